Context: an optimization exercise on an open-source flow, tuned for small area. The choices shown serve that exercise and are no tape-out recipe. RTL that was checked went through simulation tests only; none was proved equivalent to the original. Runs are listed by start time; runs that overlapped did not see each other's results, and the first one shown may already differ from the original design. Some runs may be left out. An edit can pass the tests and still lose a function that they never use. For run 9, only the layout was checked, not whether the RTL still works. Power figures rest on the tool's default switching activity, not on a simulated workload.

--- design/flow/design.v ---
module clock_divider(in_clk, rst, out_clk, rise);
input in_clk, rst;
output reg out_clk;
output rise;
reg [5:0] count;
wire wrap = count[5] & count[4] & count[0];    
always @(posedge in_clk or posedge rst)
  if (rst) begin
    count <= 6'd0;
    out_clk <= 1'b0;
  end else if (wrap) begin
    count <= 6'd0;
    out_clk <= ~out_clk;
  end else
    count <= count + 6'd1;
assign rise = wrap & ~out_clk;
endmodule
module trans_fsm(clk, rst, tick, serial_inp, dot, dash, eoc);
input clk, rst, tick, serial_inp;
output reg dot, dash, eoc;
reg [3:0] z;
reg [3:0] zn;
always @(*) begin
  zn = 4'bxxxx; dot = 1'bx; dash = 1'bx; eoc = 1'bx;
  case (z)
    4'd0: begin zn = serial_inp ? 4'd0 : 4'd1; dot = 1'b0; dash = 1'b0; eoc = 1'b0; end
    4'd1: begin zn = serial_inp ? 4'd2 : 4'd10; dot = 1'b0; dash = 1'b0; eoc = 1'b0; end
    4'd2: begin zn = serial_inp ? 4'd7 : 4'd6; dot = 1'b0; dash = 1'b0; eoc = 1'b0; end
    4'd3: begin zn = serial_inp ? 4'd7 : 4'd6; dot = 1'b1; dash = 1'b0; eoc = 1'b0; end
    4'd4: begin zn = serial_inp ? 4'd7 : 4'd6; dot = 1'b0; dash = 1'b1; eoc = 1'b0; end
    4'd5: begin zn = serial_inp ? 4'd7 : 4'd6; dot = 1'b0; dash = 1'b0; eoc = 1'b1; end
    4'd6: begin zn = serial_inp ? 4'd3 : 4'd11; dot = 1'b0; dash = 1'b0; eoc = 1'b0; end
    4'd7: begin zn = serial_inp ? 4'd8 : 4'd0; dot = 1'b0; dash = 1'b0; eoc = 1'b0; end
    4'd8: begin zn = serial_inp ? 4'd0 : 4'd9; dot = 1'b0; dash = 1'b0; eoc = 1'b0; end
    4'd9: begin zn = serial_inp ? 4'd4 : 4'd12; dot = 1'b0; dash = 1'b0; eoc = 1'b0; end
    4'd10: begin zn = serial_inp ? 4'd2 : 4'd13; dot = 1'b0; dash = 1'b0; eoc = 1'b0; end
    4'd11: begin zn = serial_inp ? 4'd2 : 4'd13; dot = 1'b1; dash = 1'b0; eoc = 1'b0; end
    4'd12: begin zn = serial_inp ? 4'd2 : 4'd13; dot = 1'b0; dash = 1'b1; eoc = 1'b0; end
    4'd13: begin zn = serial_inp ? 4'd5 : 4'd14; dot = 1'b0; dash = 1'b0; eoc = 1'b0; end
    4'd14: begin zn = serial_inp ? 4'd5 : 4'd14; dot = 1'b0; dash = 1'b0; eoc = 1'b1; end
    default: ;
  endcase
end
always @(posedge clk or posedge rst)
  if (rst) z <= 4'd0;
  else if (tick) z <= zn;
endmodule
module rec_fsm(mid_clk, clk, rst, serial_inp, VSS_LCD, VCCC, VEE, RS, RW, ENE, s_out, LEDP, LEDN);
input serial_inp, rst, clk;
output [7:0] s_out;
output mid_clk;
output VSS_LCD, VCCC, VEE, RS, RW, ENE, LEDP, LEDN;
assign VSS_LCD = 1'b0;
assign VCCC = 1'b1;
assign VEE = 1'b1;
assign RS = 1'b1;
assign RW = 1'b0;
assign ENE = 1'b1;
assign LEDP = 1'b1;
assign LEDN = 1'b0;
wire tick, dot, dash, eoc;
clock_divider clk_rec(.in_clk(clk), .rst(rst), .out_clk(mid_clk), .rise(tick));
trans_fsm trans_rec(.clk(clk), .rst(rst), .tick(tick), .serial_inp(serial_inp), .dot(dot), .dash(dash), .eoc(eoc));
reg [5:0] r;
reg f;
reg valid;
reg [7:0] asc;
always @(*) begin
  valid = 1'bx;
  case ({r, dash})
    7'd2: valid = 1'b1;
    7'd3: valid = 1'b1;
    7'd6: valid = 1'b1;
    7'd7: valid = 1'b1;
    7'd4: valid = 1'b1;
    7'd5: valid = 1'b1;
    7'd14: valid = 1'b1;
    7'd15: valid = 1'b1;
    7'd12: valid = 1'b1;
    7'd13: valid = 1'b1;
    7'd10: valid = 1'b1;
    7'd11: valid = 1'b1;
    7'd8: valid = 1'b1;
    7'd9: valid = 1'b1;
    7'd30: valid = 1'b1;
    7'd31: valid = 1'b1;
    7'd28: valid = 1'b1;
    7'd29: valid = 1'b1;
    7'd26: valid = 1'b1;
    7'd27: valid = 1'b1;
    7'd24: valid = 1'b1;
    7'd25: valid = 1'b1;
    7'd22: valid = 1'b1;
    7'd23: valid = 1'b1;
    7'd20: valid = 1'b1;
    7'd21: valid = 1'b0;
    7'd18: valid = 1'b1;
    7'd19: valid = 1'b1;
    7'd16: valid = 1'b1;
    7'd17: valid = 1'b1;
    7'd62: valid = 1'b1;
    7'd63: valid = 1'b1;
    7'd60: valid = 1'b1;
    7'd61: valid = 1'b0;
    7'd58: valid = 1'b0;
    7'd59: valid = 1'b0;
    7'd56: valid = 1'b1;
    7'd57: valid = 1'b0;
    7'd54: valid = 1'b0;
    7'd55: valid = 1'b0;
    7'd52: valid = 1'b0;
    7'd53: valid = 1'b0;
    7'd50: valid = 1'b0;
    7'd51: valid = 1'b0;
    7'd48: valid = 1'b1;
    7'd49: valid = 1'b0;
    7'd46: valid = 1'b0;
    7'd47: valid = 1'b1;
    7'd44: valid = 1'b0;
    7'd45: valid = 1'b0;
    7'd40: valid = 1'b0;
    7'd41: valid = 1'b0;
    7'd38: valid = 1'b0;
    7'd39: valid = 1'b1;
    7'd36: valid = 1'b0;
    7'd37: valid = 1'b0;
    7'd34: valid = 1'b0;
    7'd35: valid = 1'b1;
    7'd32: valid = 1'b1;
    7'd33: valid = 1'b1;
    7'd126: valid = 1'b0;
    7'd127: valid = 1'b0;
    7'd124: valid = 1'b0;
    7'd125: valid = 1'b0;
    7'd120: valid = 1'b0;
    7'd121: valid = 1'b0;
    7'd112: valid = 1'b0;
    7'd113: valid = 1'b0;
    7'd96: valid = 1'b0;
    7'd97: valid = 1'b0;
    7'd94: valid = 1'b0;
    7'd95: valid = 1'b0;
    7'd78: valid = 1'b0;
    7'd79: valid = 1'b0;
    7'd70: valid = 1'b0;
    7'd71: valid = 1'b0;
    7'd66: valid = 1'b0;
    7'd67: valid = 1'b0;
    7'd64: valid = 1'b0;
    7'd65: valid = 1'b0;
    default: ;
  endcase
end
always @(*) begin
  asc = 8'hxx;
  case (r)
    6'd1: asc = 8'h20;
    6'd3: asc = 8'h54;
    6'd2: asc = 8'h45;
    6'd7: asc = 8'h4d;
    6'd6: asc = 8'h4e;
    6'd5: asc = 8'h41;
    6'd4: asc = 8'h49;
    6'd15: asc = 8'h4f;
    6'd14: asc = 8'h47;
    6'd13: asc = 8'h4b;
    6'd12: asc = 8'h44;
    6'd11: asc = 8'h57;
    6'd10: asc = 8'h52;
    6'd9: asc = 8'h55;
    6'd8: asc = 8'h53;
    6'd31: asc = 8'h20;
    6'd30: asc = 8'h20;
    6'd29: asc = 8'h51;
    6'd28: asc = 8'h5a;
    6'd27: asc = 8'h59;
    6'd26: asc = 8'h43;
    6'd25: asc = 8'h58;
    6'd24: asc = 8'h42;
    6'd23: asc = 8'h4a;
    6'd22: asc = 8'h50;
    6'd20: asc = 8'h4c;
    6'd19: asc = 8'h20;
    6'd18: asc = 8'h46;
    6'd17: asc = 8'h56;
    6'd16: asc = 8'h48;
    6'd63: asc = 8'h30;
    6'd62: asc = 8'h39;
    6'd60: asc = 8'h38;
    6'd56: asc = 8'h37;
    6'd48: asc = 8'h36;
    6'd47: asc = 8'h31;
    6'd39: asc = 8'h32;
    6'd35: asc = 8'h33;
    6'd33: asc = 8'h34;
    6'd32: asc = 8'h35;
    default: ;
  endcase
end
always @(posedge clk or posedge rst)
  if (rst) begin
    r <= 6'd1;
    f <= 1'b0;
  end else if (tick) begin
    f <= eoc & ~f;
    if (f | ((dot | dash) & ~valid)) r <= 6'd1;
    else if (dot | dash) r <= {r[4:0], dash};
  end
assign s_out = f ? asc : 8'h20;
endmodule
--- design/flow/run.sh ---
#!/bin/bash
# synth_recipe.tcl (not shown) runs the flow's synth.tcl, then flattens the netlist and writes it again
# the make line also repeats each setting of config.mk as NAME=value (left out here)
make -C /OpenROAD-flow-scripts/flow DESIGN_CONFIG=/design/flow/config.mk WORK_HOME=/design/flow/orfs CLKGATE_MAP_FILE= SYNTH_SCRIPT=/design/flow/synth_recipe.tcl finish
--- design/flow/config.mk ---
export PLATFORM = sky130hd
export DESIGN_NAME = rec_fsm
export DESIGN_NICKNAME = rec_fsm
export VERILOG_FILES = /design/flow/design.v
export SDC_FILE = /design/flow/constraint.sdc
export NUM_CORES = 4
export LEC_CHECK = 0
export CAP_MARGIN = 20
export CORE_MARGIN = 2
export CORE_UTILIZATION = 40
export SLEW_MARGIN = 20
--- design/flow/constraint.sdc ---
create_clock -name core_clock -period 10.0 [get_ports {clk}]
set_input_delay 2.0000 -clock core_clock [delete_from_list [all_inputs] [get_ports {clk}]]
set_output_delay 2.0000 -clock core_clock [all_outputs]
set_load 0.01 [all_outputs]
==> reports/qor.yml, run 1 <==
status: "timing/DRC/antenna clean"
yosys.area.top_type: "dfrtp_1"
internal_power_mw: 0.109
p_comb_share_pct: 3.5
drtPass1Iterations: 4
gp_congestion: 0.885
syn_area_sq_um: 1640
post_cts_buffers: 0
synth_top_family_by_area: "compound AO/OA/AOI/OAI gates"
cp_num_buf_inv: 2
port_buffers: 10
netSwitchingFraction_pct: 20.5
cts_resized: 0
vias_per_cell: 5.52
setup_viol: 0
async_flop_share_pct: 100
synth_top_flop_cell: "dfrtp_1"
cts_hold_buf: 0
drc: 0
grt.overflow.total: 0
reg2reg_slack_ps: 8080
clockBufferDepth: 2
synth_compound_area_share_pct: 26.2
die_w_um: 68.1
n_antenna_cell: 0
die_area_sq_um: 4640
crit_fanout: 9
grt_max_degree: 21
ir_drop_uv: 80.6
p_leak_nw: 0.765
cpMaxStageDelayCell: "dfstp_2"
synth_area_leaders: "dfrtp_1, nand2_1, o21ai_0, ha_1, a21oi_1"
switchingPower_mw: 0.0281
grt_pass1_vias: 1168
die_y_um: 68.1
wl_mm: 3.42
worst_slew_margin_rel_pct: 46.3
p_per_area_nw_per_um2: 78.6
maxCapViolCount: 0
htree_levels: 1
cts_tree: "done"
area_growth_pct: 6.01
slowest_delay_ps: 620
routedWlPerCell_um: 13.0
grt_usage_pct: 16.3
fin_crit_ps: 4620
ant_nets: 0
yosysWarnings: 3
coreArea_sq_um: 3970
synth_simple_gate_area_share_pct: 25.9
top_level_ports: 20
num_rows: 23
initial_core_util_pct: 41.4
fin_setup_tns_ps: 0
yosysUniqueCellTypes: 53
initialDrtViolationCount: 86
required_ps: 8000
finClkSkew_ps: 1.75
clk_latency_ps: 250
p_clk_share_pct: 43.4
antenna_found_initial: 0
crit_family: "buffers and inverters"
worstPathCellList: "inv_1 -> ha_1 -> mux4_2 -> a211oi_1 -> nor2_1 -> clkdlybuf4s50_1"
syn_avg_cell_area_sq_um: 7.61
nets: 223
cp-start-kind: "flip-flop"
postSynthCellCount: 216
slew_viol_final: 0
min_period_over_period_pct: 46.2
crit_type: "flip-flop to output port"
yosys.area.top_type_share_pct: 25.9
hold_class: "flip-flop to flip-flop"
cts-root-buf: "clkbuf_8"
hold_viol_final: 0
synth_mux_area_share_pct: 1.98
drive_above_1_share_pct: 7.55
ys_ff_latch: 18
fmax_ghz: 0.216
worstMarginPinSlew_ps: 797
final_util_pct: 43.9
clk_pin_slew_ps: 70
end_kind: "output port"
synthAdderAreaFrac_pct: 5.33
synth_xor_area_share_pct: 1.60
synth_edf_count: 0
arrival_ps: 2620
clock-sinks: 18
rsz0062_at_grt: "false"
seqPwrFrac_pct: 53.2
grt_pass1_wl_mm: 5.78
vias: 1445
synth-seq-area-share_pct: 27.5
cts-buffers-inserted: 3
dp.final_hpwl_mm: 2.46
power_mw: 0.137
[through the flow]
step | area (sq um) | setup WS (ps) | cells | hold slack, ps
after global placement | 1690 | 5660 | 258 | 543
after detailed placement | 1690 | 5650 | 258 | 546
final | 1740 | 5380 | 262 | 563
after global routing | 1740 | 5210 | 262 | 589
after CTS | 1740 | 5370 | 262 | 563
after floorplan | 1670 | 6240 | 223 | 520
[synth_stat cells, types with 4 or more instances]
cell type and n:
nand2_1 26, o21ai_0 19, dfrtp_1 17, a21oi_1 16, nand3_1 14, nor2_1 13, buf_4 10, inv_1 10
clkbuf_1 8, ha_1 7, nor3_1 6, buf_2 5, nand2b_1 5, a211oi_1 4, nor2b_1 4, o21ai_1 4
[sequential cells by signal (all words and copies together), names as in the netlist]
signal,count
clk_rec.count,6
clk_rec.out_clk,1
f,1
r,6
trans_rec.z,4
[cells in the final DEF (no fill, tap or decap), types with 2 or more instances in the layout]
master / n
nand3_1: 14
nand4b_1: 3
a31oi_1: 3
inv_1: 10
o21ai_1: 4
and2_1: 3
clkdlybuf4s50_1: 10
nor2_1: 13
xnor2_1: 2
and3_1: 2
nor3_1: 6
dfrtp_1: 17
ha_1: 7
o21ai_0: 19
a211oi_1: 4
a22o_1: 2
a21oi_1: 16
clkbuf_8: 4
nand2b_1: 5
nor2b_1: 4
nand2_1: 26
conb_1: 9
a2111oi_0: 2
[worst register-to-register path: stages (launching register included)]
cell and delay [ps]:
dfrtp_1 560, or3b_4 350, o21ai_0 70, o21ai_0 640, nand2_1 140, o31ai_2 80
[area by class of cell]
type	count	area, sq um
Timing Repair Buffer	10	100
Sequential cell	18	452
Inverter	10	37.5
Multi-Input combinational cell	170	1040
Fill cell	410	2230
Tap cell	50	62.6
Clock buffer	4	55.1
[logic make-up after synthesis]
group,after synthesis
simple gates,84
flops,18
other cells,2
buf+inv,35
fa+ha+maj,7
xor+xnor,3
mux,2
compound gates,65
[worst paths after layout]
path | startpoint | to | cells after the start
max | r[0] | s_out[1] | 6
max in group asynchronous | rst | clk_rec.count[2] | 2
min reg2reg | clk_rec.out_clk | clk_rec.out_clk | 2
max reg2reg | trans_rec.z[2] | r[5] | 5
min in group asynchronous | rst | clk_rec.count[3] | 2
min | clk_rec.out_clk | clk_rec.out_clk | 2
[layer usage]
metal  part of all wire, %  GRT usage (%)  wire length [um]  up-vias
met5                     0              0                 0        -
met3                   4.1           1.97               140        5
li1                      -              -                 -      734
met4                   1.3           5.25                43        0
met2                    46           25.6              1590       37
met1                    48           23.1              1650      669
[power groups by stage]
stage	clock network [mW]	registers, mW	logic [mW]
finish	0.0594	0.0728	0.00474
global route	0.0646	0.0728	0.00560
CTS	0.0603	0.0728	0.00481
detailed placement	0	0.0742	0.00481
global placement	0	0.0742	0.00482
floorplan	0	0.0742	0.00613
==> run 2: changes to the inputs <==
==> design/flow/design.v (replaced) <==
module clock_divider(in_clk, rst, out_clk, rise);
input in_clk, rst;
output reg out_clk;
output rise;
reg t;
reg [4:0] n;
wire fb = n[4] ? (n[2] & (n[0] | n[3])) : ~n[2];
wire wrap = t & n[4] & ~n[3] & ~n[1] & ~n[0];    
always @(posedge in_clk or posedge rst)
  if (rst) begin
    t <= 1'b0;
    n <= 5'd0;
    out_clk <= 1'b0;
  end else begin
    t <= ~t;
    n <= {n[3:0], fb};
    out_clk <= out_clk ^ wrap;
  end
assign rise = wrap & ~out_clk;
endmodule
module trans_fsm(clk, rst, tick, serial_inp, sym, dsh, eoc);
input clk, rst, tick, serial_inp;
output sym, dsh, eoc;
reg [3:0] z;
wire [3:0] zn;
assign zn[0] = (z[2]) | (~z[0] & z[1] & ~z[3] & serial_inp);
assign zn[1] = (~z[2] & ~z[3] & ~serial_inp) | (z[0]) | (z[1] & ~z[3]);
assign zn[2] = (z[0] & ~serial_inp) | (z[1] & ~z[3] & ~serial_inp) | (z[2] & ~serial_inp) | (~z[1] & z[3] & ~serial_inp);
assign zn[3] = (z[0] & ~z[2]) | (~z[0] & z[2] & ~z[3]) | (z[1] & ~z[2] & serial_inp) | (z[0] & ~z[1]);
assign sym = (z[0] & ~z[1]);
assign dsh = (z[3]);
assign eoc = (z[0] & z[1] & ~z[3]);
always @(posedge clk or posedge rst)
  if (rst) z <= 4'd0;
  else if (tick) z <= zn;
endmodule
module rec_fsm(mid_clk, clk, rst, serial_inp, VSS_LCD, VCCC, VEE, RS, RW, ENE, s_out, LEDP, LEDN);
input serial_inp, rst, clk;
output [7:0] s_out;
output mid_clk;
output VSS_LCD, VCCC, VEE, RS, RW, ENE, LEDP, LEDN;
assign VSS_LCD = 1'b0;
assign VCCC = 1'b1;
assign VEE = 1'b1;
assign RS = 1'b1;
assign RW = 1'b0;
assign ENE = 1'b1;
assign LEDP = 1'b1;
assign LEDN = 1'b0;
wire tick, sym, dsh, eoc;
clock_divider clk_rec(.in_clk(clk), .rst(rst), .out_clk(mid_clk), .rise(tick));
trans_fsm trans_rec(.clk(clk), .rst(rst), .tick(tick), .serial_inp(serial_inp), .sym(sym), .dsh(dsh), .eoc(eoc));
reg [5:0] r;
reg f;
wire valid, ischar, hb;
wire [6:0] a;
assign valid = (r[0] & ~r[1] & r[2] & ~r[3]) | (r[0] & r[1] & r[3] & ~r[5] & ~dsh) | (r[0] & ~r[4] & ~r[5]) | (r[1] & ~r[4] & ~r[5]) | (r[2] & ~r[4] & ~r[5]) | (~r[0] & ~r[3] & ~r[5] & dsh) | (~r[1] & ~r[2] & r[3] & ~r[5] & ~dsh) | (~r[0] & ~r[1] & ~r[2] & r[3] & r[4]);
assign ischar = (r[3] & ~r[4]) | (r[0] & r[1]) | (~r[1] & r[2]) | (~r[2] & ~r[3] & r[4]) | (~r[0] & ~r[4]) | (r[1] & r[3]);
assign hb = (r[1]) | (r[3]);
assign a[0] = (r[0] & ~r[1] & r[5]) | (r[2] & ~r[3] & r[5]) | (~r[0] & r[1] & ~r[4]) | (~r[1] & r[2] & ~r[4] & ~r[5]) | (~r[1] & r[3] & r[4]) | (r[0] & ~r[2] & r[3] & ~r[4] & ~r[5]) | (~r[0] & ~r[2] & r[3] & r[4]);
assign a[1] = (r[0] & r[1] & r[2] & ~r[3]) | (~r[0] & r[3] & ~r[4] & ~r[5]) | (r[0] & r[3] & r[4]) | (~r[1] & r[3] & ~r[4]) | (~r[0] & ~r[3] & r[4] & ~r[5]);
assign a[2] = (~r[1] & r[2] & r[3] & ~r[4] & ~r[5]) | (r[1] & r[2] & ~r[3]) | (r[0] & r[1] & ~r[4]) | (r[1] & r[3] & r[5]) | (r[0] & ~r[1] & ~r[2] & ~r[5]) | (r[1] & ~r[3] & ~r[4]) | (~r[0] & r[2] & ~r[3] & r[4]);
assign a[3] = (~r[0] & r[2] & r[3] & ~r[5]) | (r[0] & ~r[1] & ~r[3]) | (r[0] & ~r[2] & r[3] & r[4]) | (r[1] & r[2] & ~r[3] & ~r[4]) | (r[1] & ~r[2] & r[4] & r[5]) | (~r[0] & r[1] & ~r[3] & r[4]);
assign a[4] = (~r[2] & r[3]) | (r[0] & r[1] & ~r[2]) | (r[5]) | (~r[0] & r[2] & r[4]);
assign a[6] = (~r[5]);
always @(posedge clk or posedge rst)
  if (rst) begin
    r <= 6'd1;
    f <= 1'b0;
  end else if (tick) begin
    f <= eoc & ~f & ischar;
    if (f | (sym & ~valid) | (eoc & ~ischar)) r <= 6'd1;
    else if (sym) r <= {r[4:0], dsh ^ hb};
  end
assign s_out = {1'b0, f & a[6], ~(f & a[6]), f & a[4], f & a[3], f & a[2], f & a[1], f & a[0]};
endmodule
--- a/design/flow/config.mk
+++ b/design/flow/config.mk
@@ -10,2 +10,3 @@
 export CORE_UTILIZATION = 40
+export CTS_BUF_LIST = sky130_fd_sc_hd__clkbuf_4
 export SLEW_MARGIN = 20
==> run 2 against run 1 <==
Critical path depth stayed put. Utilization increased by 0.79 points. Power fell by 18%. Sequential share of layout area increased by 6.9 points. First-iteration DRC count is 21% higher. Setup slack better by 350 ps. Routed wire length down 22%. Die area down 19%. Worst hold slack lost 180 ps. Highest routed layer unchanged.
==> reports/qor.yml, run 2 <==
setup_viol: 0  # unchanged
hold_class: "flip-flop to flip-flop"  # unchanged
reg2reg_depth: 6  # was 5
num_rows: 20  # was 23
antenna_found_initial: 0  # unchanged
routedWlPerCell_um: 13.0  # about the same
status: "timing/DRC/antenna clean"  # unchanged
htree_levels: 1  # unchanged
switchingPower_mw: 0.0244  # was 0.0281 mW
crit_fanout: 21  # was 9
grt_pass1_vias: 1001  # was 1168
layout_setup_ws_ps: 5730  # was 5380 ps
maxCapViolCount: 0  # unchanged
clk_pin_slew_ps: 100  # was 70 ps
area_growth_pct: 5.37  # was 6.01%
pre_cts_ws_ps: 6060  # was 5650 ps
synth_area_leaders: "dfrtp_1, o211ai_1, buf_4, nand2b_1, a21oi_1"  # was dfrtp_1, nand2_1, o21ai_0, ha_1, a21oi_1
seqPwrFrac_pct: 64.7  # was 53.2%
vias: 1110  # was 1445
largest_registers: "r x6, clk_rec.n x5, trans_rec.z x4"  # was clk_rec.count x6, r x6, trans_rec.z x4
drtPass1Iterations: 5  # was 4
largest_reg_flops: 6
p_per_area_nw_per_um2: 81.8  # was 78.6 nW/um^2
gp_congestion: 0.794  # was 0.885
end_kind: "output port"  # unchanged
fin_area_sq_um: 1380  # was 1740 sq um
clk_latency_ps: 280  # was 250 ps
p_comb_share_pct: 3.6  # was 3.5%
top_level_ports: 20  # unchanged
whs_ps: 386  # was 563 ps
arrival_ps: 2270  # was 2620 ps
synth-seq-area-share_pct: 34.6  # was 27.5%
port_buffers: 10  # unchanged
grt_max_degree: 22  # was 21
postSynthCellCount: 163  # was 216
cts-root-buf: "clkbuf_4"  # was clkbuf_8
syn_avg_cell_area_sq_um: 8.01  # was 7.61 sq um
fin_cells: 205  # was 262
vias_per_cell: 5.41  # was 5.52
die_area_sq_um: 3740  # was 4640 sq um
yosysWarnings: 3  # unchanged
ys_ff_latch: 18  # unchanged
worstHoldEndpoint: "clk_rec.n[2]"  # was clk_rec.out_clk
cts_hold_buf: 0  # unchanged
worstReg2RegStart: "clk_rec.n[3]"  # was trans_rec.z[2]
crit_type: "flip-flop to output port"  # unchanged
worst_slew_margin_rel_pct: 55.7  # was 46.3%
cts_tree: "done"  # unchanged
finClkSkew_ps: 6.31  # was 1.75 ps
reg2reg_slack_ps: 7880  # was 8080 ps
drc: 0  # unchanged
worstMarginPinSlew_ps: 663  # was 797 ps
synth_most_common_cell: "dfrtp_1"  # was nand2_1
required_ps: 8000  # about the same
layout_common_cells: "dfrtp_1, nor2_1, a21oi_1, o211ai_1"  # was nand2_1, o21ai_0, dfrtp_1, a21oi_1, nand3_1
cts_resized: 0  # unchanged
place_inst: 201  # was 258
synth_edf_count: 0  # unchanged
internal_power_mw: 0.0881  # was 0.109 mW
initialDrtViolationCount: 104  # was 86
yosys.area.top_type_share_pct: 32.6  # was 25.9%
grt.overflow.total: 0  # unchanged
n_antenna_cell: 0  # unchanged
die_y_um: 61.1  # was 68.1 um
post_dp_cell_area_sq_um: 1350  # was 1690 sq um
fin_setup_tns_ps: 0  # unchanged
post_cts_buffers: 0  # unchanged
nets: 166  # was 223
syn_area_sq_um: 1310  # was 1640 sq um
min-delay-start: "clk_rec.n[1]"  # was clk_rec.out_clk
synth_common_cells: "dfrtp_1, nor2_1, a21oi_1"  # was nand2_1, o21ai_0, dfrtp_1
clock-sinks: 18  # unchanged
synth_top_flop_cell: "dfrtp_1"  # unchanged
yosys.area.top_type: "dfrtp_1"  # unchanged
cts-buffers-inserted: 3  # unchanged
grt_usage_pct: 16.8  # was 16.3%
final_common_cell: "dfrtp_1"  # was nand2_1
ant_nets: 0  # unchanged
fin_crit_ps: 4270  # was 4620 ps
netSwitchingFraction_pct: 21.7  # was 20.5%
slew_viol_final: 0  # unchanged
p_clk_share_pct: 31.7  # was 43.4%
fmax_ghz: 0.234  # was 0.216 GHz
wl_mm: 2.67  # was 3.42 mm
p_leak_nw: 0.570  # was 0.765 nW
rsz0062_at_grt: "false"  # unchanged
yosysUniqueCellTypes: 43  # was 53
max_flop_register: "r"
power_mw: 0.113  # was 0.137 mW
hold_depth: 0  # was 2
dp.final_hpwl_mm: 1.89  # was 2.46 mm
cp-start-kind: "flip-flop"  # unchanged
grt_pass1_wl_mm: 4.80  # was 5.78 mm
clockBufferDepth: 2  # unchanged
coreArea_sq_um: 3080  # was 3970 sq um
final_util_pct: 44.7  # was 43.9%
drive_above_1_share_pct: 5.59  # was 7.55%
async_flop_share_pct: 100  # unchanged
r2r_end: "r[5]"  # unchanged
min_period_over_period_pct: 42.7  # was 46.2%
die_w_um: 61.1  # was 68.1 um
ir_drop_uv: 71.7  # was 80.6 uV
initial_core_util_pct: 42.4  # was 41.4%
hold_viol_final: 0  # unchanged
run 2: cell count changes in the layout (fill, tap and decap cells not counted), sizes merged, moves of 4 or more:
cell	before	now
o211ai	1	11
ha	7	1
nor3	7	2
nand3	14	10
nand2	26	8
nand2b	5	10
o21ai	24	10
a21oi	16	12
run 2: layout make-up:
cell class	count	area, sq um
Clock buffer	3	22.5
Clock inverter	1	3.75
Fill cell	310	1700
Inverter	10	37.5
Multi-Input combinational cell	119	704
Sequential cell	18	452
Tap cell	44	55.1
Timing Repair Buffer	10	100
run 2: power by group through the flow:
stage | clock, mW | sequential [mW] | combinational [mW]
3_3_place_gp | 0 | 0.0742 | 0.00401
5_1_grt | 0.0402 | 0.0728 | 0.00475
4_1_cts | 0.0365 | 0.0728 | 0.00410
6_report | 0.0357 | 0.0728 | 0.00402
2_1_floorplan | 0 | 0.0742 | 0.00537
3_5_place_dp | 0 | 0.0742 | 0.00410
run 2: logic make-up (layout without fill, tap and decap cells):
| group | after synthesis | in the layout | share of synthesized area, % |
|---|---|---|---|
| AO/OA/AOI/OAI | 50 | 50 | 25.8 |
| XOR/XNOR | 3 | 3 | 2.01 |
| adder cells (fa/ha/maj) | 1 | 1 | 0.959 |
| buffers and inverters | 33 | 24 | 13.4 |
| flip-flops | 18 | 18 | 34.6 |
| multiplexers | 1 | 1 | 0.767 |
| other | 2 | 9 | 0.575 |
| AND/OR/NAND/NOR | 55 | 55 | 21.9 |
run 2: worst max path at each step:
stage / cells after the start / slack, ps / from / endpoint
floorplan: 5 / 6680 / r[0] / s_out[3]
global route: 5 / 5500 / r[3] / s_out[2]
detailed placement: 6 / 6060 / r[3] / s_out[0]
CTS: 6 / 5730 / r[3] / s_out[0]
finish: 6 / 5730 / r[3] / s_out[0]
global placement: 6 / 6090 / r[3] / s_out[0]
run 2: worst max-delay path, cell delays in order, from the launching register on:
cell and delay, ps:
dfrtp_1 710, nand2b_1 140, nand2_1 100, a21oi_1 60, or2_2 290, a21oi_1 140, clkdlybuf4s50_1 550
run 2: metal layers:
metal / track usage [%] / share of wire (%)
met1: 24.5 / 49
met2: 27.1 / 47
met3: 1.26 / 3.5
met4: 4.66 / 0.67
met5: 0 / 0
==> run 3: changes to the inputs <==
--- a/design/flow/design.v
+++ b/design/flow/design.v
@@ -20,14 +20,15 @@
 endmodule
-module trans_fsm(clk, rst, tick, serial_inp, sym, dsh, eoc);
-input clk, rst, tick, serial_inp;
-output sym, dsh, eoc;
+module trans_fsm(clk, rst, tick, serial_inp, ischar, ap, dsh, broot, fst);
+input clk, rst, tick, serial_inp, ischar;
+output ap, dsh, broot, fst;
 reg [3:0] z;
 wire [3:0] zn;
-assign zn[0] = (z[2]) | (~z[0] & z[1] & ~z[3] & serial_inp);
-assign zn[1] = (~z[2] & ~z[3] & ~serial_inp) | (z[0]) | (z[1] & ~z[3]);
-assign zn[2] = (z[0] & ~serial_inp) | (z[1] & ~z[3] & ~serial_inp) | (z[2] & ~serial_inp) | (~z[1] & z[3] & ~serial_inp);
-assign zn[3] = (z[0] & ~z[2]) | (~z[0] & z[2] & ~z[3]) | (z[1] & ~z[2] & serial_inp) | (z[0] & ~z[1]);
-assign sym = (z[0] & ~z[1]);
-assign dsh = (z[3]);
-assign eoc = (z[0] & z[1] & ~z[3]);
+assign zn[0] = (~z[0] & ~z[2] & ~serial_inp) | (z[0] & z[2]) | (z[2] & z[3]);
+assign zn[1] = (z[0] & serial_inp) | (z[2] & serial_inp);
+assign zn[2] = (z[0] & ~z[1]) | (~z[1] & z[2]);
+assign zn[3] = (~z[0] & z[2] & ~z[3]) | (z[0] & ~z[2] & serial_inp) | (z[2] & ~z[3] & ischar);
+assign ap = (z[1] & z[2] & ~serial_inp & ~ischar) | (~z[1] & ~z[2] & z[3]) | (z[1] & z[2] & z[3] & ~serial_inp) | (~z[0] & z[1] & ~serial_inp);
+assign dsh = (~z[0] & ~z[2]);
+assign broot = (z[0] & z[2] & ~ischar) | (z[0] & z[3]);
+assign fst = (z[0] & z[3]);
 always @(posedge clk or posedge rst)
@@ -49,7 +50,6 @@
 assign LEDN = 1'b0;
-wire tick, sym, dsh, eoc;
+wire tick, ap, dsh, broot, fst;
 clock_divider clk_rec(.in_clk(clk), .rst(rst), .out_clk(mid_clk), .rise(tick));
-trans_fsm trans_rec(.clk(clk), .rst(rst), .tick(tick), .serial_inp(serial_inp), .sym(sym), .dsh(dsh), .eoc(eoc));
+trans_fsm trans_rec(.clk(clk), .rst(rst), .tick(tick), .serial_inp(serial_inp), .ischar(ischar), .ap(ap), .dsh(dsh), .broot(broot), .fst(fst));
 reg [5:0] r;
-reg f;
 wire valid, ischar, hb;
@@ -66,11 +66,12 @@
 always @(posedge clk or posedge rst)
-  if (rst) begin
+  if (rst)
     r <= 6'd1;
-    f <= 1'b0;
-  end else if (tick) begin
-    f <= eoc & ~f & ischar;
-    if (f | (sym & ~valid) | (eoc & ~ischar)) r <= 6'd1;
-    else if (sym) r <= {r[4:0], dsh ^ hb};
+  else if (tick) begin
+    if (ap) begin
+      if (broot) r <= 6'd2;
+      else if (valid) r <= {r[4:0], dsh ^ hb};
+      else r <= 6'd1;
+    end else if (broot) r <= 6'd1;
   end
-assign s_out = {1'b0, f & a[6], ~(f & a[6]), f & a[4], f & a[3], f & a[2], f & a[1], f & a[0]};
+assign s_out = {1'b0, fst & a[6], ~(fst & a[6]), fst & a[4], fst & a[3], fst & a[2], fst & a[1], fst & a[0]};
 endmodule
==> design/flow/flow/run.sh (new file) <==
#!/bin/bash
# Layout flow: the standard ORFS flow (standard.sh) with three changes.
#  1. Synthesis is the standard synthesis except that the ABC call mapping the
#     logic to cells runs flow/area.abc (area-oriented) instead of ORFS's
#     delay-oriented script; registers are untouched.
#  2. Port buffers (one per input and output port, as in the standard flow) are
#     sky130_fd_sc_hd__buf_1.
#  3. Constant outputs share one tie-high and one tie-low cell (no tie cloning).
# Each tool's full output is in the ORFS logs under orfs/logs; make's output is in
# standard.log.
set -euo pipefail
export AREA_ABC_SCRIPT="$PWD/flow/area.abc"
bash standard.sh SYNTH_SCRIPT="$PWD/flow/synth_area.tcl" \
  "BUFFER_PORTS_ARGS=-buffer_cell sky130_fd_sc_hd__buf_1" \
  SKIP_REPAIR_TIE_FANOUT=1 finish > standard.log 2>&1
==> design/flow/flow/area.abc (new file) <==
strash; &get -n; &deepsyn -I 10 -J 50; &put; dch; map -a
==> design/flow/flow/synth_area.tcl (new file) <==
# The standard flow's synthesis script (synth_recipe.tcl) with one change: the ABC call that
# maps the logic to cells runs flow/area.abc instead of ORFS's delay-oriented
# script. Everything else, registers included, is the standard synthesis.
proc synth {args} { yosys synth -nofsm -noshare {*}$args }
proc abc {args} {
  set i [lsearch -exact $args -script]
  if { $i >= 0 } {
    lset args [expr {$i + 1}] $::env(AREA_ABC_SCRIPT)
  }
  yosys abc {*}$args
}
source $::env(SCRIPTS_DIR)/synth.tcl
# left out here: clear keep_hierarchy, flatten, clean up, hide names made inside functions, write 1_2_yosys.v
==> design/flow/standard.sh (new file) <==
#!/bin/bash
# synth_recipe.tcl (not shown) runs the flow's synth.tcl, then flattens the netlist and writes it again
# the make line also repeats each setting of config.mk as NAME=value (left out here)
make -C /OpenROAD-flow-scripts/flow DESIGN_CONFIG=/design/flow/config.mk WORK_HOME=/design/flow/orfs CLKGATE_MAP_FILE= SYNTH_SCRIPT=/design/flow/synth_recipe.tcl "${@:-finish}"
--- a/design/flow/config.mk
+++ b/design/flow/config.mk
@@ -8,5 +8,5 @@
 export CAP_MARGIN = 20
-export CORE_MARGIN = 2
-export CORE_UTILIZATION = 40
+export CORE_AREA = 2.3 2.72 63.48 62.56
 export CTS_BUF_LIST = sky130_fd_sc_hd__clkbuf_4
+export DIE_AREA = 0 0 66 66
 export SLEW_MARGIN = 20
removed: design/flow/run.sh
==> run 3 against run 2 <==
Synthesized cell count is 20% lower. Area after synthesis is 22% lower. Sequential power down 5.5%. Maximum frequency is 7.1% higher. Global-route usage is 6.4 points lower. Worst hold slack got worse by 11 ps. Routed wire length decreased by 21%. Design area down 22%. Largest power group unchanged.
==> reports/qor.yml, run 3 <==
cp-startpoint: "r[3]"  # unchanged
wl_mm: 2.12  # was 2.67 mm
rsz0062_at_grt: "false"  # unchanged
maxCapViolCount: 0  # unchanged
reg2reg_slack_ps: 7760  # was 7880 ps
crit_family: "buffers and inverters"  # was flip-flops
pre_cts_ws_ps: 6360  # was 6060 ps
die_w_um: 66  # was 61.1 um
worstPathCellList: "clkinv_1 -> nor2_1 -> clkinv_1 -> nor2_1 -> o21ai_0 -> a31oi_1 -> buf_1"  # was nand2b_1 -> nand2_1 -> a21oi_1 -> or2_2 -> a21oi_1 -> clkdlybuf4s50_1
layout_common_cells: "clkinv_1, dfrtp_1, nor2_1"  # was dfrtp_1, nor2_1, a21oi_1, o211ai_1
initial_core_util_pct: 27.9  # was 42.4%
status: "timing/DRC/antenna clean"  # unchanged
worstReg2RegStart: "clk_rec.n[3]"  # unchanged
cts_tree: "done"  # unchanged
p_per_area_nw_per_um2: 101  # was 81.8 nW/um^2
fin_crit_ps: 3990  # was 4270 ps
cp_num_cells: 7  # was 6
power_mw: 0.109  # was 0.113 mW
num_rows: 22  # was 20
p_leak_nw: 0.426  # was 0.570 nW
required_ps: 8000  # about the same
synth-seq-area-share_pct: 41.8  # was 34.6%
finClkSkew_ps: 8.53  # was 6.31 ps
cp-endpoint: "s_out[0]"  # unchanged
area_growth_pct: 5.64  # was 5.37%
drive_above_1_share_pct: 5.93  # was 5.59%
cts_hold_buf: 0  # unchanged
port_buffers: 10  # unchanged
coreArea_sq_um: 3660  # was 3080 sq um
clockBufferDepth: 2  # unchanged
worstMarginPinSlew_ps: 611  # was 663 ps
drc: 0  # unchanged
arrival_ps: 1990  # was 2270 ps
postSynthCellCount: 130  # was 163
gp_congestion: 0.847  # was 0.794
reg2reg_depth: 7  # was 6
antenna_found_initial: 0  # unchanged
synth_area_leaders: "dfrtp_1, clkinv_1, buf_4, nor2_1, a21oi_1"  # was dfrtp_1, o211ai_1, buf_4, nand2b_1, a21oi_1
n_antenna_cell: 0  # unchanged
post_cts_buffers: 0  # unchanged
die_y_um: 66  # was 61.1 um
synth_common_cells: "clkinv_1, dfrtp_1, nor2_1"  # was dfrtp_1, nor2_1, a21oi_1
grt_pass1_vias: 818  # was 1001
cts_resized: 0  # unchanged
max_flop_register: "r"  # unchanged
hold_viol_final: 0  # unchanged
htree_levels: 1  # unchanged
worst_slew_margin_rel_pct: 58.9  # was 55.7%
slowest_delay_ps: 540  # was 710 ps
dp.final_hpwl_mm: 1.57  # was 1.89 mm
syn_avg_cell_area_sq_um: 7.85  # was 8.01 sq um
die_area_sq_um: 4360  # was 3740 sq um
end_kind: "output port"  # unchanged
ys_ff_latch: 17  # was 18
syn_area_sq_um: 1020  # was 1310 sq um
ant_nets: 0  # unchanged
largest_registers: "r x6, clk_rec.n x5, trans_rec.z x4"  # unchanged
synth_top_flop_cell: "dfrtp_1"  # unchanged
slew_viol_final: 0  # unchanged
yosysUniqueCellTypes: 23  # was 43
nets: 140  # was 166
fin_cells: 183  # was 205
min_period_over_period_pct: 39.9  # was 42.7%
synth_most_common_cell: "clkinv_1"  # was dfrtp_1
clk_pin_slew_ps: 100  # about the same
yosys.area.top_type_share_pct: 39.2  # was 32.6%
grt_pass1_wl_mm: 3.57  # was 4.80 mm
fin_setup_tns_ps: 0  # unchanged
fin_area_sq_um: 1080  # was 1380 sq um
use_met2_pct: 14.8  # was 27.1%
yosysWarnings: 3  # unchanged
setup_viol: 0  # unchanged
clock-sinks: 17  # was 18
final_common_cell: "clkinv_1"  # was dfrtp_1
largest_reg_flops: 6  # unchanged
place_inst: 179  # was 201
grt_max_degree: 18  # was 22
grt_usage_pct: 10.4  # was 16.8%
cts-buffers-inserted: 3  # unchanged
cp-start-kind: "flip-flop"  # unchanged
grt.overflow.total: 0  # unchanged
crit_type: "flip-flop to output port"  # unchanged
use_met1_pct: 14.7  # was 24.5%
drtPass1Iterations: 4  # was 5
hold_class: "flip-flop to flip-flop"  # unchanged
vias: 912  # was 1110
cpMaxStageDelayCell: "dfrtp_1"  # unchanged
cts-root-buf: "clkbuf_4"  # unchanged
cp_num_buf_inv: 3  # was 1
ir_drop_uv: 70.7  # was 71.7 uV
clk_latency_ps: 290  # was 280 ps
top_usage_layer: "met2"  # unchanged
synth_edf_count: 0  # unchanged
r2r_end: "r[0]"  # was r[5]
fmax_ghz: 0.251  # was 0.234 GHz
yosys.area.top_type: "dfrtp_1"  # unchanged
layout_setup_ws_ps: 6010  # was 5730 ps
routedWlPerCell_um: 11.6  # was 13.0 um
post_dp_cell_area_sq_um: 1050  # was 1350 sq um
vias_per_cell: 4.98  # was 5.41
initialDrtViolationCount: 112  # was 104
crit_fanout: 10  # was 21
top_level_ports: 20  # unchanged
grtUsageMet3_pct: 3.07  # was 1.26%
async_flop_share_pct: 100  # unchanged
## run 3: metal layers
layer / part of all wire, % / vias up
li1: - / 464
met2: 45 / 25
met1: 49 / 423
met5: 0 / -
met4: 0 / 0
met3: 5.2 / 0
## run 3: through the flow
stage,util (%),hold WS [ps]
after CTS,29.5,379
after detailed placement,28.7,355
final,29.5,376
after global routing,29.5,394
after floorplan,-,346
after global placement,28.7,352
## run 3: worst min-delay path by stage
stage / slack, ps / depth (start not counted) / end / from
2_1_floorplan: 350 / 0 / clk_rec.n[1] / clk_rec.n[0]
3_3_place_gp: 350 / 0 / clk_rec.n[1] / clk_rec.n[0]
3_5_place_dp: 360 / 0 / clk_rec.n[1] / clk_rec.n[0]
4_1_cts: 380 / 0 / clk_rec.n[1] / clk_rec.n[0]
5_1_grt: 390 / 0 / clk_rec.n[2] / clk_rec.n[1]
6_report: 380 / 0 / clk_rec.n[1] / clk_rec.n[0]
## run 3: final cells by class
class                      count  area (sq um)
multi-input combinational     83           448
tap                           48          60.1
clock inverter                 1          5.00
sequential                    17           427
clock buffer                   3          22.5
timing repair buffer          10          37.5
inverter                      21          78.8
fill                         393          2580
## run 3: logic make-up after synthesis
| group | share of synthesized area (%) |
|---|---|
| simple gates | 17.8 |
| compound gates | 23.3 |
| buf+inv | 14.3 |
| flops | 41.8 |
| other cells | 0.736 |
| xor+xnor | 0.858 |
| fa+ha+maj | 1.23 |
## run 3: worst register-to-register path, cell delays in order, from the launching register on
cell and delay [ps]:
dfrtp_1 400, or2_2 310, nor3_1 150, ha_1 310, clkinv_1 120, nor3_1 250
o21ai_0 280, o221a_2 360
## run 3: report_power, final
group,switching (mW),internal (mW),leakage [nW],total (mW)
Sequential,0,0.0688,0.188,0.0688
Combinational,0.00334,0.000585,0.220,0.00392
Clock,0.0214,0.0148,0.0177,0.0362
==> run 4: changes to the inputs <==
--- a/design/flow/design.v
+++ b/design/flow/design.v
@@ -56,10 +56,10 @@
 wire [6:0] a;
-assign valid = (r[0] & ~r[1] & r[2] & ~r[3]) | (r[0] & r[1] & r[3] & ~r[5] & ~dsh) | (r[0] & ~r[4] & ~r[5]) | (r[1] & ~r[4] & ~r[5]) | (r[2] & ~r[4] & ~r[5]) | (~r[0] & ~r[3] & ~r[5] & dsh) | (~r[1] & ~r[2] & r[3] & ~r[5] & ~dsh) | (~r[0] & ~r[1] & ~r[2] & r[3] & r[4]);
-assign ischar = (r[3] & ~r[4]) | (r[0] & r[1]) | (~r[1] & r[2]) | (~r[2] & ~r[3] & r[4]) | (~r[0] & ~r[4]) | (r[1] & r[3]);
-assign hb = (r[1]) | (r[3]);
-assign a[0] = (r[0] & ~r[1] & r[5]) | (r[2] & ~r[3] & r[5]) | (~r[0] & r[1] & ~r[4]) | (~r[1] & r[2] & ~r[4] & ~r[5]) | (~r[1] & r[3] & r[4]) | (r[0] & ~r[2] & r[3] & ~r[4] & ~r[5]) | (~r[0] & ~r[2] & r[3] & r[4]);
-assign a[1] = (r[0] & r[1] & r[2] & ~r[3]) | (~r[0] & r[3] & ~r[4] & ~r[5]) | (r[0] & r[3] & r[4]) | (~r[1] & r[3] & ~r[4]) | (~r[0] & ~r[3] & r[4] & ~r[5]);
-assign a[2] = (~r[1] & r[2] & r[3] & ~r[4] & ~r[5]) | (r[1] & r[2] & ~r[3]) | (r[0] & r[1] & ~r[4]) | (r[1] & r[3] & r[5]) | (r[0] & ~r[1] & ~r[2] & ~r[5]) | (r[1] & ~r[3] & ~r[4]) | (~r[0] & r[2] & ~r[3] & r[4]);
-assign a[3] = (~r[0] & r[2] & r[3] & ~r[5]) | (r[0] & ~r[1] & ~r[3]) | (r[0] & ~r[2] & r[3] & r[4]) | (r[1] & r[2] & ~r[3] & ~r[4]) | (r[1] & ~r[2] & r[4] & r[5]) | (~r[0] & r[1] & ~r[3] & r[4]);
-assign a[4] = (~r[2] & r[3]) | (r[0] & r[1] & ~r[2]) | (r[5]) | (~r[0] & r[2] & r[4]);
+assign valid = (r[0] & r[1] & r[2] & r[3] & ~dsh) | (r[1] & ~r[4] & ~r[5]) | (~r[0] & r[1] & ~r[3] & ~r[5] & dsh) | (r[2] & ~r[4] & ~r[5]) | (r[0] & ~r[1] & ~r[3] & ~r[5]) | (r[0] & ~r[1] & ~r[2] & ~r[5]) | (~r[0] & ~r[2] & r[3] & ~r[5] & ~dsh) | (~r[1] & r[2] & ~r[3] & ~r[5] & dsh);
+assign ischar = (r[3] & ~r[4]) | (~r[1] & r[2]) | (r[1] & r[3]) | (r[1] & ~r[4]) | (~r[2] & ~r[3] & r[4]) | (r[0] & r[2]);
+assign hb = (r[1] & ~r[4]) | (r[0] & ~r[2] & r[3] & ~r[4]) | (r[1] & ~r[2] & ~r[3]) | (r[0] & ~r[3] & r[4]) | (~r[0] & ~r[1] & r[3] & r[4]);
+assign a[0] = (r[0] & ~r[2] & r[3]) | (~r[1] & r[2] & r[3] & ~r[5]) | (~r[0] & ~r[3] & r[5]) | (~r[0] & r[1] & ~r[4] & ~r[5]) | (~r[1] & ~r[3] & ~r[4]);
+assign a[1] = (r[0] & r[1] & r[2] & ~r[3]) | (~r[0] & r[2] & ~r[3] & r[4]) | (~r[1] & r[3] & ~r[4]) | (r[0] & r[2] & r[3] & r[4]) | (~r[0] & r[3] & ~r[4] & ~r[5]) | (~r[0] & r[1] & ~r[2] & r[4] & ~r[5]) | (r[3] & r[4] & r[5]);
+assign a[2] = (r[1] & r[2] & ~r[3]) | (~r[0] & ~r[1] & ~r[3] & r[4]) | (r[1] & r[3] & r[5]) | (r[0] & r[3] & ~r[4] & ~r[5]) | (r[1] & ~r[3] & ~r[4]) | (~r[1] & r[2] & r[3] & ~r[4] & ~r[5]);
+assign a[3] = (r[0] & ~r[1] & ~r[3]) | (~r[0] & ~r[2] & r[4]) | (~r[0] & r[2] & r[3] & ~r[5]) | (r[1] & r[2] & ~r[3] & ~r[4]);
+assign a[4] = (r[0] & ~r[2]) | (~r[2] & r[3]) | (~r[0] & r[2] & r[4]) | (r[5]);
 assign a[6] = (~r[5]);
==> run 4 against run 3 <==
Sequential cell count did not move. Non-clock buffer count did not move. Still clean on timing, DRC and antenna. Critical endpoint is now s_out[1]. Synthesized cell count rose by 0.77%. Area after synthesis fell by 1.5%. Critical path type unchanged. Utilization fell by 0.34 points. Largest cell class unchanged. Sequential power barely moved. Combinational power rose by 31%.
==> reports/qor.yml, run 4 <==
status: "timing/DRC/antenna clean"  # unchanged
grt_pass1_vias: 884  # was 818
worstPathCellList: "nor2_1 -> clkinv_1 -> a22oi_1 -> o221ai_1 -> a21oi_1 -> buf_1"  # was clkinv_1 -> nor2_1 -> clkinv_1 -> nor2_1 -> o21ai_0 -> a31oi_1 -> buf_1
cts-buffers-inserted: 3  # unchanged
ir_drop_uv: 63.7  # was 70.7 uV
top_usage_layer: "met2"  # unchanged
clk_latency_ps: 290  # about the same
cp-start-kind: "flip-flop"  # unchanged
maxCapViolCount: 0  # unchanged
yosysWarnings: 3  # unchanged
initialDrtViolationCount: 155  # was 112
nets: 141  # was 140
largest_registers: "r x6, clk_rec.n x5, trans_rec.z x4"  # unchanged
synth_edf_count: 0  # unchanged
cts_resized: 0  # unchanged
vias: 907  # was 912
power_mw: 0.112  # was 0.109 mW
syn_avg_cell_area_sq_um: 7.68  # was 7.85 sq um
die_w_um: 66  # unchanged
hold_class: "flip-flop to flip-flop"  # unchanged
synth_most_common_cell: "clkinv_1"  # unchanged
setup_viol: 0  # unchanged
use_met1_pct: 14.1  # was 14.7%
gp_congestion: 0.970  # was 0.847
finClkSkew_ps: 1.76  # was 8.53 ps
max_flop_register: "r"  # unchanged
nFillCells: 407  # was 393
postSynthCellCount: 131  # was 130
cts_hold_buf: 0  # unchanged
grt_usage_pct: 10.9  # was 10.4%
yosysUniqueCellTypes: 23  # unchanged
hold_viol_final: 0  # unchanged
syn_area_sq_um: 1010  # was 1020 sq um
ff_latch_area_sq_um: 427  # unchanged
initial_core_util_pct: 27.5  # was 27.9%
crit_fanout: 7  # was 10
clockBufferDepth: 2  # unchanged
p_leak_nw: 0.424  # was 0.426 nW
rsz0062_at_grt: "false"  # unchanged
yosys.area.top_type_share_pct: 39.8  # was 39.2%
cpMaxStageDelayCell: "dfrtp_1"  # unchanged
dp.final_hpwl_mm: 1.57  # about the same
min_period_over_period_pct: 39.3  # was 39.9%
vias_per_cell: 4.93  # was 4.98
post_cts_buffers: 0  # unchanged
synth_top_flop_cell: "dfrtp_1"  # unchanged
coreArea_sq_um: 3660  # unchanged
grt_max_degree: 18  # unchanged
async_flop_share_pct: 100  # unchanged
drc: 0  # unchanged
yosys.area.top_type: "dfrtp_1"  # unchanged
fin_crit_ps: 3930  # was 3990 ps
end_kind: "output port"  # unchanged
p_per_area_nw_per_um2: 105  # was 101 nW/um^2
slew_viol_final: 0  # unchanged
drive_above_1_share_pct: 5.88  # was 5.93%
ys_ff_latch: 17  # unchanged
required_ps: 8000  # about the same
num_rows: 22  # unchanged
synth_common_cells: "clkinv_1, dfrtp_1, nor2_1"  # unchanged
ant_nets: 0  # unchanged
synth_area_leaders: "dfrtp_1, clkinv_1, buf_4, nor2_1, o21ai_0"  # was dfrtp_1, clkinv_1, buf_4, nor2_1, a21oi_1
grt_pass1_wl_mm: 3.73  # was 3.57 mm
slowest_delay_ps: 470  # was 540 ps
grtUsageMet3_pct: 1.36  # was 3.07%
drtPass1Iterations: 4  # unchanged
worst_slew_margin_rel_pct: 58.5  # was 58.9%
die_y_um: 66  # unchanged
cts-root-buf: "clkbuf_4"  # unchanged
die_area_sq_um: 4360  # unchanged
worstMarginPinSlew_ps: 618  # was 611 ps
wl_mm: 2.12  # about the same
use_met2_pct: 17.2  # was 14.8%
antenna_found_initial: 0  # unchanged
routedWlPerCell_um: 11.5  # was 11.6 um
fmax_ghz: 0.254  # was 0.251 GHz
top_level_ports: 20  # unchanged
multi_input_area_sq_um: 433  # was 448 sq um
clk_pin_slew_ps: 100  # about the same
htree_levels: 1  # unchanged
synth-seq-area-share_pct: 42.4  # was 41.8%
grt.overflow.total: 0  # unchanged
fin_setup_tns_ps: 0  # unchanged
largest_reg_flops: 6  # unchanged
cts_tree: "done"  # unchanged
crit_type: "flip-flop to output port"  # unchanged
area_growth_pct: 5.97  # was 5.64%
final_common_cell: "clkinv_1"  # unchanged
n_antenna_cell: 0  # unchanged
clock-sinks: 17  # unchanged
port_buffers: 10  # unchanged
arrival_ps: 1930  # was 1990 ps
layout_common_cells: "clkinv_1, nor2_1, dfrtp_1, nand2_1"  # was clkinv_1, dfrtp_1, nor2_1
==> run 4: cell types whose count changed after synthesis, sizes merged, moves of 2 or more <==
cell   previous run  this run
a31oi             5         3
a41oi             3         0
nand2            10        13
o21ai             5        10
o22ai             7         4
==> run 4: through the flow <==
step                cells  instance area [sq um]  setup WS, ps  utilization, %  hold WS, ps
finish                184                   1070          6070            29.1          378
global route          184                   1070          5910            29.1          396
detailed placement    180                   1040          6440            28.3          355
floorplan             131                   1010          6720               -          346
global placement      180                   1040          6400            28.3          354
CTS                   184                   1070          6090            29.1          380
==> run 4: worst max-delay path: cells and delay by family, from the launching register on <==
kind / cells / cell delay, ps
buf+inv: 2 / 330
simple gates: 1 / 330
flops: 1 / 470
compound gates: 3 / 500
==> run 4: worst paths after layout <==
kind                               from           end  slack [ps]  cells past startpoint
setup / recovery                   r[3]      s_out[1]        6070                      6
hold / removal             clk_rec.n[0]  clk_rec.n[1]         380                      0
setup reg to reg           clk_rec.n[3]          r[0]        7850                      8
hold reg to reg            clk_rec.n[0]  clk_rec.n[1]         380                      0
max in group asynchronous           rst          r[0]        8000                      2
min in group asynchronous           rst  clk_rec.n[0]        1660                      2
==> run 4: layer usage <==
| metal | share of wire, % | vias to the layer above |
|---|---|---|
| met5 | 0 | - |
| met3 | 10 | 8 |
| met4 | 2.1 | 0 |
| li1 | - | 447 |
| met1 | 46 | 397 |
| met2 | 41 | 55 |
==> run 4: cell type report <==
class / instances / area share [%]
Sequential cell: 17 / 40.0
Clock inverter: 1 / 0.704
Inverter: 21 / 7.39
Tap cell: 48 / 5.63
Timing Repair Buffer: 10 / 3.52
Clock buffer: 3 / 2.11
Multi-Input combinational cell: 84 / 40.6
==> run 4: kinds of logic after synthesis <==
logic type | synth area share [%]
AND/OR/NAND/NOR | 19.5
flip-flops | 42.4
adder cells (fa/ha/maj) | 1.24
other | 0.747
buffers and inverters | 14.6
AO/OA/AOI/OAI | 21.5
==> run 4: report_power, final <==
part / internal, mW / switching, mW / leakage, nW
clock: 0.0152 / 0.0225 / 0.0139
sequential: 0.0688 / 0 / 0.217
combinational: 0.000873 / 0.00427 / 0.193
==> run 5: changes to the inputs <==
--- a/design/flow/flow/run.sh
+++ b/design/flow/flow/run.sh
@@ -14,2 +14,3 @@
   "BUFFER_PORTS_ARGS=-buffer_cell sky130_fd_sc_hd__buf_1" \
+  "CTS_ARGS=-sink_clustering_enable -repair_clock_nets -buf_list sky130_fd_sc_hd__clkbuf_4 -dont_use_dummy_load" \
   SKIP_REPAIR_TIE_FANOUT=1 finish > standard.log 2>&1
==> run 5 against run 4 <==
Die area unchanged. Utilization down 0.21 points. Synthesized cell count did not move. Critical path type unchanged. Highest routed layer unchanged. Maximum frequency is 0.62% higher. Final cell count decreased by 0.54%. Setup slack better by 24 ps. Still clean. Critical path depth is the same. Combinational power is essentially flat. Global-route usage barely moved. Largest cell class unchanged. Design area down 0.70%. Sequential power about the same.
==> reports/qor.yml, run 5 <==
power_mw: 0.107  # was 0.112 mW
layout_common_cells: "clkinv_1, nor2_1, dfrtp_1, nand2_1"  # unchanged
dp.final_hpwl_mm: 1.57  # unchanged
drc: 0  # unchanged
drtPass1Iterations: 4  # unchanged
fin_setup_tns_ps: 0  # unchanged
routedWlPerCell_um: 11.6  # was 11.5 um
port_buffers: 10  # unchanged
synth_compound_area_share_pct: 21.5  # unchanged
p_per_area_nw_per_um2: 101  # was 105 nW/um^2
num_rows: 22  # unchanged
cp-endpoint: "s_out[1]"  # unchanged
r2r_end: "r[0]"  # unchanged
status: "timing/DRC/antenna clean"  # unchanged
final_common_cell: "clkinv_1"  # unchanged
syn_area_sq_um: 1010  # unchanged
cpMaxStageDelayCell: "dfrtp_1"  # unchanged
ant_nets: 0  # unchanged
vias: 910  # was 907
synth_common_cells: "clkinv_1, dfrtp_1, nor2_1"  # unchanged
largest_reg_flops: 6  # unchanged
nFillCells: 407  # unchanged
setup_viol: 0  # unchanged
vias_per_cell: 4.97  # was 4.93
largest_registers: "r x6, clk_rec.n x5, trans_rec.z x4"  # unchanged
synth-seq-area-share_pct: 42.4  # unchanged
ys_ff_latch: 17  # unchanged
grt.overflow.total: 0  # unchanged
finClkSkew_ps: 22.0  # was 1.76 ps
cts_resized: 0  # unchanged
grt_usage_pct: 10.8  # was 10.9%
worstPathCellList: "nor2_1 -> clkinv_1 -> a22oi_1 -> o221ai_1 -> a21oi_1 -> buf_1"  # unchanged
n_antenna_cell: 0  # unchanged
maxCapViolCount: 0  # unchanged
cts_tree: "done"  # unchanged
grt_pass1_vias: 880  # was 884
cts_hold_buf: 0  # unchanged
grt_pass1_wl_mm: 3.72  # was 3.73 mm
reg2reg_depth: 8  # unchanged
pre_cts_ws_ps: 6440  # unchanged
arrival_ps: 1910  # was 1930 ps
slew_viol_final: 0  # unchanged
syn_avg_cell_area_sq_um: 7.68  # unchanged
cp-start-kind: "flip-flop"  # unchanged
yosysUniqueCellTypes: 23  # unchanged
synth_mux_area_share_pct: 0  # unchanged
clock-sinks: 17  # unchanged
die_y_um: 66  # unchanged
initialDrtViolationCount: 131  # was 155
antenna_found_initial: 0  # unchanged
layout_setup_ws_ps: 6090  # was 6070 ps
worstReg2RegStart: "clk_rec.n[3]"  # unchanged
worst_slew_margin_rel_pct: 58.5  # about the same
async_flop_share_pct: 100  # unchanged
whs_ps: 378  # unchanged
synth_xor_area_share_pct: 0  # unchanged
die_w_um: 66  # unchanged
cts-root-buf: "clkbuf_4"  # unchanged
hold_viol_final: 0  # unchanged
coreArea_sq_um: 3660  # unchanged
cp-startpoint: "r[3]"  # unchanged
synth_simple_gate_area_share_pct: 19.5  # unchanged
top_level_ports: 20  # unchanged
gp_congestion: 0.970  # unchanged
post_cts_buffers: 0  # unchanged
min_period_over_period_pct: 39.1  # was 39.3%
crit_type: "flip-flop to output port"  # unchanged
hold_class: "flip-flop to flip-flop"  # unchanged
synth_area_leaders: "dfrtp_1, clkinv_1, buf_4, nor2_1, o21ai_0"  # unchanged
drive_above_1_share_pct: 5.19  # was 5.88%
worstMarginPinSlew_ps: 618  # about the same
max_flop_register: "r"  # unchanged
fmax_ghz: 0.256  # was 0.254 GHz
end_kind: "output port"  # unchanged
synth_most_common_cell: "clkinv_1"  # unchanged
clk_latency_ps: 290  # about the same
ir_drop_uv: 63.7  # about the same
synthAdderAreaFrac_pct: 1.24  # unchanged
area_growth_pct: 5.22  # was 5.97%
htree_levels: 1  # unchanged
postSynthCellCount: 131  # unchanged
reg2reg_slack_ps: 7850  # about the same
synth_edf_count: 0  # unchanged
yosys.area.top_type: "dfrtp_1"  # unchanged
post_dp_cell_area_sq_um: 1040  # unchanged
grt_max_degree: 18  # unchanged
slowest_delay_ps: 460  # was 470 ps
p_leak_nw: 0.424  # about the same
fin_area_sq_um: 1060  # was 1070 sq um
initial_core_util_pct: 27.5  # unchanged
yosysWarnings: 3  # unchanged
cts-buffers-inserted: 3  # unchanged
yosys.area.top_type_share_pct: 39.8  # unchanged
die_area_sq_um: 4360  # unchanged
nets: 141  # unchanged
wl_mm: 2.12  # unchanged
synth_top_flop_cell: "dfrtp_1"  # unchanged
required_ps: 8000  # about the same
crit_fanout: 7  # unchanged
clk_pin_slew_ps: 100  # about the same
clockBufferDepth: 2  # unchanged
rsz0062_at_grt: "false"  # unchanged
synth_top_family_by_area: "compound AO/OA/AOI/OAI gates"  # unchanged
fin_crit_ps: 3910  # was 3930 ps
[run 5: metal layers]
layer  routed length (um)  track usage (%)  up-vias
li1                     -                -      447
met1                  983             14.1      401
met2                  880             17.0       54
met3                  209             1.36        8
met4                   43             6.63        0
met5                    0                0        -
[run 5: how the worst min path moves through the flow]
| stage | from | endpoint | slack [ps] | cells past startpoint |
|---|---|---|---|---|
| finish | clk_rec.n[0] | clk_rec.n[1] | 380 | 0 |
| global route | clk_rec.n[0] | clk_rec.n[1] | 400 | 0 |
| CTS | clk_rec.n[0] | clk_rec.n[1] | 380 | 0 |
| detailed placement | clk_rec.n[0] | clk_rec.n[1] | 360 | 0 |
| global placement | clk_rec.n[0] | clk_rec.n[1] | 350 | 0 |
| floorplan | clk_rec.n[0] | clk_rec.n[1] | 350 | 0 |
[run 5: cell families after synthesis]
| kind of cell | count (synthesis) |
|---|---|
| buf+inv | 30 |
| fa+ha+maj | 1 |
| compound gates | 35 |
| flops | 17 |
| simple gates | 46 |
| other cells | 2 |
[run 5: metrics by stage]
step           utilization, %  std cells
2_1_floorplan               -        131
3_3_place_gp             28.3        180
3_5_place_dp             28.3        180
4_1_cts                  28.9        183
5_1_grt                  28.9        183
6_report                 28.9        183
[run 5: where the power goes]
group          switching (mW)  internal (mW)
clock                  0.0194         0.0140
sequential                  0         0.0688
combinational         0.00427       0.000873
total                  0.0237         0.0836
[run 5: final cells by class]
| class | instances | area (sq um) | area share [%] |
|---|---|---|---|
| tap | 48 | 60.1 | 5.67 |
| timing repair buffer | 10 | 37.5 | 3.55 |
| clock buffer | 3 | 22.5 | 2.13 |
| inverter | 21 | 78.8 | 7.45 |
| multi-input combinational | 84 | 433 | 40.9 |
| sequential | 17 | 427 | 40.3 |
[run 5: critical path: cells and delay by family (launching register included)]
kind	cells	cell delay, ps
buffers and inverters	2	330
AND/OR/NAND/NOR	1	340
AO/OA/AOI/OAI	3	500
flip-flops	1	460
==> run 6: changes to the inputs <==
--- a/design/flow/flow/run.sh
+++ b/design/flow/flow/run.sh
@@ -14,3 +14,3 @@
   "BUFFER_PORTS_ARGS=-buffer_cell sky130_fd_sc_hd__buf_1" \
-  "CTS_ARGS=-sink_clustering_enable -repair_clock_nets -buf_list sky130_fd_sc_hd__clkbuf_4 -dont_use_dummy_load" \
+  "CTS_ARGS=-sink_clustering_enable -repair_clock_nets -buf_list sky130_fd_sc_hd__clkbuf_4 -dont_use_dummy_load -sink_clustering_size 30 -sink_clustering_max_diameter 300" \
   SKIP_REPAIR_TIE_FANOUT=1 finish > standard.log 2>&1
==> run 6 against run 5 <==
Area after synthesis stayed put. Critical endpoint unchanged. Via count did not move. Setup slack unchanged. Largest power group unchanged. Worst hold slack unchanged. Die area is the same. Clock power about the same. First-iteration DRC count unchanged. Sequential share of layout area unchanged.
==> reports/qor.yml, run 6 <==
status: "timing/DRC/antenna clean"  # unchanged
hold_depth: 0  # unchanged
top_usage_layer: "met2"  # unchanged
clockBufferDepth: 2  # unchanged
fin_crit_ps: 3910  # unchanged
power_mw: 0.107  # unchanged
clock-sinks: 17  # unchanged
largest_registers: "r x6, clk_rec.n x5, trans_rec.z x4"  # unchanged
synth-seq-area-share_pct: 42.4  # unchanged
yosysUniqueCellTypes: 23  # unchanged
routedWlPerCell_um: 11.6  # unchanged
arrival_ps: 1910  # about the same
yosysWarnings: 3  # unchanged
fin_area_sq_um: 1060  # unchanged
clk_pin_slew_ps: 100  # about the same
use_met2_pct: 17.0  # unchanged
required_ps: 8000  # about the same
cp-start-kind: "flip-flop"  # unchanged
num_rows: 22  # unchanged
cts_resized: 0  # unchanged
cts_hold_buf: 0  # unchanged
pre_cts_ws_ps: 6440  # unchanged
initialDrtViolationCount: 131  # unchanged
p_leak_nw: 0.424  # unchanged
reg2reg_depth: 8  # unchanged
htree_levels: 1  # unchanged
slew_viol_final: 0  # unchanged
coreArea_sq_um: 3660  # unchanged
grt_usage_pct: 10.8  # unchanged
vias: 910  # unchanged
crit_type: "flip-flop to output port"  # unchanged
synth_top_flop_cell: "dfrtp_1"  # unchanged
postSynthCellCount: 131  # unchanged
grt_max_degree: 18  # unchanged
die_y_um: 66  # unchanged
die_w_um: 66  # unchanged
syn_area_sq_um: 1010  # unchanged
rsz0062_at_grt: "false"  # unchanged
largest_reg_flops: 6  # unchanged
antenna_found_initial: 0  # unchanged
synth_common_cells: "clkinv_1, dfrtp_1, nor2_1"  # unchanged
area_growth_pct: 5.22  # unchanged
max_flop_register: "r"  # unchanged
maxCapViolCount: 0  # unchanged
top_level_ports: 20  # unchanged
grt_pass1_wl_mm: 3.72  # unchanged
nets: 141  # unchanged
drc: 0  # unchanged
layout_setup_ws_ps: 6090  # unchanged
finClkSkew_ps: 22.0  # unchanged
ys_ff_latch: 17  # unchanged
use_met1_pct: 14.1  # unchanged
hold_viol_final: 0  # unchanged
cts-root-buf: "clkbuf_4"  # unchanged
min_period_over_period_pct: 39.1  # unchanged
layout_common_cells: "clkinv_1, nor2_1, dfrtp_1, nand2_1"  # unchanged
yosys.area.top_type: "dfrtp_1"  # unchanged
final_common_cell: "clkinv_1"  # unchanged
vias_per_cell: 4.97  # unchanged
wl_mm: 2.12  # unchanged
crit_fanout: 7  # unchanged
gp_congestion: 0.970  # unchanged
initial_core_util_pct: 27.5  # unchanged
async_flop_share_pct: 100  # unchanged
p_per_area_nw_per_um2: 101  # unchanged
grt_pass1_vias: 880  # unchanged
drtPass1Iterations: 4  # unchanged
clk_latency_ps: 290  # about the same
whs_ps: 378  # unchanged
port_buffers: 10  # unchanged
cts_tree: "done"  # unchanged
synth_most_common_cell: "clkinv_1"  # unchanged
fin_setup_tns_ps: 0  # unchanged
fmax_ghz: 0.256  # unchanged
cts-buffers-inserted: 3  # unchanged
grtUsageMet3_pct: 1.36  # unchanged
ir_drop_uv: 63.7  # unchanged
yosys.area.top_type_share_pct: 39.8  # unchanged
synth_edf_count: 0  # unchanged
worstMarginPinSlew_ps: 618  # unchanged
n_antenna_cell: 0  # unchanged
ant_nets: 0  # unchanged
die_area_sq_um: 4360  # unchanged
synth_area_leaders: "dfrtp_1, clkinv_1, buf_4, nor2_1, o21ai_0"  # unchanged
post_dp_cell_area_sq_um: 1040  # unchanged
post_cts_buffers: 0  # unchanged
end_kind: "output port"  # unchanged
worst_slew_margin_rel_pct: 58.5  # unchanged
drive_above_1_share_pct: 5.19  # unchanged
setup_viol: 0  # unchanged
syn_avg_cell_area_sq_um: 7.68  # unchanged
hold_class: "flip-flop to flip-flop"  # unchanged
dp.final_hpwl_mm: 1.57  # unchanged
grt.overflow.total: 0  # unchanged
## run 6: cell counts after synthesis
Identical to the previous run, type by type.
## run 6: area by class of cell
cell class | instances | area (sq um)
fill | 407 | 2600
clock buffer | 3 | 22.5
inverter | 21 | 78.8
sequential | 17 | 427
tap | 48 | 60.1
timing repair buffer | 10 | 37.5
multi-input combinational | 84 | 433
## run 6: report_power, final
group	switching, mW	leakage (nW)	internal [mW]
combinational	0.00427	0.193	0.000873
sequential	0	0.217	0.0688
clock	0.0194	0.0138	0.0140
total	0.0237	0.424	0.0836
## run 6: final timing paths
path                                   start      endpoint  slack, ps
max in group asynchronous                rst          r[0]       8000
worst min-delay path            clk_rec.n[0]  clk_rec.n[1]        380
worst max register to register  clk_rec.n[3]          r[0]       7850
min in group asynchronous                rst  clk_rec.n[0]       1660
worst max-delay path                    r[3]      s_out[1]       6090
worst min register to register  clk_rec.n[0]  clk_rec.n[1]        380
## run 6: critical path, cell delays in order, from the launching register on
cell	delay, ps
dfrtp_1	460
nor2_1	340
clkinv_1	170
a22oi_1	220
o221ai_1	140
a21oi_1	140
buf_1	160
## run 6: per-stage QoR
step / util [%] / std cells
6_report: 28.9 / 183
5_1_grt: 28.9 / 183
4_1_cts: 28.9 / 183
3_5_place_dp: 28.3 / 180
3_3_place_gp: 28.3 / 180
2_1_floorplan: - / 131
## run 6: logic make-up (layout without fill, tap and decap cells)
| group | Yosys count | count (layout) | synth area share (%) |
|---|---|---|---|
| other | 2 | 2 | 0.747 |
| buffers and inverters | 30 | 34 | 14.6 |
| and+or+nand+nor | 46 | 46 | 19.5 |
| AOI/OAI and AO/OA | 35 | 35 | 21.5 |
| DFF | 17 | 17 | 42.4 |
| adders and majority gates | 1 | 1 | 1.24 |
## run 6: routing by layer
| metal | part of all wire [%] | up-vias |
|---|---|---|
| met3 | 9.9 | 8 |
| met1 | 46 | 401 |
| met5 | 0 | - |
| met4 | 2.0 | 0 |
| li1 | - | 447 |
| met2 | 42 | 54 |
==> run 7: changes to the inputs <==
--- a/design/flow/flow/run.sh
+++ b/design/flow/flow/run.sh
@@ -14,3 +14,3 @@
   "BUFFER_PORTS_ARGS=-buffer_cell sky130_fd_sc_hd__buf_1" \
-  "CTS_ARGS=-sink_clustering_enable -repair_clock_nets -buf_list sky130_fd_sc_hd__clkbuf_4 -dont_use_dummy_load -sink_clustering_size 30 -sink_clustering_max_diameter 300" \
+  "CTS_ARGS=-sink_clustering_enable -repair_clock_nets -buf_list sky130_fd_sc_hd__clkbuf_8 -sink_clustering_size 30 -sink_clustering_max_diameter 300 -dont_use_dummy_load" \
   SKIP_REPAIR_TIE_FANOUT=1 finish > standard.log 2>&1
==> run 7 against run 6 <==
Non-clock buffer count is the same. First-iteration DRC count decreased by 1.5%. Die area stayed put. Clock power rose by 44%. Critical path depth did not move. Largest power group unchanged. Setup slack improved by 38 ps. Via count down 0.11%. Worst hold slack got worse by 7.9 ps. Count of clock-buffer cells in the layout unchanged. Maximum frequency rose by 0.99%.
==> reports/qor.yml, run 7 <==
min_period_over_period_pct: 38.7  # was 39.1%
worstMarginPinSlew_ps: 620  # was 618 ps
post_dp_cell_area_sq_um: 1040  # unchanged
routedWlPerCell_um: 11.7  # was 11.6 um
yosys.area.top_type: "dfrtp_1"  # unchanged
postSynthCellCount: 131  # unchanged
synth_top_flop_cell: "dfrtp_1"  # unchanged
finClkSkew_ps: 15.3  # was 22.0 ps
cts_resized: 0  # unchanged
cts-buffers-inserted: 3  # unchanged
setup_viol: 0  # unchanged
cpMaxStageDelayCell: "dfrtp_1"  # unchanged
whs_ps: 370  # was 378 ps
p_leak_nw: 0.432  # was 0.424 nW
p_per_area_nw_per_um2: 113  # was 101 nW/um^2
fin_area_sq_um: 1080  # was 1060 sq um
yosysWarnings: 3  # unchanged
cts-root-buf: "clkbuf_8"  # was clkbuf_4
cts_hold_buf: 0  # unchanged
die_w_um: 66  # unchanged
antenna_found_initial: 0  # unchanged
fmax_ghz: 0.258  # was 0.256 GHz
yosysUniqueCellTypes: 23  # unchanged
fin_setup_tns_ps: 0  # unchanged
clk_latency_ps: 260  # was 290 ps
synth_edf_count: 0  # unchanged
syn_area_sq_um: 1010  # unchanged
clockBufferDepth: 2  # unchanged
grt_pass1_vias: 885  # was 880
largest_reg_flops: 6  # unchanged
clk_pin_slew_ps: 70  # was 100 ps
worstPathCellList: "nor2_1 -> clkinv_1 -> a22oi_1 -> o221ai_1 -> a21oi_1 -> buf_1"  # unchanged
slowest_delay_ps: 450  # was 460 ps
synth_common_cells: "clkinv_1, dfrtp_1, nor2_1"  # unchanged
top_level_ports: 20  # unchanged
grt_pass1_wl_mm: 3.75  # was 3.72 mm
gp_congestion: 0.970  # unchanged
pre_cts_ws_ps: 6440  # unchanged
synth_most_common_cell: "clkinv_1"  # unchanged
fin_cells: 183  # unchanged
drive_above_1_share_pct: 5.19  # unchanged
layout_common_cells: "clkinv_1, nor2_1, dfrtp_1, nand2_1"  # unchanged
num_rows: 22  # unchanged
vias: 909  # was 910
max_flop_register: "r"  # unchanged
drc: 0  # unchanged
crit_type: "flip-flop to output port"  # unchanged
slew_viol_final: 0  # unchanged
port_buffers: 10  # unchanged
yosys.area.top_type_share_pct: 39.8  # unchanged
dp.final_hpwl_mm: 1.57  # unchanged
required_ps: 8000  # about the same
area_growth_pct: 7.09  # was 5.22%
ys_ff_latch: 17  # unchanged
htree_levels: 1  # unchanged
fin_crit_ps: 3870  # was 3910 ps
status: "timing/DRC/antenna clean"  # unchanged
final_util_pct: 29.4  # was 28.9%
clock-sinks: 17  # unchanged
vias_per_cell: 4.97  # about the same
n_antenna_cell: 0  # unchanged
syn_avg_cell_area_sq_um: 7.68  # unchanged
drtPass1Iterations: 4  # unchanged
grt_usage_pct: 11.0  # was 10.8%
layout_setup_ws_ps: 6130  # was 6090 ps
wl_mm: 2.14  # was 2.12 mm
worst_slew_margin_rel_pct: 58.4  # was 58.5%
arrival_ps: 1870  # was 1910 ps
coreArea_sq_um: 3660  # unchanged
die_y_um: 66  # unchanged
die_area_sq_um: 4360  # unchanged
maxCapViolCount: 0  # unchanged
hold_viol_final: 0  # unchanged
grt.overflow.total: 0  # unchanged
cp_num_buf_inv: 2  # unchanged
grt_max_degree: 18  # unchanged
post_cts_buffers: 0  # unchanged
cts_tree: "done"  # unchanged
cp-start-kind: "flip-flop"  # unchanged
initial_core_util_pct: 27.5  # unchanged
largest_registers: "r x6, clk_rec.n x5, trans_rec.z x4"  # unchanged
nets: 141  # unchanged
ir_drop_uv: 89.5  # was 63.7 uV
crit_fanout: 7  # unchanged
place_inst: 180  # unchanged
hold_class: "flip-flop to flip-flop"  # unchanged
rsz0062_at_grt: "false"  # unchanged
synth_area_leaders: "dfrtp_1, clkinv_1, buf_4, nor2_1, o21ai_0"  # unchanged
initialDrtViolationCount: 129  # was 131
final_common_cell: "clkinv_1"  # unchanged
nFillCells: 406  # was 407
async_flop_share_pct: 100  # unchanged
crit_family: "compound AO/OA/AOI/OAI gates"  # unchanged
power_mw: 0.122  # was 0.107 mW
end_kind: "output port"  # unchanged
ant_nets: 0  # unchanged
synth-seq-area-share_pct: 42.4  # unchanged
-- run 7: cell counts after synthesis --
No cell type changed its count.
-- run 7: worst paths after layout --
| check | slack (ps) | startpoint | cells after the start | end |
|---|---|---|---|---|
| worst min register to register | 370 | clk_rec.n[0] | 0 | clk_rec.n[1] |
| worst max-delay path | 6130 | r[3] | 6 | s_out[1] |
| min in group asynchronous | 1710 | rst | 2 | clk_rec.n[0] |
| worst min-delay path | 370 | clk_rec.n[0] | 0 | clk_rec.n[1] |
| max in group asynchronous | 7950 | rst | 2 | r[0] |
| worst max register to register | 7860 | clk_rec.n[3] | 8 | r[0] |
-- run 7: final cells by class --
cell class | count | area (sq um) | share of cell area (%)
inverter | 21 | 78.8 | 7.32
timing repair buffer | 10 | 37.5 | 3.48
clock buffer | 3 | 41.3 | 3.83
sequential | 17 | 427 | 39.6
tap | 48 | 60.1 | 5.57
multi-input combinational | 84 | 433 | 40.2
-- run 7: cells by family after synthesis --
kind of cell	Yosys count	synth area share, %
adders and majority gates	1	1.24
other	2	0.747
DFF	17	42.4
and+or+nand+nor	46	19.5
buffers and inverters	30	14.6
AOI/OAI and AO/OA	35	21.5
-- run 7: power breakdown --
| part | internal [mW] | switching, mW |
|---|---|---|
| combinational | 0.000873 | 0.00428 |
| sequential | 0.0689 | 0 |
| clock | 0.0267 | 0.0214 |
| total | 0.0964 | 0.0257 |
-- run 7: per-layer routing --
layer  wire (um)  track usage (%)  up-vias
li1            -                -      446
met1         986             14.1      399
met2         881             17.0       55
met3         211             1.87        9
met4          59             7.40        0
met5           0                0        -
==> run 8: changes to the inputs <==
--- a/design/flow/flow/run.sh
+++ b/design/flow/flow/run.sh
@@ -14,3 +14,3 @@
   "BUFFER_PORTS_ARGS=-buffer_cell sky130_fd_sc_hd__buf_1" \
-  "CTS_ARGS=-sink_clustering_enable -repair_clock_nets -buf_list sky130_fd_sc_hd__clkbuf_8 -sink_clustering_size 30 -sink_clustering_max_diameter 300 -dont_use_dummy_load" \
+  "CTS_ARGS=-repair_clock_nets -buf_list sky130_fd_sc_hd__clkbuf_8 -dont_use_dummy_load" \
   SKIP_REPAIR_TIE_FANOUT=1 finish > standard.log 2>&1
==> run 8 against run 7 <==
Die area unchanged. Worst hold slack unchanged. Clock power about the same. Area after synthesis did not move. Clock skew unchanged. Sequential cell count stayed put. Final cell count did not move. Design area did not move. Critical path type unchanged. Largest power group unchanged.
==> reports/qor.yml, run 8 <==
status: "timing/DRC/antenna clean"  # unchanged
arrival_ps: 1870  # about the same
initial_core_util_pct: 27.5  # unchanged
seqPwrFrac_pct: 56.4  # about the same
p_comb_share_pct: 4.2  # about the same
synth_common_cells: "clkinv_1, dfrtp_1, nor2_1"  # unchanged
finClkSkew_ps: 15.3  # unchanged
die_w_um: 66  # unchanged
dp.final_hpwl_mm: 1.57  # unchanged
fin_cells: 183  # unchanged
nets: 141  # unchanged
p_per_area_nw_per_um2: 113  # unchanged
final_common_cell: "clkinv_1"  # unchanged
crit_fanout: 7  # unchanged
yosys.area.top_type: "dfrtp_1"  # unchanged
hold_viol_final: 0  # unchanged
syn_area_sq_um: 1010  # unchanged
cts_resized: 0  # unchanged
n_antenna_cell: 0  # unchanged
clk_pin_slew_ps: 70  # about the same
drtPass1Iterations: 4  # unchanged
wl_met2_um: 881  # unchanged
fmax_ghz: 0.258  # unchanged
nFillCells: 406  # unchanged
initialDrtViolationCount: 129  # unchanged
vias: 909  # unchanged
vias_per_cell: 4.97  # unchanged
min_period_over_period_pct: 38.7  # unchanged
max_flop_register: "r"  # unchanged
internal_power_mw: 0.0964  # unchanged
maxCapViolCount: 0  # unchanged
cp-startpoint: "r[3]"  # unchanged
ir_drop_uv: 89.5  # unchanged
largest_reg_flops: 6  # unchanged
min-delay-start: "clk_rec.n[0]"  # unchanged
worst_slew_margin_rel_pct: 58.4  # unchanged
wl_met3_um: 211  # unchanged
die_area_sq_um: 4360  # unchanged
synth_xor_area_share_pct: 0  # unchanged
final_util_pct: 29.4  # unchanged
htree_levels: 1  # unchanged
dr.max_layer_used: "met4"  # unchanged
pre_cts_ws_ps: 6440  # unchanged
yosysWarnings: 3  # unchanged
cp-start-kind: "flip-flop"  # unchanged
setup_viol: 0  # unchanged
hold_class: "flip-flop to flip-flop"  # unchanged
synth_mux_area_share_pct: 0  # unchanged
wl_mm: 2.14  # unchanged
synth-seq-area-share_pct: 42.4  # unchanged
grt_pass1_wl_mm: 3.75  # unchanged
worstReg2RegStart: "clk_rec.n[3]"  # unchanged
port_buffers: 10  # unchanged
die_y_um: 66  # unchanged
yosysUniqueCellTypes: 23  # unchanged
clock-sinks: 17  # unchanged
postSynthCellCount: 131  # unchanged
drive_above_1_share_pct: 5.19  # unchanged
cts_hold_buf: 0  # unchanged
num_rows: 22  # unchanged
antenna_found_initial: 0  # unchanged
area_growth_pct: 7.09  # unchanged
async_flop_share_pct: 100  # unchanged
synthAdderAreaFrac_pct: 1.24  # unchanged
layout_setup_ws_ps: 6130  # unchanged
cpMaxStageDelayCell: "dfrtp_1"  # unchanged
grt_pass1_vias: 885  # unchanged
switchingPower_mw: 0.0257  # unchanged
largest_registers: "r x6, clk_rec.n x5, trans_rec.z x4"  # unchanged
fin_setup_tns_ps: 0  # unchanged
wl_met1_um: 986  # unchanged
routedWlPerCell_um: 11.7  # unchanged
ys_ff_latch: 17  # unchanged
grt_usage_pct: 11.0  # unchanged
worstPathCellList: "nor2_1 -> clkinv_1 -> a22oi_1 -> o221ai_1 -> a21oi_1 -> buf_1"  # unchanged
drc: 0  # unchanged
p_clk_share_pct: 39.4  # about the same
required_ps: 8000  # about the same
clockBufferDepth: 2  # unchanged
post_cts_buffers: 0  # unchanged
synth_simple_gate_area_share_pct: 19.5  # unchanged
slowest_delay_ps: 450  # about the same
netSwitchingFraction_pct: 21.0  # unchanged
gp_congestion: 0.970  # unchanged
p_leak_nw: 0.432  # unchanged
place_inst: 180  # unchanged
rsz0062_at_grt: "false"  # unchanged
ant_nets: 0  # unchanged
synth_compound_area_share_pct: 21.5  # unchanged
cts-root-buf: "clkbuf_8"  # unchanged
top_level_ports: 20  # unchanged
layout_common_cells: "clkinv_1, nor2_1, dfrtp_1, nand2_1"  # unchanged
cp_num_buf_inv: 2  # unchanged
slew_viol_final: 0  # unchanged
synth_top_family_by_area: "compound AO/OA/AOI/OAI gates"  # unchanged
synth_top_flop_cell: "dfrtp_1"  # unchanged
cts-buffers-inserted: 3  # unchanged
crit_family: "compound AO/OA/AOI/OAI gates"  # unchanged
synth_area_leaders: "dfrtp_1, clkinv_1, buf_4, nor2_1, o21ai_0"  # unchanged
clk_latency_ps: 260  # about the same
coreArea_sq_um: 3660  # unchanged
yosys.area.top_type_share_pct: 39.8  # unchanged
syn_avg_cell_area_sq_um: 7.68  # unchanged
grt_max_degree: 18  # unchanged
synth_edf_count: 0  # unchanged
worstMarginPinSlew_ps: 620  # unchanged
synth_most_common_cell: "clkinv_1"  # unchanged
cts_tree: "done"  # unchanged
end_kind: "output port"  # unchanged
crit_type: "flip-flop to output port"  # unchanged
grt.overflow.total: 0  # unchanged
fin_crit_ps: 3870  # unchanged
run 8: cell counts after synthesis:
Identical to the previous run, type by type.
run 8: logic make-up (layout without fill, tap and decap cells):
group                    Yosys count  count (layout)
AND/OR/NAND/NOR                   46              46
AO/OA/AOI/OAI                     35              35
buffers and inverters             30              34
flip-flops                        17              17
other                              2               2
adder cells (fa/ha/maj)            1               1
run 8: power groups by stage:
stage	Clock [mW]	Combinational [mW]	Sequential, mW
after floorplan	0	0.00678	0.0701
after global routing	0.0528	0.00619	0.0688
final	0.0481	0.00515	0.0689
after global placement	0	0.00522	0.0701
after CTS	0.0503	0.00522	0.0688
after detailed placement	0	0.00522	0.0701
run 8: cell type report:
| type | count | area, sq um | area share (%) |
|---|---|---|---|
| inverter | 21 | 78.8 | 7.32 |
| tap | 48 | 60.1 | 5.57 |
| sequential | 17 | 427 | 39.6 |
| multi-input combinational | 84 | 433 | 40.2 |
| timing repair buffer | 10 | 37.5 | 3.48 |
| clock buffer | 3 | 41.3 | 3.83 |
run 8: metrics by stage:
step / instance area [sq um] / hold WS, ps / total power, mW
after floorplan: 1010 / 346 / 0.0769
after global placement: 1040 / 354 / 0.0753
after detailed placement: 1040 / 355 / 0.0753
after CTS: 1080 / 371 / 0.124
after global routing: 1080 / 385 / 0.128
final: 1080 / 370 / 0.122
run 8: path summary, 6_finish.rpt:
path | cells after the start | endpoint | slack (ps)
max | 6 | s_out[1] | 6130
min | 0 | clk_rec.n[1] | 370
max reg2reg | 8 | r[0] | 7860
min reg2reg | 0 | clk_rec.n[1] | 370
max in group asynchronous | 2 | r[0] | 7950
min in group asynchronous | 2 | clk_rec.n[0] | 1710
run 8: per-layer routing:
| layer | global-route usage [%] | vias up |
|---|---|---|
| li1 | - | 446 |
| met1 | 14.1 | 399 |
| met2 | 17.0 | 55 |
| met3 | 1.87 | 9 |
| met4 | 7.40 | 0 |
| met5 | 0 | - |
==> run 9: changes to the inputs <==
--- a/design/flow/design.v
+++ b/design/flow/design.v
@@ -4,4 +4,6 @@
 output rise;
-reg t;
-reg [4:0] n;
+reg ts;
+reg [4:0] ns;
+wire t = ts ^ 1'b0;
+wire [4:0] n = ns ^ 5'd0;    
 wire fb = n[4] ? (n[2] & (n[0] | n[3])) : ~n[2];
@@ -10,8 +12,8 @@
   if (rst) begin
-    t <= 1'b0;
-    n <= 5'd0;
+    ts <= 1'b0;
+    ns <= 5'd0;
     out_clk <= 1'b0;
   end else begin
-    t <= ~t;
-    n <= {n[3:0], fb};
+    ts <= ~ts;
+    ns <= {n[3:0], fb} ^ 5'd0;
     out_clk <= out_clk ^ wrap;
@@ -23,3 +25,4 @@
 output ap, dsh, broot, fst;
-reg [3:0] z;
+reg [3:0] zs;
+wire [3:0] z = zs ^ 4'd1;
 wire [3:0] zn;
@@ -34,4 +37,4 @@
 always @(posedge clk or posedge rst)
-  if (rst) z <= 4'd0;
-  else if (tick) z <= zn;
+  if (rst) zs <= 4'd1;
+  else if (tick) zs <= zn ^ 4'd1;
 endmodule
@@ -53,3 +56,5 @@
 trans_fsm trans_rec(.clk(clk), .rst(rst), .tick(tick), .serial_inp(serial_inp), .ischar(ischar), .ap(ap), .dsh(dsh), .broot(broot), .fst(fst));
-reg [5:0] r;
+reg [5:0] rs;
+wire [5:0] r = rs ^ 6'd0;    
+reg [5:0] rn;
 wire valid, ischar, hb;
@@ -65,12 +70,15 @@
 assign a[6] = (~r[5]);
+always @(*) begin
+  rn = r;
+  if (ap) begin
+    if (broot) rn = 6'd2;
+    else if (valid) rn = {r[4:0], dsh ^ hb};
+    else rn = 6'd1;
+  end else if (broot) rn = 6'd1;
+end
 always @(posedge clk or posedge rst)
   if (rst)
-    r <= 6'd1;
-  else if (tick) begin
-    if (ap) begin
-      if (broot) r <= 6'd2;
-      else if (valid) r <= {r[4:0], dsh ^ hb};
-      else r <= 6'd1;
-    end else if (broot) r <= 6'd1;
-  end
+    rs <= 6'd1;
+  else if (tick)
+    rs <= rn ^ 6'd0;
 assign s_out = {1'b0, fst & a[6], ~(fst & a[6]), fst & a[4], fst & a[3], fst & a[2], fst & a[1], fst & a[0]};
--- a/design/flow/flow/run.sh
+++ b/design/flow/flow/run.sh
@@ -14,3 +14,3 @@
   "BUFFER_PORTS_ARGS=-buffer_cell sky130_fd_sc_hd__buf_1" \
-  "CTS_ARGS=-repair_clock_nets -buf_list sky130_fd_sc_hd__clkbuf_8 -dont_use_dummy_load" \
+  "CTS_ARGS=-sink_clustering_enable -repair_clock_nets -buf_list sky130_fd_sc_hd__clkbuf_4 -dont_use_dummy_load" \
   SKIP_REPAIR_TIE_FANOUT=1 finish > standard.log 2>&1
==> run 9 against run 8 <==
Critical path type unchanged. Via count rose by 2.0%. Final cell count is 1.6% higher. First-iteration DRC count decreased by 41%. Design area down 0.58%. Critical path depth is 3 higher. Non-clock buffer count unchanged.
==> reports/qor.yml, run 9 <==
status: "timing/DRC/antenna clean"  # unchanged
port_buffers: 10  # unchanged
antenna_found_initial: 0  # unchanged
p_per_area_nw_per_um2: 100  # was 113 nW/um^2
n_antenna_cell: 0  # unchanged
slew_viol_final: 0  # unchanged
async_flop_share_pct: 100  # unchanged
synth_top_flop_cell: "dfrtp_1"  # unchanged
vias_per_cell: 4.98  # was 4.97
synth_compound_area_share_pct: 21.9  # was 21.5%
dp.final_hpwl_mm: 1.63  # was 1.57 mm
worst_slew_margin_rel_pct: 61.5  # was 58.4%
post_cts_buffers: 0  # unchanged
fin_setup_tns_ps: 0  # unchanged
cpMaxStageDelayCell: "dfrtp_1"  # unchanged
clk_latency_ps: 290  # was 260 ps
cp-startpoint: "rs[3]"  # was r[3]
synth_simple_gate_area_share_pct: 19.3  # was 19.5%
worstMarginPinSlew_ps: 574  # was 620 ps
worstPathCellList: "clkinv_1 -> nor2_1 -> clkinv_1 -> nor2_1 -> nand2_1 -> o21ai_0 -> nand2_1 -> a21oi_1 -> buf_1"  # was nor2_1 -> clkinv_1 -> a22oi_1 -> o221ai_1 -> a21oi_1 -> buf_1
grt.overflow.total: 0  # unchanged
clock-sinks: 17  # unchanged
r2r_end: "rs[3]"  # was r[0]
synthAdderAreaFrac_pct: 1.23  # was 1.24%
synth_xor_area_share_pct: 0.860  # was 0%
grt_pass1_wl_mm: 3.64  # was 3.75 mm
place_inst: 183  # was 180
fmax_ghz: 0.251  # was 0.258 GHz
whs_ps: 380  # was 370 ps
grt_max_degree: 18  # unchanged
drc: 0  # unchanged
yosysWarnings: 3  # unchanged
syn_avg_cell_area_sq_um: 7.60  # was 7.68 sq um
rsz0062_at_grt: "false"  # unchanged
fin_cells: 186  # was 183
finClkSkew_ps: 12.3  # was 15.3 ps
end_kind: "output port"  # unchanged
largest_reg_flops: 6  # unchanged
ant_nets: 0  # unchanged
htree_levels: 1  # unchanged
power_mw: 0.107  # was 0.122 mW
worstReg2RegStart: "clk_rec.ns[3]"  # was clk_rec.n[3]
die_area_sq_um: 4360  # unchanged
yosysUniqueCellTypes: 23  # unchanged
largest_registers: "rs x6, clk_rec.ns x5, trans_rec.zs x4"  # was r x6, clk_rec.n x5, trans_rec.z x4
synth_area_leaders: "dfrtp_1, clkinv_1, nand2_1, buf_4, dfstp_2"  # was dfrtp_1, clkinv_1, buf_4, nor2_1, o21ai_0
reg2reg_depth: 9  # was 8
clk_pin_slew_ps: 90  # was 70 ps
required_ps: 8000  # about the same
p_leak_nw: 0.449  # was 0.432 nW
grt_pass1_vias: 820  # was 885
synth_top_family_by_area: "compound AO/OA/AOI/OAI gates"  # unchanged
die_w_um: 66  # unchanged
synth-seq-area-share_pct: 42.0  # was 42.4%
routedWlPerCell_um: 11.4  # was 11.7 um
synth_common_cells: "clkinv_1, nand2_1, dfrtp_1"  # was clkinv_1, dfrtp_1, nor2_1
max_flop_register: "rs"  # was r
cts-root-buf: "clkbuf_4"  # was clkbuf_8
setup_viol: 0  # unchanged
hold_class: "flip-flop to flip-flop"  # unchanged
synth_mux_area_share_pct: 0  # unchanged
ir_drop_uv: 67.8  # was 89.5 uV
initialDrtViolationCount: 76  # was 129
nets: 144  # was 141
slowest_delay_ps: 450  # about the same
maxCapViolCount: 0  # unchanged
vias: 927  # was 909
wl_mm: 2.13  # was 2.14 mm
arrival_ps: 1980  # was 1870 ps
area_growth_pct: 5.16  # was 7.09%
cts_resized: 0  # unchanged
cts_hold_buf: 0  # unchanged
cp-endpoint: "s_out[2]"  # was s_out[1]
postSynthCellCount: 134  # was 131
num_rows: 22  # unchanged
grt_usage_pct: 10.8  # was 11.0%
min_period_over_period_pct: 39.8  # was 38.7%
syn_area_sq_um: 1020  # was 1010 sq um
reg2reg_slack_ps: 7580  # was 7860 ps
die_y_um: 66  # unchanged
final_util_pct: 29.3  # was 29.4%
yosys.area.top_type_share_pct: 36.9  # was 39.8%
nFillCells: 380  # was 406
ys_ff_latch: 17  # unchanged
crit_fanout: 10  # was 7
cts_tree: "done"  # unchanged
yosys.area.top_type: "dfrtp_1"  # unchanged
top_level_ports: 20  # unchanged
coreArea_sq_um: 3660  # unchanged
crit_type: "flip-flop to output port"  # unchanged
initial_core_util_pct: 27.8  # was 27.5%
drive_above_1_share_pct: 5.07  # was 5.19%
synth_edf_count: 0  # unchanged
gp_congestion: 0.934  # was 0.970
cp-start-kind: "flip-flop"  # unchanged
hold_viol_final: 0  # unchanged
fin_crit_ps: 3980  # was 3870 ps
clockBufferDepth: 2  # unchanged
drtPass1Iterations: 4  # unchanged
cts-buffers-inserted: 3  # unchanged
layout_common_cells: "clkinv_1, nand2_1, dfrtp_1, nor2_1"  # was clkinv_1, nor2_1, dfrtp_1, nand2_1
## run 9: cell count changes after synthesis, moves of 2 or more
cell	previous run	this run
nor2_1	16	14
o31ai_1	0	2
nand2_1	13	20
nor3_1	7	4
o22ai_1	4	6
o211ai_1	1	3
## run 9: worst min path at each step
stage	start	to	slack, ps	cells after the start
finish	clk_rec.ns[0]	clk_rec.ns[1]	380	0
global placement	clk_rec.ns[1]	clk_rec.ns[2]	360	0
floorplan	clk_rec.ns[0]	clk_rec.ns[1]	350	0
detailed placement	clk_rec.ns[0]	clk_rec.ns[1]	360	0
CTS	clk_rec.ns[0]	clk_rec.ns[1]	380	0
global route	clk_rec.ns[0]	clk_rec.ns[1]	410	0
## run 9: final cells by class
class / instances / area [sq um] / share of cell area, %
inverter: 20 / 75.1 / 7.01
timing repair buffer: 10 / 37.5 / 3.50
clock buffer: 3 / 22.5 / 2.10
multi-input combinational: 88 / 448 / 41.8
tap: 48 / 60.1 / 5.61
sequential: 17 / 428 / 40.0
## run 9: kinds of logic after synthesis
group,after synthesis
compound gates,37
xor+xnor,1
fa+ha+maj,1
buf+inv,29
flops,17
other cells,2
simple gates,47
## run 9: critical path, delay by kind of cell (launching register included)
| kind | cells | cell delay (ps) |
|---|---|---|
| AOI/OAI and AO/OA | 2 | 210 |
| and+or+nand+nor | 4 | 470 |
| buffers and inverters | 3 | 580 |
| DFF | 1 | 450 |
## run 9: layer usage
layer | wire length, um | share of wire [%] | global-route usage, % | vias up
met1 | 1030 | 48 | 15.1 | 427
li1 | - | - | - | 465
met3 | 108 | 5.1 | 1.53 | 6
met2 | 938 | 44 | 15.9 | 29
met4 | 50 | 2.4 | 5.87 | 0
met5 | 0 | 0 | 0 | -
## run 9: power breakdown
group | internal (mW) | total, mW | switching (mW)
combinational | 0.000881 | 0.00515 | 0.00427
clock | 0.0140 | 0.0332 | 0.0192
sequential | 0.0688 | 0.0688 | 0
## run 9: metrics by stage
step	cell area (sq um)	worst slack, ps
after floorplan	1020	6690
after CTS	1070	6060
final	1070	6020
after global placement	1050	6340
after global routing	1070	5820
after detailed placement	1050	6380
==> run 10: changes to the inputs <==
--- a/design/flow/design.v
+++ b/design/flow/design.v
@@ -26,3 +26,3 @@
 reg [3:0] zs;
-wire [3:0] z = zs ^ 4'd1;
+wire [3:0] z = zs ^ 4'd0;
 wire [3:0] zn;
@@ -37,4 +37,4 @@
 always @(posedge clk or posedge rst)
-  if (rst) zs <= 4'd1;
-  else if (tick) zs <= zn ^ 4'd1;
+  if (rst) zs <= 4'd0;
+  else if (tick) zs <= zn ^ 4'd0;
 endmodule
--- a/design/flow/flow/run.sh
+++ b/design/flow/flow/run.sh
@@ -8,2 +8,3 @@
 #  3. Constant outputs share one tie-high and one tie-low cell (no tie cloning).
+#  4. Clock tree synthesis inserts no dummy loads.
 # Each tool's full output is in the ORFS logs under orfs/logs; make's output is in
==> run 10 against run 9 <==
First-iteration DRC count rose to 2.5 times the previous value. Via count fell by 2.7%. Worst hold slack worse by 8.9 ps.
==> reports/qor.yml, run 10 <==
top_level_ports: 20  # unchanged
antenna_found_initial: 0  # unchanged
coreArea_sq_um: 3660  # unchanged
nFillCells: 399  # was 380
reg2reg_depth: 10  # was 9
worst_slew_margin_rel_pct: 59.4  # was 61.5%
cts-buffers-inserted: 3  # unchanged
async_flop_share_pct: 100  # unchanged
yosysUniqueCellTypes: 23  # unchanged
rsz0062_at_grt: "false"  # unchanged
worstMarginPinSlew_ps: 605  # was 574 ps
finClkSkew_ps: 3.94  # was 12.3 ps
largest_reg_flops: 6  # unchanged
place_inst: 181  # was 183
min_period_over_period_pct: 38.7  # was 39.8%
postSynthCellCount: 132  # was 134
synth_top_flop_cell: "dfrtp_1"  # unchanged
cp-start-kind: "flip-flop"  # unchanged
grt_pass1_wl_mm: 3.85  # was 3.64 mm
wl_mm: 2.13  # about the same
largest_registers: "rs x6, clk_rec.ns x5, trans_rec.zs x4"  # unchanged
cts_resized: 0  # unchanged
p_leak_nw: 0.409  # was 0.449 nW
slowest_delay_ps: 460  # was 450 ps
drtPass1Iterations: 5  # was 4
status: "timing/DRC/antenna clean"  # unchanged
ant_nets: 0  # unchanged
min-delay-start: "clk_rec.ns[3]"  # was clk_rec.ns[0]
grt_max_degree: 18  # unchanged
port_buffers: 10  # unchanged
cpMostUsedCell: "a21oi_1"
grt_usage_pct: 11.3  # was 10.8%
ir_drop_uv: 76.1  # was 67.8 uV
required_ps: 8000  # about the same
setup_viol: 0  # unchanged
cpMaxStageDelayCell: "dfrtp_1"  # unchanged
synth-seq-area-share_pct: 42.5  # was 42.0%
cts_hold_buf: 0  # unchanged
n_antenna_cell: 0  # unchanged
layout_common_cells: "clkinv_1, nor2_1, nand2_1, dfrtp_1, a21oi_1"  # was clkinv_1, nand2_1, dfrtp_1, nor2_1
yosys.area.top_type: "dfrtp_1"  # unchanged
yosysWarnings: 3  # unchanged
whs_ps: 371  # was 380 ps
gp_congestion: 0.920  # was 0.934
hold_class: "flip-flop to flip-flop"  # unchanged
worstPathCellList: "clkinv_1 -> a21oi_1 -> nor2_1 -> a221oi_1 -> a21oi_1 -> buf_1"  # was clkinv_1 -> nor2_1 -> clkinv_1 -> nor2_1 -> nand2_1 -> o21ai_0 -> nand2_1 -> a21oi_1 -> buf_1
grt_pass1_vias: 875  # was 820
r2r_end: "rs[3]"  # unchanged
die_area_sq_um: 4360  # unchanged
vias_per_cell: 4.90  # was 4.98
drive_above_1_share_pct: 3.68  # was 5.07%
die_y_um: 66  # unchanged
fin_crit_ps: 3870  # was 3980 ps
drc: 0  # unchanged
worstHoldEndpoint: "clk_rec.ns[4]"  # was clk_rec.ns[1]
nets: 142  # was 144
crit_family: "compound AO/OA/AOI/OAI gates"  # was buffers and inverters
htree_levels: 1  # unchanged
arrival_ps: 1870  # was 1980 ps
clk_pin_slew_ps: 90  # about the same
initialDrtViolationCount: 193  # was 76
fmax_ghz: 0.258  # was 0.251 GHz
fin_setup_tns_ps: 0  # unchanged
clk_latency_ps: 280  # was 290 ps
ys_ff_latch: 17  # unchanged
hold_depth: 0  # unchanged
num_rows: 22  # unchanged
slew_viol_final: 0  # unchanged
cp_num_buf_inv: 2  # was 3
cts-root-buf: "clkbuf_4"  # unchanged
dp.final_hpwl_mm: 1.59  # was 1.63 mm
post_cts_buffers: 0  # unchanged
final_common_cell: "clkinv_1"
clockBufferDepth: 2  # unchanged
initial_core_util_pct: 27.4  # was 27.8%
p_per_area_nw_per_um2: 100  # about the same
syn_avg_cell_area_sq_um: 7.61  # was 7.60 sq um
routedWlPerCell_um: 11.5  # was 11.4 um
fin_cells: 184  # was 186
end_kind: "output port"  # unchanged
vias: 902  # was 927
yosys.area.top_type_share_pct: 39.9  # was 36.9%
reg2reg_slack_ps: 7620  # was 7580 ps
max_flop_register: "rs"  # unchanged
crit_fanout: 8  # was 10
synth_area_leaders: "dfrtp_1, clkinv_1, nor2_1, buf_4, a21oi_1"  # was dfrtp_1, clkinv_1, nand2_1, buf_4, dfstp_2
syn_area_sq_um: 1000  # was 1020 sq um
synth_edf_count: 0  # unchanged
clock-sinks: 17  # unchanged
die_w_um: 66  # unchanged
worstReg2RegStart: "rs[4]"  # was clk_rec.ns[3]
hold_viol_final: 0  # unchanged
cts_tree: "done"  # unchanged
crit_type: "flip-flop to output port"  # unchanged
maxCapViolCount: 0  # unchanged
grt.overflow.total: 0  # unchanged
synth_most_common_cell: "clkinv_1"
area_growth_pct: 5.23  # was 5.16%
synth_common_cells: "clkinv_1, nor2_1, dfrtp_1, nand2_1, a21oi_1"  # was clkinv_1, nand2_1, dfrtp_1
[run 10: cell types whose count changed after synthesis, moves of 2 or more]
cell,before,now
nor2_1,14,19
nor3_1,4,2
o32ai_1,0,2
o21ai_0,10,7
o211ai_1,3,1
a21oi_1,9,12
o31ai_1,2,0
a221oi_1,0,2
nand2_1,20,16
[run 10: cell type report]
type | count | area, sq um | share of cell area, %
Timing Repair Buffer | 10 | 37.5 | 3.55
Inverter | 21 | 78.8 | 7.46
Tap cell | 48 | 60.1 | 5.68
Clock buffer | 3 | 22.5 | 2.13
Multi-Input combinational cell | 85 | 432 | 40.8
Sequential cell | 17 | 427 | 40.4
[run 10: per-stage QoR]
| step | total power, mW | setup slack, ps | util (%) | instance area [sq um] |
|---|---|---|---|---|
| final | 0.106 | 6130 | 28.9 | 1060 |
| after CTS | 0.109 | 6130 | 28.9 | 1060 |
| after floorplan | 0.0757 | 6760 | - | 1000 |
| after global routing | 0.112 | 5970 | 28.9 | 1060 |
| after global placement | 0.0740 | 6460 | 28.3 | 1030 |
| after detailed placement | 0.0740 | 6470 | 28.3 | 1030 |
[run 10: cell families (layout without fill, tap and decap cells)]
family | count (synthesis) | in the layout | synth area share, %
AOI/OAI and AO/OA | 37 | 37 | 22.8
adders and majority gates | 1 | 1 | 1.25
DFF | 17 | 17 | 42.5
buffers and inverters | 30 | 34 | 14.6
other | 2 | 2 | 0.747
and+or+nand+nor | 45 | 45 | 18.2
[run 10: how the worst max path moves through the flow]
stage               start        to  slack, ps  cells past startpoint
floorplan           rs[0]  s_out[3]       6760                      6
global placement    rs[1]  s_out[1]       6460                      6
detailed placement  rs[1]  s_out[0]       6470                      6
CTS                 rs[1]  s_out[0]       6130                      6
global route        rs[1]  s_out[0]       5970                      6
finish              rs[1]  s_out[0]       6130                      6
[run 10: routing by layer]
layer / GRT usage (%) / vias to the layer above / wire (um)
met3: 3.07 / 9 / 196
met1: 15.3 / 384 / 1000
met5: 0 / - / 0
met4: 4.08 / 0 / 46
li1: - / 453 / -
met2: 17.2 / 56 / 879
[run 10: report_power, final]
group / internal, mW / switching, mW
logic: 0.000489 / 0.00325
registers: 0.0688 / 0
clock network: 0.0140 / 0.0193
total: 0.0832 / 0.0226
==> run 11: changes to the inputs <==
--- a/design/flow/design.v
+++ b/design/flow/design.v
@@ -59,7 +59,8 @@
 reg [5:0] rn;
+wire [5:0] b = broot ? 6'd1 : r;
 wire valid, ischar, hb;
 wire [6:0] a;
-assign valid = (r[0] & r[1] & r[2] & r[3] & ~dsh) | (r[1] & ~r[4] & ~r[5]) | (~r[0] & r[1] & ~r[3] & ~r[5] & dsh) | (r[2] & ~r[4] & ~r[5]) | (r[0] & ~r[1] & ~r[3] & ~r[5]) | (r[0] & ~r[1] & ~r[2] & ~r[5]) | (~r[0] & ~r[2] & r[3] & ~r[5] & ~dsh) | (~r[1] & r[2] & ~r[3] & ~r[5] & dsh);
+assign valid = (b[0] & b[1] & b[2] & b[3] & ~dsh) | (b[1] & ~b[4] & ~b[5]) | (~b[0] & b[1] & ~b[3] & ~b[5] & dsh) | (b[2] & ~b[4] & ~b[5]) | (b[0] & ~b[1] & ~b[3] & ~b[5]) | (b[0] & ~b[1] & ~b[2] & ~b[5]) | (~b[0] & ~b[2] & b[3] & ~b[5] & ~dsh) | (~b[1] & b[2] & ~b[3] & ~b[5] & dsh);
 assign ischar = (r[3] & ~r[4]) | (~r[1] & r[2]) | (r[1] & r[3]) | (r[1] & ~r[4]) | (~r[2] & ~r[3] & r[4]) | (r[0] & r[2]);
-assign hb = (r[1] & ~r[4]) | (r[0] & ~r[2] & r[3] & ~r[4]) | (r[1] & ~r[2] & ~r[3]) | (r[0] & ~r[3] & r[4]) | (~r[0] & ~r[1] & r[3] & r[4]);
+assign hb = (b[1] & ~b[4]) | (b[0] & ~b[2] & b[3] & ~b[4]) | (b[1] & ~b[2] & ~b[3]) | (b[0] & ~b[3] & b[4]) | (~b[0] & ~b[1] & b[3] & b[4]);
 assign a[0] = (r[0] & ~r[2] & r[3]) | (~r[1] & r[2] & r[3] & ~r[5]) | (~r[0] & ~r[3] & r[5]) | (~r[0] & r[1] & ~r[4] & ~r[5]) | (~r[1] & ~r[3] & ~r[4]);
@@ -71,8 +72,7 @@
 always @(*) begin
-  rn = r;
+  rn = b;
   if (ap) begin
-    if (broot) rn = 6'd2;
-    else if (valid) rn = {r[4:0], dsh ^ hb};
+    if (valid) rn = {b[4:0], dsh ^ hb};
     else rn = 6'd1;
-  end else if (broot) rn = 6'd1;
+  end
 end
--- a/design/flow/flow/run.sh
+++ b/design/flow/flow/run.sh
@@ -1,3 +1,3 @@
 #!/bin/bash
-# Layout flow: the standard ORFS flow (standard.sh) with three changes.
+# Layout flow: the standard ORFS flow (standard.sh) with four changes.
 #  1. Synthesis is the standard synthesis except that the ABC call mapping the
==> run 11 against run 10 <==
Clock skew grew 11 ps. Critical path depth did not move. Clock power fell by 3%. Setup slack lost 7.2 ps. Sequential cell count is the same. Worst hold slack got worse by 15 ps. Routed wire length decreased by 4.6%. Critical path type unchanged. Non-clock buffer count did not move. Utilization decreased by 0.27 points. Combinational power barely moved. Area after synthesis decreased by 1.0%.
==> reports/qor.yml, run 11 <==
synth_most_common_cell: "clkinv_1"  # unchanged
htree_levels: 1  # unchanged
nets: 135  # was 142
vias_per_cell: 5.15  # was 4.90
cts_tree: "done"  # unchanged
ys_ff_latch: 17  # unchanged
yosys.area.top_type: "dfrtp_1"  # unchanged
drc: 0  # unchanged
synth_xor_area_share_pct: 0  # unchanged
p_leak_nw: 0.396  # was 0.409 nW
yosysWarnings: 3  # unchanged
final_util_pct: 28.6  # was 28.9%
layout_setup_ws_ps: 6120  # was 6130 ps
setup_viol: 0  # unchanged
required_ps: 8000  # about the same
cts_hold_buf: 0  # unchanged
crit_family: "compound AO/OA/AOI/OAI gates"  # unchanged
yosys.area.top_type_share_pct: 40.3  # was 39.9%
layout_common_cells: "clkinv_1, dfrtp_1, nor2_1, buf_1"  # was clkinv_1, nor2_1, nand2_1, dfrtp_1, a21oi_1
antenna_found_initial: 0  # unchanged
initial_core_util_pct: 27.2  # was 27.4%
async_flop_share_pct: 100  # unchanged
synth_top_family_by_area: "compound AO/OA/AOI/OAI gates"  # unchanged
cts-root-buf: "clkbuf_4"  # unchanged
vias: 911  # was 902
final_common_cell: "clkinv_1"  # unchanged
largest_reg_flops: 6  # unchanged
postSynthCellCount: 125  # was 132
fin_crit_ps: 3880  # was 3870 ps
cp-start-kind: "flip-flop"  # unchanged
cp_num_buf_inv: 2  # unchanged
routedWlPerCell_um: 11.5  # about the same
fmax_ghz: 0.258  # about the same
pre_cts_ws_ps: 6470  # about the same
grt_usage_pct: 10.5  # was 11.3%
clk_latency_ps: 280  # about the same
synth_mux_area_share_pct: 0  # unchanged
maxCapViolCount: 0  # unchanged
max_flop_register: "rs"  # unchanged
synth_simple_gate_area_share_pct: 17.5  # was 18.2%
drive_above_1_share_pct: 3.88  # was 3.68%
grt.overflow.total: 0  # unchanged
die_y_um: 66  # unchanged
initialDrtViolationCount: 169  # was 193
synth_common_cells: "clkinv_1, dfrtp_1, nor2_1"  # was clkinv_1, nor2_1, dfrtp_1, nand2_1, a21oi_1
slowest_delay_ps: 590  # was 460 ps
syn_avg_cell_area_sq_um: 7.96  # was 7.61 sq um
die_area_sq_um: 4360  # unchanged
cts-buffers-inserted: 3  # unchanged
grt_pass1_vias: 853  # was 875
ir_drop_uv: 69.4  # was 76.1 uV
grt_pass1_wl_mm: 3.67  # was 3.85 mm
whs_ps: 356  # was 371 ps
p_per_area_nw_per_um2: 100  # about the same
gp_congestion: 0.970  # was 0.920
synthAdderAreaFrac_pct: 1.26  # was 1.25%
cpMaxStageDelayCell: "dfstp_2"  # was dfrtp_1
num_rows: 22  # unchanged
hold_viol_final: 0  # unchanged
coreArea_sq_um: 3660  # unchanged
clockBufferDepth: 2  # unchanged
synth_top_flop_cell: "dfrtp_1"  # unchanged
largest_registers: "rs x6, clk_rec.ns x5, trans_rec.zs x4"  # unchanged
cts_resized: 0  # unchanged
die_w_um: 66  # unchanged
post_cts_buffers: 0  # unchanged
rsz0062_at_grt: "false"  # unchanged
dp.final_hpwl_mm: 1.56  # was 1.59 mm
n_antenna_cell: 0  # unchanged
crit_type: "flip-flop to output port"  # unchanged
hold_class: "flip-flop to flip-flop"  # unchanged
arrival_ps: 1880  # was 1870 ps
slew_viol_final: 0  # unchanged
status: "timing/DRC/antenna clean"  # unchanged
grt_max_degree: 18  # unchanged
synth_compound_area_share_pct: 22.9  # was 22.8%
worstPathCellList: "clkinv_1 -> a21oi_1 -> a22oi_1 -> a211oi_1 -> nor3_1 -> buf_1"  # was clkinv_1 -> a21oi_1 -> nor2_1 -> a221oi_1 -> a21oi_1 -> buf_1
finClkSkew_ps: 15.2  # was 3.94 ps
drtPass1Iterations: 4  # was 5
min_period_over_period_pct: 38.8  # was 38.7%
worst_slew_margin_rel_pct: 60.7  # was 59.4%
top_level_ports: 20  # unchanged
wl_mm: 2.03  # was 2.13 mm
synth-seq-area-share_pct: 42.9  # was 42.5%
end_kind: "output port"  # unchanged
ant_nets: 0  # unchanged
synth_edf_count: 0  # unchanged
port_buffers: 10  # unchanged
area_growth_pct: 5.28  # was 5.23%
yosysUniqueCellTypes: 22  # was 23
synth_area_leaders: "dfrtp_1, clkinv_1, buf_4, nor2_1, o22ai_1"  # was dfrtp_1, clkinv_1, nor2_1, buf_4, a21oi_1
fin_setup_tns_ps: 0  # unchanged
clk_pin_slew_ps: 100  # was 90 ps
clock-sinks: 17  # unchanged
syn_area_sq_um: 995  # was 1000 sq um
crit_fanout: 7  # was 8
worstMarginPinSlew_ps: 586  # was 605 ps
-- run 11: final timing paths --
check	startpoint	endpoint	slack, ps	cells after the start
worst max-delay path	rs[0]	s_out[1]	6120	6
worst min register to register	clk_rec.ns[3]	clk_rec.ns[4]	360	0
max in group asynchronous	rst	rs[0]	8000	2
min in group asynchronous	rst	clk_rec.ns[4]	1670	2
worst max register to register	rs[4]	rs[1]	7640	11
worst min-delay path	clk_rec.ns[3]	clk_rec.ns[4]	360	0
-- run 11: logic make-up after synthesis --
kind of cell | after synthesis
AND/OR/NAND/NOR | 40
AO/OA/AOI/OAI | 35
buffers and inverters | 30
flip-flops | 17
other | 2
adder cells (fa/ha/maj) | 1
-- run 11: routing by layer --
metal	track usage [%]	wire, um	vias to the layer above
met5	0	0	-
met4	2.30	13	0
met3	3.41	155	2
met2	17.0	900	50
met1	13.8	958	418
li1	-	-	441
-- run 11: area by class of cell --
cell class | count | area, sq um
Fill cell | 410 | 2610
Sequential cell | 17 | 427
Multi-Input combinational cell | 78 | 422
Inverter | 21 | 78.8
Tap cell | 48 | 60.1
Timing Repair Buffer | 10 | 37.5
Clock buffer | 3 | 22.5
-- run 11: metrics by stage --
step / cells / power, mW / instance area (sq um)
global route: 177 / 0.110 / 1050
global placement: 174 / 0.0738 / 1020
floorplan: 125 / 0.0757 / 995
detailed placement: 174 / 0.0740 / 1020
CTS: 177 / 0.108 / 1050
finish: 177 / 0.105 / 1050
-- run 11: worst reg2reg max path: cells and delay by family (launching register included) --
kind,cells,cell delay [ps]
compound gates,5,900
buf+inv,3,490
simple gates,3,490
flops,1,390
-- run 11: where the power goes --
| group | leakage (nW) | switching (mW) | internal (mW) |
|---|---|---|---|
| logic | 0.187 | 0.00324 | 0.000503 |
| registers | 0.196 | 0 | 0.0688 |
| clock network | 0.0138 | 0.0184 | 0.0139 |

-- port drivers added, routing unchanged --
In the flow no input, the clock included, has a driving cell. The finished layouts below were timed again as built, in two steps. Step 1, drivers: a clkbuf_16 drives clk and a buf_2 each remaining input, both assumed. Step 2 moves the port delays by t, midway between the first and last clock arrival at a register: inputs arrive t later, outputs are due t later. That takes back most of the time a late clock gives input paths. a / b / c = ideal / step 1 / step 2; a / b = the first two.
| run | t (ns) | setup slack, ns | worst setup path after step 2 | worst slew at a driven data input, ns |
|---|---|---|---|---|
| run 1 | 0.276 | 5.378 / 5.353 / 5.629 | register to output | 0.03 |
| run 2 | 0.300 | 5.729 / 5.710 / 6.010 | register to output | 0.03 |
| run 3 | 0.300 | 6.011 / 5.992 / 6.293 | register to output | 0.03 |
| run 4 | 0.310 | 6.065 / 6.047 / 6.357 | register to output | 0.03 |
| run 5 | 0.300 | 6.090 / 6.071 / 6.371 | register to output | 0.03 |
| run 6 | 0.300 | 6.090 / 6.071 / 6.371 | register to output | 0.03 |
| run 7 | 0.269 | 6.128 / 6.107 / 6.376 | register to output | 0.03 |
| run 8 | 0.269 | 6.128 / 6.107 / 6.376 | register to output | 0.03 |
| run 9 | 0.298 | 6.022 / 6.004 / 6.302 | register to output | 0.03 |
| run 10 | 0.296 | 6.129 / 6.109 / 6.405 | register to output | 0.03 |
| run 11 | 0.293 | 6.122 / 6.101 / 6.395 | register to output | 0.03 |
After both steps every run listed still meets setup and hold.
